Source: an optimization exercise on an open RTL-to-GDS flow (aim: small area). Production flows keep margins and buffers that such runs may drop.
Only simulation tests tie the RTL to the original design; equivalence was not proved.
The runs stand in the order in which they began. Some may have run side by side, so a run need not build on the results above it, and the first need not be the original design.
The series may have gaps, and a smaller design here may also do less where the tests do not look.
In runs 4 to 9 the design's own scripts or RTL, not TritonCTS, make the clock network.
The flow treats the clock pin as an ideal source. Dropping or thinning the clock tree relies on that and would not hold on a real chip.
Power is estimated from default activity; no workload was simulated.

## design.v

```verilog
`timescale 1ns / 1ps 
module mdio_interface #(
parameter REGISTER_RD_WR_CNT = 7 
)(
    input clk_8_3mhz,
    input reset_n,
    input pckt_rcvd,
    input done,
    output rd_wr_sig,
    output reg busy,
    output reg mdio_packet_valid,
    output reg [95:0] mdio_packet_reg
    );
localparam [1:0]    idle            = 2'b00, 
                    active          = 2'b01,
                    send            = 2'b10,
                    wait_state      = 2'b11;
localparam [1:0]    data_idle           = 2'b00,
                    data_feed           = 2'b01,
                    data_infinite_wait  = 2'b10;
localparam [1:0]    transact_idle   = 2'b00,
                    transact_write  = 2'b01,
                    transact_read   = 2'b10;                  
reg [1:0] transact_state,transact_next_state;
reg [1:0] state, next_state; 
reg [1:0] data_state,data_state_next; 
reg packetise_complt;
reg transact_complt;
reg rd_wr;
reg [2:0] data_counter;
reg [4:0] reg_addr;
reg [15:0] reg_data;
reg data_valid;
reg data_seq_valid;
reg [15:0] reg_data_i;
wire data_valid_posedge;
reg pckt_rcvd_d,pckt_rcvd_d1; 
wire packet_rcvd;        
reg done_d,done_d1; 
wire transmit_complt;        
reg transmit_complt_d;
reg data_seq_valid_d, data_seq_valid_d1,data_seq_valid_d2,data_seq_valid_d3;
localparam [31:0] preamble         = {32{1'b1}};
localparam [1:0] sof                = 2'b01;
localparam [1:0] read_opcode        = 2'b10;
localparam [1:0] write_opcode       = 2'b01;
localparam [4:0] phy_addr_reg       = 5'b00011; 
localparam [1:0] trn_arnd_read      = 2'b00;
localparam [1:0] trn_arnd_write     = 2'b10;
reg [4:0] register_addr[0:6]; 
reg [15:0] register_data[0:6];
assign data_valid_posedge = ((data_counter == 3'b001) && (transact_complt == 1'b1))? 1'b0 : data_valid ;
assign packet_rcvd = (pckt_rcvd_d && (~ pckt_rcvd_d1));
assign transmit_complt = (done_d && (~ done_d1));
assign rd_wr_sig = rd_wr;
always@(posedge clk_8_3mhz)
begin
  if(!reset_n)
  begin
    pckt_rcvd_d <= 1'b0;
    pckt_rcvd_d1 <= 1'b0;
    done_d <= 1'b0;
    done_d1 <= 1'b0;
    transmit_complt_d <= 1'b0;
    data_seq_valid_d <= 1'b0;
    data_seq_valid_d1 <= 1'b0;
    data_seq_valid_d2 <= 1'b0;
    data_seq_valid_d3 <= 1'b0;
	register_addr[0] <= 5'h0;
    register_addr[1] <= 5'h0;
    register_addr[2] <= 5'h0;
    register_addr[3] <= 5'h0;
    register_addr[4] <= 5'h0;
    register_addr[5] <= 5'h0;
    register_addr[6] <= 5'h0; 
    register_data[0] <= 16'h0000;
    register_data[1] <= 16'h0000;
    register_data[2] <= 16'h0000;
    register_data[3] <= 16'h0000;
    register_data[4] <= 16'h0000;
    register_data[5] <= 16'h0000;
    register_data[6] <= 16'h0000;
  end
  else
  begin
    pckt_rcvd_d <= pckt_rcvd;
    pckt_rcvd_d1 <= pckt_rcvd_d;
    transmit_complt_d <= transmit_complt;
    done_d <= done;
    done_d1 <= done_d;
    data_seq_valid_d <= data_seq_valid;
    data_seq_valid_d1 <= data_seq_valid_d;
    data_seq_valid_d2 <= data_seq_valid_d1;
    data_seq_valid_d3 <= data_seq_valid_d2;
	register_addr[0] <= 5'h2;
    register_addr[1] <= 5'h4;
    register_addr[2] <= 5'h0;
    register_addr[3] <= 5'h15;
    register_addr[4] <= 5'h16;
    register_addr[5] <= 5'h10;
    register_addr[6] <= 5'h0; 
    register_data[0] <= 16'h0000;
    register_data[1] <= 16'h0081;
    register_data[2] <= 16'hA000;
    register_data[3] <= 16'h3000;
    register_data[4] <= 16'h0002;
    register_data[5] <= 16'h1023;
    register_data[6] <= 16'hA000;
  end
end
always @(posedge clk_8_3mhz)
begin
  if (!reset_n)
  begin
    reg_addr <= 5'b0;
    reg_data <= 16'b0;
    data_valid <= 1'b0;
  end
  else 
  begin
  case (data_counter)
  4'b001: 
   begin
    reg_addr <= register_addr[0];
    reg_data <= register_data[0];
    data_valid <= 1'b1;
   end
  4'b010: 
   begin
    reg_addr <= register_addr[1];
    reg_data <= register_data[1];
    data_valid <= 1'b1;
   end
  4'b011:               
   begin
    reg_addr <= register_addr[2];
    reg_data <= register_data[2];
    data_valid <= 1'b1;
   end
  4'b100:                
   begin
   reg_addr <= register_addr[3];
   reg_data <= register_data[3];
   data_valid <= 1'b1;
   end
  4'b101: 
    begin
     reg_addr <= register_addr[4];
     reg_data <= register_data[4];
     data_valid <= 1'b1;
    end
  4'b110: 
    begin
     reg_addr <= register_addr[5];
     reg_data <= register_data[5];
     data_valid <= 1'b1;
    end
  4'b111:                 
    begin
     reg_addr <= register_addr[6];
     reg_data <= register_data[6];
     data_valid <= 1'b1;
    end
   4'b000:                 
    begin
     reg_addr <= register_addr[0];
     reg_data <= register_data[0];
     data_valid <= 1'b0;
    end
  default: 
    begin
     reg_addr <= register_addr[0];
     reg_data <= register_data[0];
     data_valid <= 1'b1;
    end
   endcase
  end
 end
always @(posedge clk_8_3mhz)
begin
  if (!reset_n)
  begin
  data_state <= data_idle;
  end
 else
 begin 
  data_state <= data_state_next;
 end
end
always @ *
  begin
    case(data_state)
    data_idle:
      begin
      if((reset_n) && (REGISTER_RD_WR_CNT != 0))
          data_state_next <= data_feed;
      else
         data_state_next <= data_idle;
      end
    data_feed : 
      begin
      if ((data_counter == 3'b000) || ((data_counter == 3'b001) && (transact_complt == 1'b1)))
        data_state_next <= data_infinite_wait; 
      else
        data_state_next <= data_feed;
      end
    data_infinite_wait:
     data_state_next <= data_infinite_wait; 
    default:
     data_state_next <= data_idle;
    endcase
  end
always @(posedge clk_8_3mhz)
begin
 if (!reset_n)
 begin
  data_counter <= 3'b0;
  data_seq_valid <= 1'b0;
 end
else
begin
 if(data_state == data_idle)
 begin
  if(REGISTER_RD_WR_CNT != 0) 
    begin        
    data_counter <= REGISTER_RD_WR_CNT;
    data_seq_valid <= 1'b1;
    end
  else
    begin
    data_counter <= 3'b0;
    data_seq_valid <= 1'b0;
    end
 end
 else if(data_state == data_feed)
  begin
     if (transact_complt == 1'b1)
      begin
        data_counter <= data_counter - 1;
        data_seq_valid <= 1'b1;
      end
     else if(transmit_complt_d == 1'b1)
     begin
      data_seq_valid <= 1'b1;
      data_counter <= data_counter;
     end
     else
     begin
       data_counter <= data_counter;
       data_seq_valid <= 1'b0;
     end
  end
  else
   begin
    data_counter <= 3'b0;
    data_seq_valid <= 1'b0;
   end
 end
 end
always@ (posedge clk_8_3mhz)
begin 
if (!reset_n) 
  transact_state <= transact_idle;
else
  transact_state <= transact_next_state;
end
always@ *
begin 
case (transact_state)
transact_idle: 
  if(data_counter > 3'b000)
    transact_next_state <= transact_write;
  else 
    transact_next_state <= transact_idle;
transact_write: 
  if(transmit_complt_d == 1'b1)
    transact_next_state <= transact_read;
  else 
    transact_next_state <= transact_write;
transact_read : 
  if(transmit_complt_d == 1'b1)
    transact_next_state <= transact_idle;
  else 
    transact_next_state <= transact_read;
default:
    transact_next_state <= transact_idle;
endcase           
end
always@ (posedge clk_8_3mhz)
begin
if(!reset_n)
  begin
  rd_wr <= 1'b0;
  reg_data_i <= reg_data;
  transact_complt <= 1'b0;
  end
else
  begin
  transact_complt <= 1'b0;
  case(transact_state)
  transact_idle:
    begin
      rd_wr <= 1'b0;
      reg_data_i <= reg_data_i;
    end
  transact_write: 
    begin
      rd_wr <= 1'b0;
      if((data_seq_valid_d2 == 1'b1) && (data_valid_posedge == 1'b1))
      reg_data_i <= reg_data;
    end
  transact_read:
    begin
    rd_wr <= 1'b1;
    reg_data_i <= {16{1'b0}};
    if(transmit_complt_d == 1'b1)
      begin
      transact_complt <= 1'b1;
      end
    else
      transact_complt <= 1'b0;
    end
  default :
    begin
      rd_wr <= 1'b0;
      reg_data_i <= reg_data_i;
    end
  endcase
  end
end
always @(posedge clk_8_3mhz)
begin 
if (!reset_n) 
    state <= idle;
else
    state <= next_state;
end
always@*
begin 
case (state)
idle: if((data_valid_posedge == 1'b1) && (data_seq_valid_d3 == 1'b1))
        next_state <= active;
      else 
        next_state <= idle;
active: if(packetise_complt == 1'b1)
        next_state <= send;
      else 
        next_state <= active;
send : if(packet_rcvd == 1'b1)
        next_state <= wait_state;
      else 
        next_state <= send;        
wait_state : if(transmit_complt_d == 1'b1)
            next_state <= idle;
         else 
            next_state <= wait_state;
default:
        next_state <= idle;
endcase           
end
always@(posedge clk_8_3mhz)
begin
if(!reset_n)
begin
    mdio_packet_reg <= {96{1'b0}};
    mdio_packet_valid <= 1'b0;
end
else
  case(state)
  idle: 
    begin
     mdio_packet_reg <= {96{1'b1}};
     busy <= 1'b0;
     packetise_complt <= 1'b0;
     mdio_packet_valid <= 1'b0;
    end
  active: 
    begin
     busy <= 1'b1;
      if(rd_wr == 1'b1)
      begin
         mdio_packet_reg <= {preamble,sof,read_opcode,phy_addr_reg,reg_addr,trn_arnd_read,{16{1'b1}},preamble};
         mdio_packet_valid <= 1'b1;
         packetise_complt <= 1'b1;  
      end
      else
      begin
         mdio_packet_reg <= {preamble,sof,write_opcode,phy_addr_reg,reg_addr,trn_arnd_write,reg_data_i,preamble};
         mdio_packet_valid <= 1'b1;
         packetise_complt <= 1'b1;
      end
    end
  send : 
    begin
     busy <= 1'b1;
     mdio_packet_reg <= mdio_packet_reg;
     packetise_complt <= 1'b0;
     mdio_packet_valid <= 1'b0;
    end
  wait_state : 
    begin
     busy <= 1'b1;
     mdio_packet_reg <= mdio_packet_reg;
     packetise_complt <= 1'b0;
     mdio_packet_valid <= 1'b0;
    end
  default: 
    begin
      mdio_packet_reg <= {96{1'b1}};
      packetise_complt <= 1'b0;
      mdio_packet_valid <= 1'b0;
      busy <= 1'b0;
    end
  endcase
end
endmodule
`timescale 1ns / 1ps 
module mdio_phy(
    input clk_8_3mhz,
    input reset_n,
    input [95:0] mdio_packet_data,
    input mdio_packet_valid,
    input rd_wr_sig,
    output pckt_rcvd,
    output done,
    output reg [15:0] read_reg_data,
    output read_valid,
    input mdio_in,
    output mdio_out,
    output read_en,
    output mdc
    );
reg packet_valid_d,packet_valid_d1;
reg [6:0]counter; 
reg [95:0] mdio_packet_data_reg;
reg [95:0] shift_mdio_packet;
reg mdio_reg,pckt_rcvd_reg,done_reg;
reg rd_wr_sig_d, rd_wr_sig_d1;
reg start_d, start_d1;
reg start,serialise_complt;
wire posedge_packet_valid, start_posedge;
reg [15:0] read_reg;
reg read_valid_reg;
reg read_en_reg;
(*KEEP="TRUE"*) reg mdio_in_reg;
assign mdc = clk_8_3mhz;
assign mdio_out = mdio_reg;
assign done = done_reg;
assign pckt_rcvd = pckt_rcvd_reg;
assign read_en = read_en_reg;
assign posedge_packet_valid = (packet_valid_d && (~ packet_valid_d1));
assign read_valid = read_valid_reg; 
assign start_posedge =  (start_d && (~ start_d1));
always@(posedge clk_8_3mhz)
begin
  if(!reset_n)
    begin
    packet_valid_d <= 1'b0;
    packet_valid_d1 <= 1'b0;
    rd_wr_sig_d1 <= 1'b0;
    rd_wr_sig_d <= 1'b0;
    start_d <= 1'b0;
    start_d1<= 1'b0;
    mdio_in_reg <= 1'b0;
    end
  else
    begin
    packet_valid_d <= mdio_packet_valid;
    packet_valid_d1 <= packet_valid_d;
    rd_wr_sig_d <= rd_wr_sig;
    rd_wr_sig_d1 <= rd_wr_sig_d;
    start_d <= start;
    start_d1 <= start_d;
    mdio_in_reg <= mdio_in;
    end
end
always@(posedge clk_8_3mhz)
begin
  if(!reset_n)
    begin
      mdio_packet_data_reg <= {96{1'b0}};
      pckt_rcvd_reg <= 1'b0;
      start <= 1'b0;
    end
  else
   begin
    if (posedge_packet_valid == 1'b1)
      begin
      mdio_packet_data_reg <= mdio_packet_data;
      pckt_rcvd_reg <= 1'b1;
      start <= 1'b1;
      end
    else if (serialise_complt == 1'b1)
      begin
      start <= 1'b0;
      mdio_packet_data_reg <= mdio_packet_data_reg;
      pckt_rcvd_reg <= 1'b0;
      end
    else
      begin
      mdio_packet_data_reg <= mdio_packet_data_reg;
      pckt_rcvd_reg <= 1'b0;
      start <= start;
      end
   end
end
always@ (posedge clk_8_3mhz)
begin
  if (!reset_n)
  begin
    read_reg_data <= {16{1'b0}};
    read_valid_reg <= 1'b0;
  end
  else
  begin
    if((done_reg == 1'b1) && (rd_wr_sig_d1 == 1'b1))
      begin
          read_reg_data <= read_reg;
          read_valid_reg <= 1'b1;
      end
    else
      begin
          read_reg_data <= read_reg_data;
          read_valid_reg <= 1'b0;
      end
  end
end
always@(negedge clk_8_3mhz)
begin
if(!reset_n)
  begin
  mdio_reg <= 1'b1;
  counter <= 7'b0;
  done_reg <= 1'b0;
  serialise_complt <= 1'b0;
  shift_mdio_packet <= {96{1'b1}};
  end
else
  begin
  if (start == 1'b1) 
  begin
  if (start_posedge == 1'b1)
    begin
    shift_mdio_packet <= mdio_packet_data_reg;
    end
  else if (counter == 7'h60)
    begin 
    counter <= 7'b0;
    done_reg <= 1'b1;
    serialise_complt <= 1'b1;
    end
  else
    begin
    mdio_reg <= shift_mdio_packet[95];    
    shift_mdio_packet <= { shift_mdio_packet[94:0], 1'b0};
    counter <= counter + 1'b1;
    done_reg <= 1'b0;
    end
  end
  else
    begin
    serialise_complt <= 1'b0;
    mdio_reg <= 1'b1;
    counter <= 7'b0;
    done_reg <= 1'b0;
    end
  end
end    
always@ (posedge clk_8_3mhz)
begin
  if (!reset_n) 
  read_reg <= {16{1'b0}};
  else
  begin
    if (rd_wr_sig_d1 ==1'b1)
      begin
      if ((counter > 7'd49)  && (counter < 7'd67))
      read_reg <= {read_reg[14:0], mdio_in_reg};
      else
      read_reg <= read_reg;
      end
    else
      read_reg <= {16{1'b0}};
  end
end
always@ (counter,rd_wr_sig_d1,reset_n)
begin
  if (!reset_n) 
  read_en_reg <= 1'b0;
  else
  begin
    if (rd_wr_sig_d1 ==1'b1)
      begin
      if ((counter > 7'd49)  && (counter < 7'd67))
          read_en_reg <= 1'b1;
      else if (counter == 7'd48) 
          read_en_reg <= 1'b1;
      else
          read_en_reg <= 1'b0;
      end
    else if (start == 1'b0)
        read_en_reg <= 1'b0;
    else 
        read_en_reg <= 1'b0;
  end
end
endmodule
`timescale 1ns / 1ps 
module mdc_if_top(
    input clk_8_3mhz,
    input reset_n,
    input mdio_in,
    output [15:0] read_reg_data,
    output read_valid,
    output busy,
    output mdio_out,
    output read_en
    );
wire pckt_rcvd;
wire done;
wire mdio_packet_valid;
wire [95:0] mdio_packet_data;
wire rd_wr_sig;
wire mdc_unused;
mdio_interface mdio_if_inst(
    .clk_8_3mhz(clk_8_3mhz),
   .reset_n(reset_n),
   .rd_wr_sig(rd_wr_sig),
   .pckt_rcvd(pckt_rcvd),
   .done(done),
   .busy(busy),
   .mdio_packet_valid(mdio_packet_valid),
   .mdio_packet_reg(mdio_packet_data)
    );
mdio_phy mdio_phy_inst(
        .clk_8_3mhz(clk_8_3mhz),
        .reset_n(reset_n),
        .mdio_packet_data(mdio_packet_data),
        .mdio_packet_valid(mdio_packet_valid),
        .pckt_rcvd(pckt_rcvd),
        .done(done),
        .rd_wr_sig(rd_wr_sig),
        .read_reg_data(read_reg_data),
        .read_valid(read_valid),
        .mdio_in(mdio_in),
        .mdio_out(mdio_out),
        .read_en(read_en),
        .mdc(mdc_unused)
        );
endmodule
```

## run.sh

```bash
#!/bin/bash
# synth_recipe.tcl (not shown) runs the flow's synth.tcl, then flattens the netlist and writes it again
# the make line also repeats each setting of config.mk as NAME=value (left out here)
make -C /OpenROAD-flow-scripts/flow DESIGN_CONFIG=/design/flow/config.mk WORK_HOME=/design/flow/orfs CLKGATE_MAP_FILE= SYNTH_SCRIPT=/design/flow/synth_recipe.tcl finish
```

## config.mk

```make
export PLATFORM = sky130hd
export DESIGN_NAME = mdc_if_top
export DESIGN_NICKNAME = mdc_if_top
export VERILOG_FILES = /design/flow/design.v
export SDC_FILE = /design/flow/constraint.sdc
export NUM_CORES = 4
export LEC_CHECK = 0
export CAP_MARGIN = 20
export CORE_MARGIN = 2
export CORE_UTILIZATION = 40
export SLEW_MARGIN = 20
```

## constraint.sdc

```tcl
create_clock -name core_clock -period 20.0 [get_ports {clk_8_3mhz}]
set_input_delay 4.0000 -clock core_clock [delete_from_list [all_inputs] [get_ports {clk_8_3mhz}]]
set_output_delay 4.0000 -clock core_clock [all_outputs]
set_load 0.01 [all_outputs]
```

==> results of run 1 <==
## cell type report
| type | instances | area (sq um) |
|---|---|---|
| inverter | 11 | 41.3 |
| multi-input combinational | 510 | 3160 |
| clock inverter | 123 | 602 |
| tap | 265 | 332 |
| timing repair buffer | 29 | 268 |
| clock buffer | 24 | 601 |
| sequential | 222 | 4530 |
| fill | 1891 | 9990 |
## placed cells by master, fill, tap and decap left out, types with 8 or more instances in the layout
master,n
and3_1,16
mux2i_1,16
dfxtp_1,213
inv_1,117
nor2_1,37
edfxtp_1,9
a21boi_0,32
a2bb2oi_1,47
ha_1,8
and2_1,27
clkdlybuf4s50_1,21
o21ai_0,77
nand2_1,127
a221o_1,35
a21oi_1,16
clkbuf_16,24
## report_power, final
| part | switching (uW) | total (uW) | internal [uW] |
|---|---|---|---|
| Combinational | 12.5 | 22.6 | 10.0 |
| Sequential | 4.21 | 459 | 454 |
| Clock | 230 | 540 | 310 |
| Total | 247 | 1020 | 774 |
## synthesized netlist by cell type, drive strengths merged, types with 5 or more instances
| library cell | count | area [sq um] |
|---|---|---|
| dfxtp | 213 | 4260 |
| nand2 | 128 | 480 |
| o21ai | 77 | 385 |
| clkbuf | 49 | 184 |
| a2bb2oi | 47 | 412 |
| nor2 | 38 | 143 |
| a221o | 35 | 350 |
| a21boi | 32 | 240 |
| and2 | 27 | 169 |
| a21oi | 17 | 85.1 |
| and3 | 17 | 111 |
| mux2i | 16 | 160 |
| buf | 13 | 96.3 |
| inv | 11 | 41.3 |
| edfxtp | 9 | 270 |
| ha | 8 | 100 |
| nor2b | 7 | 43.8 |
| nor3 | 7 | 35.0 |
| nand2b | 6 | 37.5 |
| nand3 | 5 | 25.0 |
| o221a | 5 | 56.3 |
## stage by stage
| stage | util [%] | std cells | power [uW] | hold slack [ns] | worst slack (ns) |
|---|---|---|---|---|---|
| 2_1_floorplan | - | 806 | 517 | 0.367 | 4.61 |
| 3_3_place_gp | 42.7 | 1038 | 522 | 0.371 | 4.05 |
| 3_5_place_dp | 42.7 | 1038 | 522 | 0.374 | 4.04 |
| 4_1_cts | 48.8 | 1184 | 1040 | 0.383 | 3.44 |
| 5_1_grt | 48.8 | 1184 | 1080 | 0.394 | 3.38 |
| 6_report | 48.8 | 1184 | 1020 | 0.384 | 3.47 |
## layer usage
metal  share of wire (%)  wire length, um
met2                  44             6610
met1                  51             7590
met3                 3.5              528
met4                 1.8              266
met5                   0                0
## worst paths after layout
check,endpoint,slack (ns),cells past startpoint
min reg2reg,mdio_if_inst.transmit_complt_d,0.38,1
min,mdio_if_inst.transmit_complt_d,0.38,1
max,read_en,3.47,4
max reg2reg,mdio_phy_inst.shift_mdio_packet[47],7.44,5
## cells by family (layout without fill, tap and decap cells)
kind of cell	Yosys count	count (layout)	share of synthesized area, %
xor+xnor	6	6	0.658
buf+inv	74	187	4.07
fa+ha+maj	8	8	1.25
flops	222	222	56.7
mux	16	16	2.00
simple gates	248	248	14.3
compound gates	232	232	20.9
==> results.txt, run 1 <==
* Status: timing/DRC/antenna clean
* Die X at 145 um
* Die area at 21100 sq um
* DR WL/cell at 12.7 um
* Met3 GRT Util at 4.55%
* Cts hold-fix bufs at 0
* Cts repair resizes at 0
* Ys flop type: dfxtp_1
* Met2 Track Usage GR at 21.5%
* Mapped Cells at 806
* WL final at 15.0 mm
* Clock Skew at 0.0870 ns
* Grt ovf at 0
* CP peak stage delay at 0.61 ns
* Seq/Total Area, Yosys at 56.7%
* Slew Viols, Final at 0
* Cell chosen for the clock root: clkbuf_16
* Nets at 914
* Layout area overhead at 19.3%
* # diodes at 0
* Setup crit end kind: primary output
* Static leakage at 0.00401 uW
* Worst Path Buf+Inv at 1
* Final setup violation count at 0
* Share of layout cells above drive strength 1 at 6.42%
* Type of the tightest min-delay check: reg -> reg
* Syn Area/Cell at 9.91 sq um
* Final count of hold timing violations at 0
* Setup TNS at 0 ns
* Vias in the first global route at 5802
* Worst slew pin tran at 0.989 ns
* Hold path start: mdio_if_inst.done_d1
* Critical path's top delay family: simple AND/OR/NAND/NOR gates
* Routed Antenna Nets at 0
* VDD IR max at 0.0648 mV
* DPL Wire Length at 8.22 mm
* Die Height at 145 um
* Gpl congestion at 0.714
* Crit path arrival time at 12.53 ns
* Largest net degree at the start of global routing at 89
* Synth Register Bits at 222
* First-pass GRT wire length at 25.8 mm
* Synth Cell Area at 7990 sq um
* Drt pass-1 iters at 4
* Worst Path Max Fanout at 8
* Clk sink count at 222
* Final Cell Area at 9530 sq um
* Fraction of registers with async set/reset at 0%
* Core area at 19500 sq um
* Bufs on Longest Clock Path at 3
* Number of flip-flops in the largest register at 96
* Global route hottest layer: met2
* Met1 usage at 18.0%
* # Post-CTS Setup Buffers at 0
* Critical-path cell list: or4b_4 -> a211oi_1 -> o21a_1 -> clkdlybuf4s50_1
* CTS tree: yes
* H-tree depth at 1
* Iter 0 DRT Violations at 322
* CP startpoint kind: flip-flop
* Via density at 4.96
* EDFF count, synth at 9
* RSZ-0062 raised after global routing: false
* Max cap viols at 0
* CP startpoint: mdio_phy_inst.counter[2]
* Power Dens Cells at 107 nW/um^2
* Synthesis Warnings at 4
* Initial Utilization at 40.9%
* Unique masters post-synth at 47
* Synthesized Nets at 817
* Io pins at 23
* CP max stage cell: or4b_4
* IO Port Bufs at 22
* CTS Buf Count at 23
* Number of placement rows at 51
* GRT Resource Usage Total at 13.9%
* R2R Path Start: mdio_phy_inst.start_d
* WP data required at 16.00 ns
* Dpl cell area at 8330 sq um
* Drt drc at 0
* Kind of critical path: reg -> out
* Initial antenna violation count at 0
* Worst-path clk slew at 0.06 ns
* Slew HR at 33.9%
* Via count at 5867
* Worst-skew pair later-pin latency at 0.58 ns
==> run 2, diff against run 1 <==
==> design.v (replaced) <==
`timescale 1ns / 1ps
module mdc_if_top(
    input clk_8_3mhz,
    input reset_n,
    input mdio_in,
    output reg [15:0] read_reg_data,
    output read_valid,
    output busy,
    output mdio_out,
    output read_en
    );
reg [6:0] c;
reg [3:0] f;
reg [15:0] sr;
wire done = f[3] & f[2] & f[1];
wire rd   = f[0];
always @(posedge clk_8_3mhz)
begin
  if (!reset_n) begin
    c <= 7'd97;
    f <= 4'd15;
  end else begin
    c <= (c == 7'd107) ? 7'd0 : c + 7'd1;
    if (c == 7'd103 && f != 4'd14)
      f <= f + 4'd1;
  end
end
reg [4:0] addr;
reg [15:0] data;
always @*
begin
  case (f[3:1])
    3'd0: begin addr = 5'h00; data = 16'hA000; end
    3'd1: begin addr = 5'h10; data = 16'h1023; end
    3'd2: begin addr = 5'h16; data = 16'h0002; end
    3'd3: begin addr = 5'h15; data = 16'h3000; end
    3'd4: begin addr = 5'h00; data = 16'hA000; end
    3'd5: begin addr = 5'h04; data = 16'h0081; end
    3'd6: begin addr = 5'h02; data = 16'h0000; end
    default: begin addr = 5'h1F; data = 16'hFFFF; end
  endcase
end
wire [31:0] frame = rd ? {2'b01, 2'b10, 5'b00011, addr, 2'b00, 16'hFFFF}
                        : {2'b01, 2'b01, 5'b00011, addr, 2'b10, data};
wire bit_out = frame[~c[4:0]];
assign mdio_out = ~reset_n | ~(c[6:5] == 2'b01) | bit_out | done;
assign busy = ~done & ~(c >= 7'd99 && c <= 7'd103);
assign read_en = reset_n & rd & (c == 7'd46 || (c >= 7'd48 && c <= 7'd64));
assign read_valid = rd & (c == 7'd96);
always @(posedge clk_8_3mhz)
  sr <= {sr[14:0], (rd && c[6:4] == 3'b011) ? mdio_in : sr[15]};
always @(posedge clk_8_3mhz)
begin
  if (!reset_n)
    read_reg_data <= 16'h0000;
  else if (rd && c == 7'd95)
    read_reg_data <= {sr[14:0], sr[15]};
end
endmodule
==> results.txt, run 2 <==
* # diodes at 0 (unchanged)
* Gpl congestion at 0.883 (+24%)
* Synth top area cells: dfxtp_1 47%, mux2i_1 8.7%, nor2b_1 5.8%
* Worst-path clk slew at 0.08 ns (+0.02 ns)
* H-tree depth at 2 (+1)
* Fmax at 98.2 MHz
* Fraction of registers with async set/reset at 0% (unchanged)
* Most common cell after layout, fill and taps aside: dfxtp_1
* Crit path arrival time at 6.18 ns (-6.35 ns)
* Commonest cells post-synth: 43 x dfxtp_1, 17 x nor2b_1, 16 x mux2i_1
* CP max stage cell: clkdlybuf4s50_1
* Finished Layout Cells at 250 (-79%)
* Post-synth top area cell: dfxtp_1
* Drt drc at 0 (unchanged)
* Critical-path cell list: clkdlybuf4s50_1 -> nand3_1 -> nand3b_1 -> o32a_1 -> clkdlybuf4s50_1
* Synthesized Nets at 190 (-77%)
* Seq/Total Area, Yosys at 46.7% (-10 points)
* Worst-skew pair later-pin latency at 0.29 ns (-0.29 ns)
* Status: timing/DRC/antenna clean
* Clk pwr share at 38.9% (-14 points)
* Worst Path Max Fanout at 26 (+18)
* Setup crit end kind: primary output
* Clk sink count at 43 (-81%)
* Switch Pwr at 39.0 uW (-84%)
* Via count at 1311 (-78%)
* Setup TNS at 0 ns (unchanged)
* Initial antenna violation count at 0 (unchanged)
* Initial Utilization at 42.0% (+1.1 points)
* Core area at 4380 sq um (-78%)
* DR WL/cell at 13.7 um (+7.8%)
* CP startpoint kind: input pin
* Sequential standard cell area at 861 sq um (-81%)
* Cts hold-fix bufs at 0 (unchanged)
* Routed Antenna Nets at 0 (unchanged)
* Cell chosen for the clock root: clkbuf_8
* Layout Utilization at 49.2% (+0.35 points)
* Worst slew pin tran at 0.750 ns (-0.239 ns)
* Final count of hold timing violations at 0 (unchanged)
* Slew HR at 49.8% (+16 points)
* Kind of critical path: in -> out
* Io pins at 23 (unchanged)
* Unique masters post-synth at 43 (-8.5%)
* CTS tree: yes
* Most frequent cells in the layout: 43 x dfxtp_1, 22 x clkdlybuf4s50_1, 17 x nor2b_1, 16 x mux2i_1, 11 x o21ai_0
* Cts repair resizes at 0 (unchanged)
* Flop pwr share at 54.0% (+9.1 points)
* VDD IR max at 0.0275 mV (-58%)
* Drt pass-1 iters at 4 (unchanged)
* DPL Wire Length at 2.32 mm (-72%)
* WL final at 3.41 mm (-77%)
* EDFF count, synth at 0 (-9)
* Tcrit/Tclk final at 50.9%
* First-pass GRT wire length at 5.87 mm (-77%)
* Die area at 5160 sq um (-76%)
* CP peak stage delay at 0.96 ns (+0.35 ns)
* Slew Viols, Final at 0 (unchanged)
* Switching share of total power at 23.1% (-1.0 points)
* # Post-CTS Setup Buffers at 0 (unchanged)
* Worst r2r path cells at 6 (+1)
* Ys flop type: dfxtp_1
* Share of layout cells above drive strength 1 at 8.08% (+1.7 points)
* Static leakage at 0.000791 uW (-80%)
* Final setup violation count at 0 (unchanged)
* Largest net degree at the start of global routing at 27 (-70%)
* GRT Resource Usage Total at 14.6% (+0.69 points)
* IO Port Bufs at 22 (unchanged)
* Fillers at 407 (-78%)
* Share of Yosys cell area claimed by the top area cell type at 46.7% (-6.6 points)
* Bufs on Longest Clock Path at 2 (-1)
* Type of the tightest min-delay check: reg -> reg
* Final min period at 10.18 ns
* Nets at 206 (-77%)
* Clock Skew at 0.00945 ns (-0.0775 ns)
* Max cap viols at 0 (unchanged)
* RSZ-0062 raised after global routing: false
* Synthesis Warnings at 1 (-3)
* Int Power at 130 uW (-83%)
* Via density at 5.24 (+5.8%)
* Most common cell in the synthesized netlist: dfxtp_1
* CTS Buf Count at 5 (-78%)
* Footprint of the multi-input gates at 875 sq um (-72%)
* Die X at 71.9 um (-51%)
* Logic gate share of total power at 7.1% (+4.9 points)
* Mapped Cells at 181 (-78%)
* Hold Crit Depth at 0 (-1)
* Number of placement rows at 24 (-53%)
* Vias in the first global route at 1242 (-79%)
* Synth Register Bits at 43 (-81%)
* Power Dens Cells at 78.3 nW/um^2 (-27%)
* Iter 0 DRT Violations at 39 (-88%)
* WP data required at 16.00 ns (about the same)
* Syn Area/Cell at 10.2 sq um (+2.6%)
* Grt ovf at 0 (unchanged)
* Worst path most repeated cell: clkdlybuf4s50_1
* Layout area overhead at 17.1%
* Synth Cell Area at 1840 sq um (-77%)
* Dpl cells at 242 (-77%)
* Die Height at 71.9 um (-51%)
[run 2: logic make-up (layout without fill, tap and decap cells)]
kind of cell,after synthesis,after routing,synth area share [%]
flops,43,43,46.7
mux,17,17,9.31
buf+inv,19,36,5.77
compound gates,26,26,9.04
xor+xnor,7,7,3.33
simple gates,63,63,21.7
fa+ha+maj,6,6,4.08
[run 2: power by group through the flow]
stage | combinational (uW) | clock (uW) | sequential (uW)
final | 12.0 | 65.6 | 91.1
after detailed placement | 12.1 | 0 | 92.9
after CTS | 12.1 | 67.3 | 90.9
after global placement | 11.7 | 0 | 92.9
after floorplan | 11.7 | 0 | 89.8
after global routing | 13.6 | 72.2 | 91.5
[run 2: metal layers]
layer	share of wire [%]	track usage (%)	up-vias
met1	47	19.0	626
met3	4.1	3.52	4
li1	-	-	653
met4	1.4	6.92	0
met2	47	22.8	28
met5	0	0	-
[run 2: worst paths after layout]
path,start,to,slack [ns]
worst min-delay path,sr[13],sr[14],0.35
worst max-delay path,reset_n,mdio_out,9.82
worst min register to register,sr[13],sr[14],0.35
worst max register to register,c[0],f[3],17.90
[run 2: per-stage QoR]
| stage | cell area [sq um] | hold slack, ns | worst slack (ns) | power, uW |
|---|---|---|---|---|
| after floorplan | 1840 | 0.331 | 11.43 | 102 |
| after global placement | 2040 | 0.335 | 9.83 | 105 |
| after detailed placement | 2040 | 0.339 | 9.78 | 105 |
| after CTS | 2160 | 0.355 | 9.76 | 170 |
| after global routing | 2160 | 0.362 | 9.57 | 177 |
| final | 2160 | 0.353 | 9.82 | 169 |
[run 2: area by class of cell]
cell class                 count  share of cell area (%)
tap                           52                    3.02
clock inverter                 3                    2.03
clock buffer                   5                    3.19
sequential                    43                    39.9
timing repair buffer          22                    10.2
inverter                       6                    1.04
multi-input combinational    119                    40.6
[run 2: worst max-delay path, delay by kind of cell]
kind	cells	cell delay (ns)
buf+inv	2	1.44
simple gates	2	0.40
compound gates	1	0.34
==> run 3, diff against run 2 <==
--- a/design.v
+++ b/design.v
@@ -19,7 +19,7 @@
   if (!reset_n) begin
-    c <= 7'd97;
+    c <= 7'd21;
     f <= 4'd15;
   end else begin
-    c <= (c == 7'd107) ? 7'd0 : c + 7'd1;
-    if (c == 7'd103 && f != 4'd14)
+    c <= (&c) ? 7'd20 : c + 7'd1;
+    if (c == 7'd27 && f != 4'd14)
       f <= f + 4'd1;
@@ -42,18 +42,15 @@
 end
-wire [31:0] frame = rd ? {2'b01, 2'b10, 5'b00011, addr, 2'b00, 16'hFFFF}
-                        : {2'b01, 2'b01, 5'b00011, addr, 2'b10, data};
+wire [31:0] frame = {2'b01, rd ? 2'b10 : 2'b01, 5'b00011, addr, 2'b10, data};
 wire bit_out = frame[~c[4:0]];
-assign mdio_out = ~reset_n | ~(c[6:5] == 2'b01) | bit_out | done;
-assign busy = ~done & ~(c >= 7'd99 && c <= 7'd103);
-assign read_en = reset_n & rd & (c == 7'd46 || (c >= 7'd48 && c <= 7'd64));
-assign read_valid = rd & (c == 7'd96);
+assign mdio_out = ~reset_n | ~(c[6:5] == 2'b10) | bit_out | done;
+assign busy = ~done & ~(c >= 7'd23 && c <= 7'd27);
+assign read_en = reset_n & rd & (c == 7'd78 || (c >= 7'd80 && c <= 7'd96));
+assign read_valid = rd & (c == 7'd20);
 always @(posedge clk_8_3mhz)
-  sr <= {sr[14:0], (rd && c[6:4] == 3'b011) ? mdio_in : sr[15]};
+  sr <= {sr[14:0], (rd && c[6:4] == 3'b101) ? mdio_in : sr[15]};
+wire ld = rd & (&c);
+wire ld1 = reset_n & ld;
+wire ld0 = reset_n & ~ld;
 always @(posedge clk_8_3mhz)
-begin
-  if (!reset_n)
-    read_reg_data <= 16'h0000;
-  else if (rd && c == 7'd95)
-    read_reg_data <= {sr[14:0], sr[15]};
-end
+  read_reg_data <= ({16{ld1}} & {sr[14:0], sr[15]}) | ({16{ld0}} & read_reg_data);
 endmodule
==> flow/run.sh (new file) <==
#!/bin/bash
# Layout flow: the standard synthesis, then an area-only re-mapping of
# the combinational logic (registers untouched), then the standard ORFS
# steps with minimum-size port buffers and a small clock tree.
set -euo pipefail
W=$PWD
R=$W/orfs/results/sky130hd/mdc_if_top/base

# 1. standard synthesis, unchanged
bash standard.sh synth > 01_synth_standard.log 2>&1

# 2. re-map the combinational cells for area; flip-flops keep names and cells
cp $R/1_2_yosys.v $W/synth_standard.v
SYNTH_IN=$W/synth_standard.v SYNTH_OUT=$W/synth_remap.v ABC_SCRIPT=$W/flow/area.abc \
  yosys -c $W/flow/remap.tcl > 02_remap.log 2>&1
cp $W/synth_remap.v $R/1_2_yosys.v
rm -f $R/1_synth.odb $R/1_synth.sdc

# 3. the rest of the standard flow
export BUFFER_PORTS_ARGS="-buffer_cell sky130_fd_sc_hd__buf_1"
export CTS_ARGS="-sink_clustering_enable -repair_clock_nets -dont_use_dummy_load -root_buf sky130_fd_sc_hd__clkbuf_4 -buf_list sky130_fd_sc_hd__clkbuf_4"
bash standard.sh > 03_layout.log 2>&1
==> flow/area.abc (new file) <==
strash
&get -n
&dch -f
&nf -R 1000
&put
==> flow/remap.tcl (new file) <==
# Re-map the combinational logic of the standard synthesis netlist for
# minimum area. Flip-flop cells are kept as black boxes, so their instance
# names, cell types and connections stay as the standard synthesis made them.
yosys -import
set lib /OpenROAD-flow-scripts/flow/platforms/sky130hd/lib/sky130_fd_sc_hd__tt_025C_1v80.lib
read_liberty -ignore_miss_func $lib
blackbox sky130_fd_sc_hd__df* sky130_fd_sc_hd__edf* sky130_fd_sc_hd__sdf* sky130_fd_sc_hd__dl*
read_verilog $::env(SYNTH_IN)
hierarchy -top mdc_if_top
flatten
opt -purge
abc -liberty $lib -dont_use *probe* -dont_use *lpflow* -script $::env(ABC_SCRIPT)
opt_clean -purge
write_verilog -noattr -selected -nohex -nodec $::env(SYNTH_OUT).tmp.v

design -reset
read_liberty -lib $lib
read_verilog $::env(SYNTH_OUT).tmp.v
hierarchy -top mdc_if_top
opt_clean -purge
yosys rename -hide w:*.*
opt_clean -purge
hilomap -singleton -hicell sky130_fd_sc_hd__conb_1 HI -locell sky130_fd_sc_hd__conb_1 LO
insbuf -buf sky130_fd_sc_hd__buf_1 A X
opt_clean -purge
tee -o $::env(SYNTH_OUT).stat stat -liberty $lib
check -assert -mapped
write_verilog -noattr -nohex -nodec $::env(SYNTH_OUT)
==> standard.sh (new file) <==
#!/bin/bash
# synth_recipe.tcl (not shown) runs the flow's synth.tcl, then flattens the netlist and writes it again
# the make line also repeats each setting of config.mk as NAME=value (left out here)
make -C /OpenROAD-flow-scripts/flow DESIGN_CONFIG=/design/flow/config.mk WORK_HOME=/design/flow/orfs CLKGATE_MAP_FILE= SYNTH_SCRIPT=/design/flow/synth_recipe.tcl "${@:-finish}"
removed: run.sh
==> results.txt, run 3 <==
* Initial antenna violation count at 0 (unchanged)
* CP max stage cell: buf_1
* Slew Viols, Final at 0 (unchanged)
* Fmax at 113 MHz (+15%)
* Core area at 3420 sq um (-22%)
* Synthesis Warnings at 1 (unchanged)
* Critical path depth in cells at 4 (-1)
* Iter 0 DRT Violations at 67 (+72%)
* Worst Path Max Fanout at 10 (-62%)
* Mapped Cells at 140 (-23%)
* Die area at 4130 sq um (-20%)
* Vias in the first global route at 1010 (-19%)
* Worst-path clk slew at 0.11 ns (+0.03 ns)
* Tcrit/Tclk final at 44.1% (-6.8 points)
* Worst r2r path cells at 5 (-1)
* Share of layout cells above drive strength 1 at 4.19% (-3.9 points)
* Initial Utilization at 42.5% (+0.52 points)
* Critical path's top delay family: buffers and inverters
* Bufs on Longest Clock Path at 2 (unchanged)
* Setup TNS at 0 ns (unchanged)
* DR WL/cell at 13.4 um (-2.0%)
* CTS Buf Count at 5 (unchanged)
* CTS tree: yes
* Via density at 5.51 (+5.0%)
* Synthesized Nets at 143 (-25%)
* WP data required at 16.00 ns (about the same)
* Type of the tightest min-delay check: reg -> reg
* VDD IR max at 0.0429 mV (+56%)
* Dpl cell area at 1590 sq um (-22%)
* Critical-path cell list: buf_1 -> nand3_1 -> a21oi_1 -> buf_1
* Drt pass-1 iters at 4 (unchanged)
* CP startpoint kind: input pin
* Final count of hold timing violations at 0 (unchanged)
* Cts repair resizes at 0 (unchanged)
* R2R setup slack at 17.62 ns (-0.28 ns)
* Largest net degree at the start of global routing at 17 (-37%)
* Fillers at 342 (-16%)
* Nets at 172 (-17%)
* WL final at 2.85 mm (-16%)
* Clock Skew at 0.0208 ns (+0.0113 ns)
* CP startpoint: reset_n
* Routed Antenna Nets at 0 (unchanged)
* IO Port Bufs at 22 (unchanged)
* Die X at 64.3 um (-11%)
* Worst path most repeated cell: buf_1
* Max cap viols at 0 (unchanged)
* Tot Pwr at 132 uW (-22%)
* # Post-CTS Setup Buffers at 0 (unchanged)
* Hold_ws at 0.348 ns (-0.00486 ns)
* DPL Wire Length at 1.90 mm (-18%)
* Final min period at 8.83 ns (-1.36 ns)
* Die Height at 64.3 um (-11%)
* GRT Resource Usage Total at 14.6% (+0.041 points)
* Number of placement rows at 21 (-13%)
* Clk sink count at 43 (unchanged)
* Static leakage at 0.000601 uW (-24%)
* Syn Area/Cell at 10.4 sq um (+2.0%)
* Gpl congestion at 0.851 (-3.6%)
* Most frequent cells in the layout: 43 x dfxtp_1, 22 x buf_1, 16 x a22o_1, 10 x nand2_1, 9 x nor2_1
* Power Dens Cells at 80.5 nW/um^2 (+2.9%)
* Io pins at 23 (unchanged)
* Status: timing/DRC/antenna clean
* Worst slew pin tran at 0.686 ns (-0.0645 ns)
* First-pass GRT wire length at 4.75 mm (-19%)
* Cell chosen for the clock root: clkbuf_4
* Critical Path Sink: read_en
* Drt drc at 0 (unchanged)
* Kind of critical path: in -> out
* Crit path arrival time at 4.83 ns (-1.35 ns)
* Most common cell after layout, fill and taps aside: dfxtp_1
* Synth Cell Area at 1450 sq um (-21%)
* Worst Path Buf+Inv at 2 (unchanged)
* Slew HR at 54.1% (+4.3 points)
* H-tree depth at 2 (unchanged)
* Grt ovf at 0 (unchanged)
* Via count at 1173 (-11%)
* Layout area overhead at 12.7%
* Final Worst Setup Slack at 11.17 ns (+1.36 ns)
* # diodes at 0 (unchanged)
* RSZ-0062 raised after global routing: false
* CP peak stage delay at 0.31 ns (-0.65 ns)
* R2R Path Start: c[1]
* Post-place setup slack at 11.19 ns (+1.41 ns)
* Final setup violation count at 0 (unchanged)
* RR Endpoint: read_reg_data[13]
* Worst-skew pair later-pin latency at 0.33 ns (+0.04 ns)
* Cts hold-fix bufs at 0 (unchanged)
* Final Cell Area at 1640 sq um (-24%)
* Setup crit end kind: primary output
-- run 3: changes by cell type in the layout (fill, tap and decap cells not counted), sizes merged, moves of 14 or more --
cell,before,now
mux2i,16,0
nor2b,17,3
a22o,0,16
clkdlybuf4s50,22,0
buf,0,22
-- run 3: worst register-to-register path, delay by kind of cell (launching register included) --
family,cells,cell delay (ns)
AND/OR/NAND/NOR,4,1.53
flip-flops,1,0.55
AO/OA/AOI/OAI,1,0.24
-- run 3: per-layer routing --
metal | wire, um | track usage (%)
met2 | 1260 | 19.9
met3 | 206 | 4.58
met5 | 0 | 0
met4 | 34 | 6.38
met1 | 1350 | 21.1
-- run 3: cell type report --
type	instances	area (sq um)	share of cell area [%]
sequential	43	861	52.6
multi-input combinational	94	587	35.9
clock buffer	5	37.5	2.29
tap	46	57.6	3.52
inverter	3	11.3	0.688
timing repair buffer	22	82.6	5.05
-- run 3: through the flow --
stage,util [%],std cells
after global placement,46.6,208
after floorplan,-,140
after CTS,47.7,213
after global routing,47.9,213
after detailed placement,46.6,208
final,47.9,213
-- run 3: where the power goes --
part | leakage (uW) | switching [uW] | internal (uW)
combinational | 0.000230 | 4.18 | 2.98
sequential | 0.000348 | 3.00 | 86.9
clock | 0.0000230 | 23.0 | 11.8
total | 0.000601 | 30.2 | 102
-- run 3: worst min-delay path by stage --
stage,start,endpoint,cells after the start
6_report,sr[14],sr[15],0
5_1_grt,sr[14],sr[15],0
4_1_cts,sr[14],sr[15],0
3_5_place_dp,sr[5],sr[6],0
3_3_place_gp,sr[3],sr[4],0
2_1_floorplan,sr[9],sr[10],0
==> run 4, diff against run 3 <==
--- a/flow/run.sh
+++ b/flow/run.sh
@@ -3,3 +3,4 @@
 # the combinational logic (registers untouched), then the standard ORFS
-# steps with minimum-size port buffers and a small clock tree.
+# steps with minimum-size port buffers and a one-level clock tree
+# (clock_tree.tcl replaces the tree CTS builds).
 set -euo pipefail
@@ -21,2 +22,3 @@
 export CTS_ARGS="-sink_clustering_enable -repair_clock_nets -dont_use_dummy_load -root_buf sky130_fd_sc_hd__clkbuf_4 -buf_list sky130_fd_sc_hd__clkbuf_4"
+export POST_CTS_TCL=$W/flow/clock_tree.tcl CLKTREE_NBUF=2 CLKTREE_CELL=sky130_fd_sc_hd__clkbuf_8 CLKTREE_PORT=clk_8_3mhz
 bash standard.sh > 03_layout.log 2>&1
==> flow/area.abc (replaced) <==
strash
&get -n
&deepsyn -T 60
&dch -f
&nf -R 1000
&put
==> flow/clock_tree.tcl (new file) <==
# Replace the clock tree CTS built with a one-level tree: the clock port
# drives CLKTREE_NBUF buffers (CLKTREE_CELL), each placed at the centre of
# the flip-flops it drives. The flip-flops are split into groups by position.
set block [ord::get_db_block]
set db [ord::get_db]
set nbuf $::env(CLKTREE_NBUF)
set master [$db findMaster $::env(CLKTREE_CELL)]
set clk_port_net [$block findNet $::env(CLKTREE_PORT)]

# collect the clock sinks and the CTS buffers below the port
set sinks {}
set bufs {}
set todo [list $clk_port_net]
while {[llength $todo]} {
  set net [lindex $todo 0]
  set todo [lrange $todo 1 end]
  foreach it [$net getITerms] {
    set inst [$it getInst]
    set mname [[$inst getMaster] getName]
    if {[string match "sky130_fd_sc_hd__clkbuf_*" $mname] || [string match "sky130_fd_sc_hd__clkinv_*" $mname] || [string match "sky130_fd_sc_hd__buf_*" $mname]} {
      if {[$it isOutputSignal]} { continue }
      if {[lsearch $bufs $inst] < 0} {
        lappend bufs $inst
        lappend todo [[$inst findITerm X] getNet]
      }
    } else {
      if {[$it isInputSignal]} { lappend sinks $it }
    }
  }
}
puts "clock_tree: [llength $sinks] sinks, removing [llength $bufs] CTS cells"
foreach b $bufs {
  set onet [[$b findITerm X] getNet]
  foreach it [$b getITerms] { $it disconnect }
  odb::dbInst_destroy $b
  if {$onet != "NULL" && $onet != $clk_port_net} { odb::dbNet_destroy $onet }
}
foreach it $sinks { $it disconnect }

# split the sinks into nbuf groups of near-equal size by recursive
# bisection along the longer side of each group's bounding box
set items {}
foreach it $sinks {
  set box [[$it getInst] getBBox]
  lappend items [list [expr {([$box xMin] + [$box xMax]) / 2}] [expr {([$box yMin] + [$box yMax]) / 2}] $it]
}
proc split_groups {items k} {
  if {$k <= 1} { return [list $items] }
  set xs {}; set ys {}
  foreach e $items { lappend xs [lindex $e 0]; lappend ys [lindex $e 1] }
  set xs [lsort -integer $xs]; set ys [lsort -integer $ys]
  set axis [expr {([lindex $xs end] - [lindex $xs 0]) >= ([lindex $ys end] - [lindex $ys 0]) ? 0 : 1}]
  set items [lsort -integer -index $axis $items]
  set k1 [expr {$k / 2}]
  set n1 [expr {[llength $items] * $k1 / $k}]
  return [concat [split_groups [lrange $items 0 [expr {$n1 - 1}]] $k1] \
                 [split_groups [lrange $items $n1 end] [expr {$k - $k1}]]]
}
set groups [split_groups $items $nbuf]
for {set g 0} {$g < $nbuf} {incr g} {
  set grp [lindex $groups $g]
  set net [odb::dbNet_create $block "clknet_leaf_$g"]
  $net setSigType CLOCK
  set inst [odb::dbInst_create $block $master "clkbuf_leaf_$g"]
  [$inst findITerm A] connect $clk_port_net
  [$inst findITerm X] connect $net
  set sx 0; set sy 0
  foreach e $grp {
    [lindex $e 2] connect $net
    set sx [expr {$sx + [lindex $e 0]}]
    set sy [expr {$sy + [lindex $e 1]}]
  }
  set cnt [llength $grp]
  $inst setLocation [expr {$sx / $cnt}] [expr {$sy / $cnt}]
  $inst setPlacementStatus PLACED
  puts "clock_tree: clkbuf_leaf_$g drives $cnt sinks"
}
$clk_port_net setSigType CLOCK
detailed_placement
check_placement -verbose
estimate_parasitics -placement
repair_timing -hold
detailed_placement
check_placement -verbose
report_clock_skew
==> results.txt, run 4 <==
* Number of placement rows at 21 (unchanged)
* Final min period at 8.76 ns (-0.0706 ns)
* Worst path most repeated cell: buf_1
* Static leakage at 0.000602 uW (+0.19%)
* Mapped Cells at 136 (-2.9%)
* WL final at 2.75 mm (-3.6%)
* Via count at 1088 (-7.2%)
* Most common cell after layout, fill and taps aside: dfxtp_1
* Syn Area/Cell at 10.5 sq um (+1.3%)
* Most frequent cells in the layout: 43 x dfxtp_1, 22 x buf_1, 16 x a22o_1, 12 x nand2_1, 11 x nor2_1
* Type of the tightest min-delay check: reg -> reg
* Worst r2r path cells at 9 (+4)
* Drt pass-1 iters at 4 (unchanged)
* Worst-skew pair later-pin latency at 0.17 ns (-0.16 ns)
* WHS Endpoint: sr[14]
* Post-place setup slack at 11.26 ns (+0.0647 ns)
* R2R Path Start: c[0]
* R2R setup slack at 17.21 ns (-0.41 ns)
* Clk sink count at 43 (unchanged)
* CP max stage cell: buf_1
* Synthesized Nets at 139 (-2.8%)
* VDD IR max at 0.0414 mV (-3.4%)
* Io pins at 23 (unchanged)
* Worst-path clk slew at 0.12 ns (about the same)
* Worst Path Max Fanout at 10 (unchanged)
* Iter 0 DRT Violations at 105 (+57%)
* IO Port Bufs at 22 (unchanged)
* Kind of critical path: in -> out
* Tot Pwr at 142 uW (+7.8%)
* Fmax at 114 MHz (+0.81%)
* Hold path start: sr[13]
* Setup crit end kind: primary output
* Via density at 5.26 (-4.6%)
* Die area at 4070 sq um (-1.5%)
* GRT Resource Usage Total at 14.4% (-0.28 points)
* CP startpoint kind: input pin
* # diodes at 0 (unchanged)
* Layout area overhead at 12.4%
* Vias in the first global route at 1025 (+1.5%)
* Initial Utilization at 42.2% (-0.37 points)
* Final count of hold timing violations at 0 (unchanged)
* Core area at 3390 sq um (-0.77%)
* Slew HR at 55.6% (+1.6 points)
* Final setup violation count at 0 (unchanged)
* Die Height at 63.8 um (-0.77%)
* RSZ-0062 raised after global routing: false
* Layout Utilization at 47.4% (-0.51 points)
* Final Worst Setup Slack at 11.24 ns (+0.0706 ns)
* Initial antenna violation count at 0 (unchanged)
* Die X at 63.8 um (-0.77%)
* Synth Cell Area at 1430 sq um (-1.6%)
* DR WL/cell at 13.3 um (-0.82%)
* Nets at 166 (-3.5%)
* Crit path arrival time at 4.76 ns (-0.07 ns)
* Largest net degree at the start of global routing at 23 (+6)
* Synthesis Warnings at 1 (unchanged)
* Tcrit/Tclk final at 43.8% (-0.35 points)
* Critical-path cell list: buf_1 -> nand3_1 -> nor2_1 -> buf_1
* Worst slew pin tran at 0.662 ns (-0.0235 ns)
* Max cap viols at 0 (unchanged)
* WP data required at 16.00 ns (about the same)
* Hold Crit Depth at 0 (unchanged)
* Power Dens Cells at 88.4 nW/um^2 (+9.8%)
* Clock Skew at 0.00197 ns (-0.0188 ns)
* Drt drc at 0 (unchanged)
* First-pass GRT wire length at 4.75 mm (-0.15%)
* Status: timing/DRC/antenna clean
* Setup TNS at 0 ns (unchanged)
* Routed Antenna Nets at 0 (unchanged)
* Gpl congestion at 0.831 (-2.3%)
* DPL Wire Length at 1.94 mm (+1.9%)
* Share of layout cells above drive strength 1 at 2.48% (-1.7 points)
* RR Endpoint: f[3]
* CP peak stage delay at 0.29 ns (-0.02 ns)
* Grt ovf at 0 (unchanged)
* Slew Viols, Final at 0 (unchanged)
==> run 4: worst max-delay path: cells and delay by family <==
| family | cells | cell delay (ns) |
|---|---|---|
| buf+inv | 2 | 0.46 |
| simple gates | 2 | 0.29 |
==> run 4: area by class of cell <==
type | instances | area [sq um]
Fill cell | 349 | 1780
Sequential cell | 43 | 861
Multi-Input combinational cell | 90 | 559
Timing Repair Buffer | 23 | 90.1
Tap cell | 46 | 57.6
Buffer | 2 | 27.5
Inverter | 3 | 11.3
==> run 4: power breakdown <==
part           internal (uW)  total (uW)  switching, uW
Combinational           8.18        18.2           10.0
Clock                   9.41        29.8           20.4
Sequential              88.4        94.0           5.61
==> run 4: worst max path at each step <==
stage	from	end	slack (ns)	cells after the start
finish	reset_n	read_en	11.24	4
global route	reset_n	read_en	11.15	4
global placement	reset_n	read_en	11.29	4
floorplan	reset_n	read_en	11.73	2
detailed placement	reset_n	read_en	11.26	4
==> run 4: metal layers <==
| metal | wire, um | part of all wire [%] | track usage (%) | vias up |
|---|---|---|---|---|
| met5 | 0 | 0 | 0 | - |
| met2 | 1290 | 47 | 23.9 | 16 |
| met3 | 100 | 3.6 | 2.11 | 4 |
| met4 | 43 | 1.6 | 4.08 | 0 |
| li1 | - | - | - | 546 |
| met1 | 1310 | 48 | 19.4 | 522 |
==> run 4: metrics by stage <==
stage               hold slack (ns)  cells  area (sq um)
global placement              0.335    205          1580
floorplan                     0.331    136          1430
global route                  0.368    207          1610
detailed placement            0.340    205          1580
finish                        0.359    207          1610
==> run 5, diff against run 4 <==
--- a/design.v
+++ b/design.v
@@ -39,3 +39,3 @@
     3'd6: begin addr = 5'h02; data = 16'h0000; end
-    default: begin addr = 5'h1F; data = 16'hFFFF; end
+    default: begin addr = 5'h05; data = 16'h2080; end  
   endcase
--- a/flow/run.sh
+++ b/flow/run.sh
@@ -14,3 +14,4 @@
 cp $R/1_2_yosys.v $W/synth_standard.v
-SYNTH_IN=$W/synth_standard.v SYNTH_OUT=$W/synth_remap.v ABC_SCRIPT=$W/flow/area.abc \
+SYNTH_IN=$W/synth_standard.v SYNTH_OUT=$W/synth_remap.v \
+  ABC_SCRIPTS="$(ls $W/flow/abc*.script | tr '\n' ' ')" \
   yosys -c $W/flow/remap.tcl > 02_remap.log 2>&1
==> flow/abc1.script (new file) <==
strash
&get -n
&deepsyn -T 20
&dch -f
&nf -R 1000
&put
==> flow/abc2.script (new file) <==
strash
&get -n
&deepsyn -T 20
&dch -f
&nf -R 1000
&put
strash
&get -n
&deepsyn -T 20
&dch -f
&nf -R 1000
&put
==> flow/abc3.script (new file) <==
strash
&get -n
&deepsyn -T 20
&dc2
&dch -f
&nf -R 1000
&put
==> flow/abc4.script (new file) <==
strash
collapse
sop
fx
strash
&get -n
&deepsyn -T 20
&dch -f
&nf -R 1000
&put
==> flow/abc5.script (new file) <==
strash
collapse
strash
&get -n
&deepsyn -T 20
&dch -f
&nf -R 1000
&put
--- a/flow/remap.tcl
+++ b/flow/remap.tcl
@@ -1,3 +1,4 @@
 # Re-map the combinational logic of the standard synthesis netlist for
-# minimum area. Flip-flop cells are kept as black boxes, so their instance
+# minimum area: each ABC script in ABC_SCRIPTS is tried and the smallest
+# result kept. Flip-flop cells are black boxes throughout, so their instance
 # names, cell types and connections stay as the standard synthesis made them.
@@ -11,5 +12,22 @@
 opt -purge
-abc -liberty $lib -dont_use *probe* -dont_use *lpflow* -script $::env(ABC_SCRIPT)
-opt_clean -purge
-write_verilog -noattr -selected -nohex -nodec $::env(SYNTH_OUT).tmp.v
+design -save base
+
+set best_area 1e18
+set best_file ""
+set i 0
+foreach script $::env(ABC_SCRIPTS) {
+  incr i
+  design -load base
+  abc -liberty $lib -dont_use *probe* -dont_use *lpflow* -script $script
+  opt_clean -purge
+  set st [tee -q -s result.string stat -liberty $lib]
+  regexp {Chip area for module '\\mdc_if_top': ([0-9.]+)} $st -> area
+  puts "remap: $script area $area"
+  write_verilog -noattr -selected -nohex -nodec $::env(SYNTH_OUT).try$i.v
+  if {$area < $best_area} {
+    set best_area $area
+    set best_file $::env(SYNTH_OUT).try$i.v
+  }
+}
+puts "remap: best $best_file area $best_area"
 
@@ -17,3 +35,3 @@
 read_liberty -lib $lib
-read_verilog $::env(SYNTH_OUT).tmp.v
+read_verilog $best_file
 hierarchy -top mdc_if_top
removed: flow/area.abc
==> results.txt, run 5 <==
* Status: timing/DRC/antenna clean
* Most common cell after layout, fill and taps aside: dfxtp_1
* Synth Cell Area at 1410 sq um (-1.3%)
* Static leakage at 0.000600 uW (-0.33%)
* Worst r2r path cells at 7 (-2)
* Drt drc at 0 (unchanged)
* CP startpoint: reset_n
* IO Port Bufs at 22 (unchanged)
* Die X at 63.4 um (-0.61%)
* Share of layout cells above drive strength 1 at 2.52% (+0.031 points)
* Tcrit/Tclk final at 43.9% (+0.15 points)
* RSZ-0062 raised after global routing: false
* Clk sink count at 43 (unchanged)
* WL final at 2.81 mm (+2.4%)
* Synthesized Nets at 137 (-1.4%)
* Final Worst Setup Slack at 11.21 ns (-0.0304 ns)
* Via density at 5.30 (+0.79%)
* First-pass GRT wire length at 4.82 mm (+1.5%)
* CP startpoint kind: input pin
* CP peak stage delay at 0.28 ns (about the same)
* Grt ovf at 0 (unchanged)
* Initial Utilization at 41.9% (-0.23 points)
* Fmax at 114 MHz (-0.35%)
* Drt pass-1 iters at 4 (unchanged)
* WP data required at 16.00 ns (about the same)
* Type of the tightest min-delay check: reg -> reg
* Syn Area/Cell at 10.5 sq um (+0.16%)
* Worst-skew pair later-pin latency at 0.17 ns (about the same)
* Dpl cells at 203 (-0.98%)
* Iter 0 DRT Violations at 82 (-22%)
* Initial antenna violation count at 0 (unchanged)
* Footprint of the multi-input gates at 544 sq um (-2.7%)
* Finished Layout Cells at 205 (-0.97%)
* Nets at 164 (-1.2%)
* Number of placement rows at 21 (unchanged)
* Power Dens Cells at 88.2 nW/um^2 (-0.22%)
* Critical Path Sink: read_en
* DR WL/cell at 13.7 um (+3.4%)
* Hold path start: sr[8]
* Via count at 1086 (-0.18%)
* Layout area overhead at 12.6%
* Fillers at 347 (-0.57%)
* Routed Antenna Nets at 0 (unchanged)
* Worst path most repeated cell: buf_1
* DPL Wire Length at 1.97 mm (+1.8%)
* Sequential standard cell area at 861 sq um (unchanged)
* Slew Viols, Final at 0 (unchanged)
* GRT Resource Usage Total at 14.8% (+0.47 points)
* Worst slew pin tran at 0.676 ns (+0.0135 ns)
* CP max stage cell: buf_1
* Most frequent cells in the layout: 43 x dfxtp_1, 22 x buf_1, 16 x a22o_1, 12 x a21oi_1
* Post-place setup slack at 11.22 ns (-0.0407 ns)
* R2R setup slack at 17.89 ns (+0.68 ns)
* Clock Skew at 0.00634 ns (+0.00437 ns)
* R2R Path Start: c[1]
* Critical-path cell list: buf_1 -> nand3_1 -> nor2_1 -> buf_1
* Core area at 3360 sq um (-0.78%)
* Worst-path clk slew at 0.12 ns (about the same)
* Vias in the first global route at 1049 (+2.3%)
* Die area at 4020 sq um (-1.2%)
* Setup TNS at 0 ns (unchanged)
* Synthesis Warnings at 1 (unchanged)
* Gpl congestion at 0.791 (-4.8%)
* Crit path arrival time at 4.79 ns (+0.03 ns)
* Slew HR at 54.7% (-0.90 points)
* Final setup violation count at 0 (unchanged)
* # diodes at 0 (unchanged)
* Mapped Cells at 134 (-1.5%)
* RR Endpoint: f[3]
* Io pins at 23 (unchanged)
* Final count of hold timing violations at 0 (unchanged)
* Setup crit end kind: primary output
* Final min period at 8.79 ns (+0.0304 ns)
* Worst Path Max Fanout at 11 (+1)
* Die Height at 63.4 um (-0.61%)
* Largest net degree at the start of global routing at 23 (unchanged)
* Dpl cell area at 1560 sq um (-1.2%)
* Max cap viols at 0 (unchanged)
* Final Cell Area at 1590 sq um (-1.2%)
* Tot Pwr at 140 uW (-1.4%)
* Kind of critical path: in -> out
* VDD IR max at 0.0365 mV (-12%)
## run 5: where the power goes
group,switching [uW],internal [uW],leakage (uW)
Combinational,8.78,6.69,0.000237
Sequential,5.86,88.4,0.000349
Clock,20.9,9.42,0.0000144
## run 5: routing by layer
layer  up-vias  track usage (%)  part of all wire [%]
li1        542                -                     -
met1       515             20.6                    50
met2        26             24.2                    45
met3         3             1.96                   4.0
met4         0             4.08                   1.0
met5         -                0                     0
## run 5: per-stage QoR
step,utilization (%),hold WS [ns]
floorplan,-,0.331
global placement,46.3,0.333
detailed placement,46.3,0.337
global route,47.2,0.369
finish,47.2,0.359
## run 5: worst min-delay path by stage
| stage | end | cells past startpoint |
|---|---|---|
| floorplan | sr[10] | 0 |
| global placement | sr[10] | 0 |
| detailed placement | sr[9] | 0 |
| global route | sr[12] | 0 |
| finish | sr[9] | 0 |
## run 5: cell type report
class / instances / share of cell area (%)
tap: 46 / 3.62
timing repair buffer: 23 / 5.67
multi-input combinational: 89 / 34.3
inverter: 2 / 0.473
buffer: 2 / 1.73
sequential: 43 / 54.2
## run 5: worst max-delay path: cells and delay by family
family | cells | cell delay [ns]
buffers and inverters | 2 | 0.44
AND/OR/NAND/NOR | 2 | 0.34
==> run 6, diff against run 5 <==
--- a/flow/run.sh
+++ b/flow/run.sh
@@ -1,6 +1,2 @@
 #!/bin/bash
-# Layout flow: the standard synthesis, then an area-only re-mapping of
-# the combinational logic (registers untouched), then the standard ORFS
-# steps with minimum-size port buffers and a one-level clock tree
-# (clock_tree.tcl replaces the tree CTS builds).
 set -euo pipefail
@@ -23,3 +19,3 @@
 export CTS_ARGS="-sink_clustering_enable -repair_clock_nets -dont_use_dummy_load -root_buf sky130_fd_sc_hd__clkbuf_4 -buf_list sky130_fd_sc_hd__clkbuf_4"
-export POST_CTS_TCL=$W/flow/clock_tree.tcl CLKTREE_NBUF=2 CLKTREE_CELL=sky130_fd_sc_hd__clkbuf_8 CLKTREE_PORT=clk_8_3mhz
+export POST_CTS_TCL=$W/flow/clock_tree.tcl CLKTREE_CANDIDATES="2 sky130_fd_sc_hd__clkbuf_8 4 sky130_fd_sc_hd__clkbuf_4 3 sky130_fd_sc_hd__clkbuf_8 4 sky130_fd_sc_hd__clkbuf_8" CLKTREE_MAX_SLEW=0.112 CLKTREE_PORT=clk_8_3mhz
 bash standard.sh > 03_layout.log 2>&1
==> flow/clock_tree.tcl (replaced) <==
# Replace the clock tree CTS built with a one-level tree: the clock port
# drives a few buffers, each placed at the centre of the flip-flops it
# drives, the flip-flops split into groups by position. The candidates in
# CLKTREE_CANDIDATES ("count cell" pairs, smallest area first) are tried in
# turn; the first whose estimated clock-pin slew stays under
# CLKTREE_MAX_SLEW (ns) is kept.
set block [ord::get_db_block]
set db [ord::get_db]
set clk_port_net [$block findNet $::env(CLKTREE_PORT)]

proc tree_cells {root} {
  # buffers and sinks below root
  set sinks {}; set bufs {}
  set todo [list $root]
  while {[llength $todo]} {
    set net [lindex $todo 0]
    set todo [lrange $todo 1 end]
    foreach it [$net getITerms] {
      if {[$it isOutputSignal]} { continue }
      set inst [$it getInst]
      set mname [[$inst getMaster] getName]
      if {[regexp {^sky130_fd_sc_hd__(clkbuf|clkinv|buf|inv|clkdlybuf)} $mname]} {
        if {[lsearch $bufs $inst] < 0} {
          lappend bufs $inst
          foreach o [$inst getITerms] {
            if {[$o isOutputSignal]} { lappend todo [$o getNet] }
          }
        }
      } else {
        lappend sinks $it
      }
    }
  }
  return [list $sinks $bufs]
}

proc rip_tree {root} {
  lassign [tree_cells $root] sinks bufs
  foreach b $bufs {
    set onets {}
    foreach o [$b getITerms] {
      if {[$o isOutputSignal]} { lappend onets [$o getNet] }
    }
    foreach it [$b getITerms] { $it disconnect }
    odb::dbInst_destroy $b
    foreach n $onets {
      if {$n != "NULL" && $n != $root} { odb::dbNet_destroy $n }
    }
  }
  foreach it $sinks { $it disconnect }
  return $sinks
}

proc split_groups {items k} {
  if {$k <= 1} { return [list $items] }
  set xs {}; set ys {}
  foreach e $items { lappend xs [lindex $e 0]; lappend ys [lindex $e 1] }
  set xs [lsort -integer $xs]; set ys [lsort -integer $ys]
  set axis [expr {([lindex $xs end] - [lindex $xs 0]) >= ([lindex $ys end] - [lindex $ys 0]) ? 0 : 1}]
  set items [lsort -integer -index $axis $items]
  set k1 [expr {$k / 2}]
  set n1 [expr {[llength $items] * $k1 / $k}]
  return [concat [split_groups [lrange $items 0 [expr {$n1 - 1}]] $k1] \
                 [split_groups [lrange $items $n1 end] [expr {$k - $k1}]]]
}

proc build_tree {root sinks nbuf cell} {
  set block [ord::get_db_block]
  set master [[ord::get_db] findMaster $cell]
  set items {}
  foreach it $sinks {
    set box [[$it getInst] getBBox]
    lappend items [list [expr {([$box xMin] + [$box xMax]) / 2}] [expr {([$box yMin] + [$box yMax]) / 2}] $it]
  }
  set groups [split_groups $items $nbuf]
  for {set g 0} {$g < $nbuf} {incr g} {
    set grp [lindex $groups $g]
    set net [odb::dbNet_create $block "clknet_leaf_$g"]
    $net setSigType CLOCK
    set inst [odb::dbInst_create $block $master "clkbuf_leaf_$g"]
    [$inst findITerm A] connect $root
    [$inst findITerm X] connect $net
    set sx 0; set sy 0
    foreach e $grp {
      [lindex $e 2] connect $net
      set sx [expr {$sx + [lindex $e 0]}]
      set sy [expr {$sy + [lindex $e 1]}]
    }
    set cnt [llength $grp]
    $inst setLocation [expr {$sx / $cnt}] [expr {$sy / $cnt}]
    $inst setPlacementStatus PLACED
    puts "clock_tree: clkbuf_leaf_$g ($cell) drives $cnt sinks"
  }
}

proc max_clk_slew {sinks} {
  set mx 0
  foreach it $sinks {
    set pin [get_pins [[$it getInst] getName]/[[$it getMTerm] getName]]
    set s [get_property $pin slew_max]
    if {$s > $mx} { set mx $s }
  }
  return $mx
}

$clk_port_net setSigType CLOCK
set sinks [rip_tree $clk_port_net]
puts "clock_tree: [llength $sinks] sinks"
set ncand [llength $::env(CLKTREE_CANDIDATES)]
set ci 0
foreach {nbuf cell} $::env(CLKTREE_CANDIDATES) {
  incr ci 2
  build_tree $clk_port_net $sinks $nbuf $cell
  detailed_placement
  estimate_parasitics -placement
  set s [max_clk_slew $sinks]
  puts "clock_tree: $nbuf x $cell: estimated clock-pin slew $s"
  if {$s <= $::env(CLKTREE_MAX_SLEW) || $ci >= $ncand} { break }
  set sinks [rip_tree $clk_port_net]
}
check_placement -verbose
estimate_parasitics -placement
repair_timing -hold
detailed_placement
check_placement -verbose
report_clock_skew
--- a/config.mk
+++ b/config.mk
@@ -7,5 +7,6 @@
 export LEC_CHECK = 0
-export CAP_MARGIN = 20
+export CAP_MARGIN = 0
 export CORE_MARGIN = 2
 export CORE_UTILIZATION = 40
-export SLEW_MARGIN = 20
+export GPL_TIMING_DRIVEN = 0
+export SLEW_MARGIN = 0
==> results.txt, run 6 <==
* Status: timing/DRC/antenna clean
* Setup crit end kind: primary output
* Final setup violation count at 0 (unchanged)
* Global route hottest layer: met1
* Die Height at 63.5 um (+0.21%)
* Initial Utilization at 42.1% (+0.19 points)
* Drt pass-1 iters at 4 (unchanged)
* Most frequent cells in the layout: 43 x dfxtp_1, 22 x buf_1, 16 x a22o_1, 12 x nand2_1, 11 x nor2_1
* Clk sink count at 43 (unchanged)
* Met2 Track Usage GR at 20.4% (-3.8 points)
* Crit path arrival time at 4.97 ns (+0.18 ns)
* Worst-path clk slew at 0.10 ns (-0.02 ns)
* GRT Resource Usage Total at 14.5% (-0.36 points)
* Slew HR at 25.9% (-29 points)
* Grt ovf at 0 (unchanged)
* Via density at 5.38 (+1.6%)
* Final min period at 8.97 ns (+0.179 ns)
* Layout area overhead at 12.0%
* Number of placement rows at 21 (unchanged)
* # diodes at 0 (unchanged)
* Worst slew pin tran at 1.11 ns (+0.432 ns)
* Tcrit/Tclk final at 44.8% (+0.90 points)
* Gpl congestion at 0.843 (+6.5%)
* Synthesis Warnings at 1 (unchanged)
* Final count of hold timing violations at 0 (unchanged)
* Critical Path Sink: mdio_out
* WL final at 2.57 mm (-8.8%)
* Core area at 3360 sq um (unchanged)
* DPL Wire Length at 1.77 mm (-10%)
* Met3 GRT Util at 3.57% (+1.6 points)
* Syn Area/Cell at 10.6 sq um (+0.44%)
* Type of the tightest min-delay check: reg -> reg
* VDD IR max at 0.0455 mV (+25%)
* R2R setup slack at 17.02 ns (-0.87 ns)
* Fmax at 112 MHz (-2.0%)
* Nets at 165 (+0.61%)
* Die X at 63.5 um (+0.21%)
* Mapped Cells at 134 (unchanged)
* Kind of critical path: in -> out
* DR WL/cell at 12.5 um (-9.3%)
* RR Endpoint: read_reg_data[7]
* IO Port Bufs at 22 (unchanged)
* RSZ-0062 raised after global routing: false
* Iter 0 DRT Violations at 53 (-35%)
* Share of layout cells above drive strength 1 at 2.50% (-0.016 points)
* Drt drc at 0 (unchanged)
* Routed Antenna Nets at 0 (unchanged)
* Via count at 1109 (+2.1%)
* CP startpoint: reset_n
* Largest net degree at the start of global routing at 18 (-22%)
* Synthesized Nets at 137 (unchanged)
* Io pins at 23 (unchanged)
* Max cap viols at 0 (unchanged)
* Setup TNS at 0 ns (unchanged)
* Initial antenna violation count at 0 (unchanged)
* Worst r2r path cells at 6 (-1)
* First-pass GRT wire length at 4.70 mm (-2.5%)
* Worst-skew pair later-pin latency at 0.16 ns (about the same)
* Synth Cell Area at 1420 sq um (+0.44%)
* Worst Path Max Fanout at 11 (unchanged)
* WP data required at 16.00 ns (about the same)
* Clock Skew at 0.00604 ns (-0.000302 ns)
* R2R Path Start: c[1]
* Vias in the first global route at 1012 (-3.5%)
* Most common cell after layout, fill and taps aside: dfxtp_1
* CP startpoint kind: input pin
* Static leakage at 0.000601 uW (+0.18%)
* Met1 usage at 21.1% (+0.44 points)
* Slew Viols, Final at 0 (unchanged)
* Layout Utilization at 47.2% (about the same)
* Power Dens Cells at 86.8 nW/um^2 (-1.6%)
* Die area at 4030 sq um (+0.41%)
## run 6: cell count changes in the layout (fill, tap and decap cells not counted), sizes merged, moves of 2 or more
| cell | delta |
|---|---|
| nand2 | +3 |
| nand3 | -2 |
| clkbuf | +2 |
| a21oi | -3 |
| nor3 | -2 |
| nor2 | +2 |
## run 6: through the flow
step                      hold slack [ns]  setup slack (ns)  instance area [sq um]  total power (uW)  std cells
after global placement              0.331             11.04                   1560               110        202
after global routing                0.364             10.88                   1590               147        206
after floorplan                     0.331             11.56                   1420               106        134
after detailed placement            0.337             11.00                   1560               111        202
final                               0.353             11.03                   1590               138        206
## run 6: layout make-up
class	count	area, sq um
fillers	358	1780
flip-flops and latches	43	861
multi-input cells	89	548
repair buffers	22	82.6
well taps	46	57.6
plain buffers	4	30.0
inverters	2	7.51
## run 6: routing by layer
metal	vias to the layer above	wire length [um]
met5	-	0
met4	0	43
met3	4	151
met2	39	1100
met1	516	1270
li1	550	-
## run 6: where the power goes
part	leakage [uW]	total, uW	switching [uW]	internal [uW]
registers	0.000349	93.8	5.47	88.3
logic	0.000234	15.4	8.57	6.83
clock network	0.0000184	28.5	18.9	9.59
## run 6: worst min path at each step
stage | startpoint | end | slack (ns) | cells past startpoint
after floorplan | sr[9] | sr[10] | 0.33 | 0
final | sr[9] | sr[10] | 0.35 | 0
after global placement | sr[9] | sr[10] | 0.33 | 0
after detailed placement | sr[7] | sr[8] | 0.34 | 0
after global routing | sr[7] | sr[8] | 0.36 | 0
## run 6: worst max-delay path: stages
cell     delay, ns
buf_1         0.32
nand2_1       0.09
nor2_1        0.11
nand3_1       0.08
a211o_1       0.23
buf_1         0.13
==> run 7, diff against run 6 <==
==> flow/run.sh (replaced) <==
#!/bin/bash
set -euo pipefail
W=$PWD
R=$W/orfs/results/sky130hd/mdc_if_top/base

# 1. standard synthesis, unchanged
bash standard.sh synth > 01_synth_standard.log 2>&1

# 2. re-map the combinational cells for area; flip-flops keep names and cells.
#    Two starting points: the standard synthesis netlist, and the RTL
#    synthesized directly with its flip-flops renamed to the standard names.
cp $R/1_2_yosys.v $W/synth_standard.v
starts="$W/synth_standard.v"
if RTL_IN=$W/design.v RTL_OUT=$W/synth_rtl_raw.v yosys -c $W/flow/rtl_synth.tcl > 02a_rtl_synth.log 2>&1 &&
   python3 $W/flow/rename_flops.py $W/synth_standard.v $W/synth_rtl_raw.v $W/synth_rtl.v > 02b_rename_flops.log 2>&1; then
  starts="$starts $W/synth_rtl.v"
fi
best=""
best_area=""
k=0
for start in $starts; do
  k=$((k + 1))
  SYNTH_IN=$start SYNTH_OUT=$W/synth_remap$k.v \
    ABC_SCRIPTS="$(ls $W/flow/abc*.script | tr '\n' ' ')" REMAP_PASSES=1 \
    yosys -c $W/flow/remap.tcl > 02c_remap$k.log 2>&1 || continue
  area=$(sed -n "s/.*Chip area for module '.mdc_if_top': \([0-9.]*\).*/\1/p" $W/synth_remap$k.v.stat)
  echo "start $start: area $area" >> 02d_remap_choice.log
  if [ -z "$best" ] || awk "BEGIN {exit !($area < $best_area)}"; then
    best=$W/synth_remap$k.v
    best_area=$area
  fi
done
echo "kept $best ($best_area)" >> 02d_remap_choice.log
cp $best $W/synth_remap.v
cp $W/synth_remap.v $R/1_2_yosys.v
rm -f $R/1_synth.odb $R/1_synth.sdc

# 3. the rest of the standard flow
export BUFFER_PORTS_ARGS="-buffer_cell sky130_fd_sc_hd__buf_1"
export CTS_ARGS="-sink_clustering_enable -repair_clock_nets -dont_use_dummy_load -root_buf sky130_fd_sc_hd__clkbuf_4 -buf_list sky130_fd_sc_hd__clkbuf_4"
export POST_CTS_TCL=$W/flow/clock_tree.tcl CLKTREE_CANDIDATES="2 sky130_fd_sc_hd__clkbuf_8 3 sky130_fd_sc_hd__clkbuf_4 4 sky130_fd_sc_hd__clkbuf_4 5 sky130_fd_sc_hd__clkbuf_4" CLKTREE_MAX_SLEW=0.118 CLKTREE_PORT=clk_8_3mhz
bash standard.sh > 03_layout.log 2>&1
--- a/flow/clock_tree.tcl
+++ b/flow/clock_tree.tcl
@@ -2,6 +2,6 @@
 # drives a few buffers, each placed at the centre of the flip-flops it
-# drives, the flip-flops split into groups by position. The candidates in
-# CLKTREE_CANDIDATES ("count cell" pairs, smallest area first) are tried in
-# turn; the first whose estimated clock-pin slew stays under
-# CLKTREE_MAX_SLEW (ns) is kept.
+# drives, the flip-flops split into groups by position. For each candidate
+# in CLKTREE_CANDIDATES ("count cell" pairs), the buffer of any group whose
+# estimated clock-pin slew is over CLKTREE_MAX_SLEW (ns) is upsized until
+# none is; the candidate with the smallest buffer area is kept.
 set block [ord::get_db_block]
@@ -66,5 +66,4 @@
 
-proc build_tree {root sinks nbuf cell} {
+proc build_tree {root sinks cells} {
   set block [ord::get_db_block]
-  set master [[ord::get_db] findMaster $cell]
   set items {}
@@ -74,5 +73,8 @@
   }
+  set nbuf [llength $cells]
   set groups [split_groups $items $nbuf]
+  set result {}
   for {set g 0} {$g < $nbuf} {incr g} {
     set grp [lindex $groups $g]
+    set master [[ord::get_db] findMaster [lindex $cells $g]]
     set net [odb::dbNet_create $block "clknet_leaf_$g"]
@@ -83,4 +85,6 @@
     set sx 0; set sy 0
+    set gs {}
     foreach e $grp {
       [lindex $e 2] connect $net
+      lappend gs [lindex $e 2]
       set sx [expr {$sx + [lindex $e 0]}]
@@ -91,4 +95,5 @@
     $inst setPlacementStatus PLACED
-    puts "clock_tree: clkbuf_leaf_$g ($cell) drives $cnt sinks"
+    lappend result [list $inst $gs]
   }
+  return $result
 }
@@ -105,2 +110,10 @@
 
+set upsize(sky130_fd_sc_hd__clkbuf_2) sky130_fd_sc_hd__clkbuf_4
+set upsize(sky130_fd_sc_hd__clkbuf_4) sky130_fd_sc_hd__clkbuf_8
+set upsize(sky130_fd_sc_hd__clkbuf_8) sky130_fd_sc_hd__clkbuf_16
+proc cell_area {name} {
+  set m [[ord::get_db] findMaster $name]
+  return [expr {[$m getWidth] * [$m getHeight]}]
+}
+
 $clk_port_net setSigType CLOCK
@@ -108,13 +121,36 @@
 puts "clock_tree: [llength $sinks] sinks"
-set ncand [llength $::env(CLKTREE_CANDIDATES)]
-set ci 0
+set best_cells {}
+set best_area 0
 foreach {nbuf cell} $::env(CLKTREE_CANDIDATES) {
-  incr ci 2
-  build_tree $clk_port_net $sinks $nbuf $cell
-  detailed_placement
-  estimate_parasitics -placement
-  set s [max_clk_slew $sinks]
-  puts "clock_tree: $nbuf x $cell: estimated clock-pin slew $s"
-  if {$s <= $::env(CLKTREE_MAX_SLEW) || $ci >= $ncand} { break }
-  set sinks [rip_tree $clk_port_net]
+  set cells [lrepeat $nbuf $cell]
+  while 1 {
+    set groups [build_tree $clk_port_net $sinks $cells]
+    detailed_placement
+    estimate_parasitics -placement
+    set worst -1; set worst_slew 0
+    for {set g 0} {$g < $nbuf} {incr g} {
+      set s [max_clk_slew [lindex $groups $g 1]]
+      if {$s > $::env(CLKTREE_MAX_SLEW) && $s > $worst_slew} { set worst $g; set worst_slew $s }
+    }
+    set sinks [rip_tree $clk_port_net]
+    if {$worst < 0} { break }
+    set c [lindex $cells $worst]
+    if {![info exists upsize($c)]} { set cells {}; break }
+    lset cells $worst $upsize($c)
+  }
+  if {[llength $cells] == 0} { continue }
+  set area 0
+  foreach c $cells { set area [expr {$area + [cell_area $c]}] }
+  puts "clock_tree: candidate $nbuf x $cell gives $cells, area $area"
+  if {[llength $best_cells] == 0 || $area < $best_area} {
+    set best_cells $cells
+    set best_area $area
+  }
+}
+puts "clock_tree: using $best_cells"
+set groups [build_tree $clk_port_net $sinks $best_cells]
+detailed_placement
+estimate_parasitics -placement
+for {set g 0} {$g < [llength $best_cells]} {incr g} {
+  puts "clock_tree: [[lindex $groups $g 0] getName] ([lindex $best_cells $g]) drives [llength [lindex $groups $g 1]] sinks, estimated slew [max_clk_slew [lindex $groups $g 1]]"
 }
==> flow/remap.tcl (replaced) <==
# Re-map the combinational logic of the standard synthesis netlist for
# minimum area: each ABC script in ABC_SCRIPTS is tried and the smallest
# result kept. Each pass re-maps the smallest netlist of the pass before,
# for REMAP_PASSES passes, and the smallest netlist of all passes is kept. Flip-flop cells are
# black boxes throughout, so their instance names, cell types and
# connections stay as the standard synthesis made them.
yosys -import
set lib /OpenROAD-flow-scripts/flow/platforms/sky130hd/lib/sky130_fd_sc_hd__tt_025C_1v80.lib

proc load_gates {lib file} {
  design -reset
  read_liberty -ignore_miss_func $lib
  blackbox sky130_fd_sc_hd__df* sky130_fd_sc_hd__edf* sky130_fd_sc_hd__sdf* sky130_fd_sc_hd__dl*
  read_verilog $file
  hierarchy -top mdc_if_top
  flatten
  opt -purge
}

set best_area 1e18
set best_file ""
set cur $::env(SYNTH_IN)
for {set pass 1} {$pass <= $::env(REMAP_PASSES)} {incr pass} {
  load_gates $lib $cur
  design -save base
  set pass_area 1e18
  set pass_file ""
  set i 0
  foreach script $::env(ABC_SCRIPTS) {
    incr i
    design -load base
    abc -liberty $lib -dont_use *probe* -dont_use *lpflow* -script $script
    opt_clean -purge
    set st [tee -q -s result.string stat -liberty $lib]
    regexp {Chip area for module '\\mdc_if_top': ([0-9.]+)} $st -> area
    puts "remap: pass $pass $script area $area"
    if {$area < $pass_area} {
      set pass_area $area
      set pass_file $::env(SYNTH_OUT).pass${pass}_try$i.v
      write_verilog -noattr -selected -nohex -nodec $pass_file
    }
  }
  if {$pass_area < $best_area} {
    set best_area $pass_area
    set best_file $pass_file
  }
  puts "remap: after pass $pass best $best_file area $best_area"
  set cur $pass_file
}

design -reset
read_liberty -lib $lib
read_verilog $best_file
hierarchy -top mdc_if_top
opt_clean -purge
yosys rename -hide w:*.*
opt_clean -purge
hilomap -singleton -hicell sky130_fd_sc_hd__conb_1 HI -locell sky130_fd_sc_hd__conb_1 LO
insbuf -buf sky130_fd_sc_hd__buf_1 A X
opt_clean -purge
tee -o $::env(SYNTH_OUT).stat stat -liberty $lib
check -assert -mapped
write_verilog -noattr -nohex -nodec $::env(SYNTH_OUT)
==> flow/rename_flops.py (new file) <==
#!/usr/bin/env python3
"""Give each flip-flop of a netlist the instance name the standard synthesis
gave the flip-flop that drives the same register net (its Q net).

usage: rename_flops.py STANDARD.v IN.v OUT.v
Exits with status 1, writing nothing, unless both netlists have the same
flip-flops: the same count, Q nets and cell types."""
import re
import sys

INST = re.compile(r'^(\s*)(sky130_fd_sc_hd__\w+)\s+(\S+)\s*\((.*?)\);', re.M | re.S)
QPIN = re.compile(r'\.Q\(\s*(.*?)\s*\)', re.S)


def norm(net):
    return net.strip().lstrip('\\').strip()


def aliases(text):
    """single-bit nets joined by assign statements: net -> set of names"""
    cls = {}
    for a, b in re.findall(r'^\s*assign\s+(\\?\S+(?:\s*\[\d+\])?)\s*=\s*(\\?\S+(?:\s*\[\d+\])?)\s*;', text, re.M):
        a, b = norm(a).replace(' ', ''), norm(b).replace(' ', '')
        if ':' in a or ':' in b or "'" in a or "'" in b:
            continue
        s = cls.get(a, {a}) | cls.get(b, {b})
        for n in s:
            cls[n] = s
    return cls


def flops(text):
    cls = aliases(text)
    out = {}
    for m in INST.finditer(text):
        cell, name, body = m.group(2), m.group(3), m.group(4)
        if not re.match(r'sky130_fd_sc_hd__(df|edf|sdf)', cell):
            continue
        q = QPIN.search(body)
        if not q:
            sys.exit('flip-flop %s without Q' % name)
        for n in cls.get(norm(q.group(1)).replace(' ', ''), {norm(q.group(1)).replace(' ', '')}):
            out[n] = (cell, name)
    return out


std_text = open(sys.argv[1]).read()
new_text = open(sys.argv[2]).read()
std = flops(std_text)
new = flops(new_text)
rename = {}
for q, (cell, name) in std.items():
    if q not in new or new[q][0] != cell:
        print('no flip-flop of type %s on net %s' % (cell, q))
        sys.exit(1)
    if rename.get(new[q][1], name) != name:
        print('flip-flop %s matches two standard names' % new[q][1])
        sys.exit(1)
    rename[new[q][1]] = name
if len(rename) != len(set(v[1] for v in std.values())) or \
        len(rename) != len(set(v[1] for v in new.values())):
    print('flip-flop counts differ')
    sys.exit(1)


def sub(m):
    indent, cell, name, body = m.groups()
    if name in rename:
        name = rename[name]
    return '%s%s %s (%s);' % (indent, cell, name, body)


out = INST.sub(sub, new_text)
open(sys.argv[3], 'w').write(out)
print('renamed %d flip-flops' % len(rename))
==> flow/rtl_synth.tcl (new file) <==
# A second starting point for the area re-mapping: the RTL synthesized
# directly (flattened, without the fsm and share passes, as the standard
# synthesis does), its flip-flops mapped to the same cells. rename_flops.py
# then gives each flip-flop the name the standard synthesis gave it.
yosys -import
set lib /OpenROAD-flow-scripts/flow/platforms/sky130hd/lib/sky130_fd_sc_hd__tt_025C_1v80.lib
read_liberty -lib $lib
read_verilog $::env(RTL_IN)
synth -top mdc_if_top -flatten -nofsm -noshare
dfflibmap -liberty $lib -dont_use *probe* -dont_use *lpflow*
opt
abc -liberty $lib -dont_use *probe* -dont_use *lpflow*
opt_clean -purge
check -assert
write_verilog -noattr -nohex -nodec $::env(RTL_OUT)
==> results.txt, run 7 <==
* Status: timing/DRC/antenna clean
* Final min period at 9.32 ns (+0.353 ns)
* Tcrit/Tclk final at 46.6% (+1.8 points)
* Core area at 3360 sq um (unchanged)
* Slew HR at 22.3% (-3.6 points)
* CP startpoint kind: input pin
* Layout area overhead at 12.5%
* Worst-skew pair later-pin latency at 0.16 ns (about the same)
* CP startpoint: reset_n
* Worst Path Buf+Inv at 3 (+1)
* GRT Resource Usage Total at 14.9% (+0.47 points)
* Grt ovf at 0 (unchanged)
* Fmax at 107 MHz (-3.8%)
* WP data required at 16.00 ns (about the same)
* # diodes at 0 (unchanged)
* Routed Antenna Nets at 0 (unchanged)
* Via count at 1105 (-0.36%)
* Sequential standard cell area at 861 sq um (unchanged)
* Synthesis Warnings at 1 (unchanged)
* Critical-path cell list: buf_1 -> clkinv_1 -> a21oi_1 -> nand4_1 -> a311o_1 -> buf_1
* Max cap viols at 0 (unchanged)
* Footprint of the multi-input gates at 531 sq um (-3.2%)
* Final Worst Setup Slack at 10.68 ns (-0.353 ns)
* Mapped Cells at 133 (-0.75%)
* Gpl congestion at 0.821 (-2.6%)
* Final count of hold timing violations at 0 (unchanged)
* Synthesized Nets at 136 (-0.73%)
* Hold path start: sr[1]
* Layout Utilization at 47.2% (unchanged)
* Initial Utilization at 41.9% (-0.19 points)
* Most common cell after layout, fill and taps aside: dfxtp_1
* Share of layout cells above drive strength 1 at 2.52% (+0.016 points)
* Via density at 5.39 (+0.13%)
* Type of the tightest min-delay check: reg -> reg
* Most frequent cells in the layout: 43 x dfxtp_1, 22 x buf_1, 16 x a22o_1, 14 x nor2_1, 12 x nand2_1
* RSZ-0062 raised after global routing: false
* Power Dens Cells at 80.9 nW/um^2 (-6.8%)
* Critical path's top delay family: buffers and inverters
* Worst Path Max Fanout at 9 (-2)
* Largest net degree at the start of global routing at 18 (unchanged)
* Clock Skew at 0.0262 ns (+0.0202 ns)
* Kind of critical path: in -> out
* Setup TNS at 0 ns (unchanged)
* Die Height at 63.4 um (-0.20%)
* Static leakage at 0.000587 uW (-2.4%)
* VDD IR max at 0.0409 mV (-10%)
* CP peak stage delay at 0.30 ns (-0.02 ns)
* Fillers at 359 (+0.28%)
* IO Port Bufs at 22 (unchanged)
* Nets at 164 (-0.61%)
* Post-place setup slack at 10.71 ns (-0.288 ns)
* DPL Wire Length at 1.89 mm (+6.4%)
* Die X at 63.4 um (-0.20%)
* Worst-path clk slew at 0.10 ns (about the same)
* Drt drc at 0 (unchanged)
* Syn Area/Cell at 10.6 sq um (+0.31%)
* Worst path most repeated cell: buf_1
* Slew Viols, Final at 0 (unchanged)
* Final setup violation count at 0 (unchanged)
* Worst slew pin tran at 1.16 ns (+0.0534 ns)
* WL final at 2.79 mm (+8.7%)
* Crit path arrival time at 5.32 ns (+0.35 ns)
* Vias in the first global route at 997 (-1.5%)
* Initial antenna violation count at 0 (unchanged)
* R2R Path Start: c[1]
* CP max stage cell: a311o_1
* Setup crit end kind: primary output
* First-pass GRT wire length at 4.71 mm (+0.15%)
* Drt pass-1 iters at 4 (unchanged)
* Io pins at 23 (unchanged)
* Synth Cell Area at 1410 sq um (-0.44%)
* Clk sink count at 43 (unchanged)
* DR WL/cell at 13.6 um (+9.2%)
* Iter 0 DRT Violations at 59 (+11%)
* Number of placement rows at 21 (unchanged)
* Die area at 4020 sq um (-0.41%)
* Hold_ws at 0.354 ns (+0.000641 ns)
[run 7: path summary, 6_finish.rpt]
kind                       endpoint  slack, ns  cells after the start
setup / recovery           mdio_out      10.68                      6
hold / removal                sr[2]       0.35                      0
setup reg to reg  read_reg_data[13]      16.84                      6
hold reg to reg               sr[2]       0.35                      0
[run 7: metrics by stage]
step                total power (uW)  std cells  cell area (sq um)
floorplan                       95.9        133               1410
global placement                98.1        201               1550
detailed placement              98.2        201               1550
global route                     135        205               1590
finish                           128        205               1590
[run 7: area by class of cell]
class                      instances  share of cell area [%]
buffer                             4                    2.29
inverter                           5                    1.18
multi-input combinational         85                    33.4
sequential                        43                    54.3
tap                               46                    3.63
timing repair buffer              22                    5.21
[run 7: power by group]
part,internal (uW),switching [uW]
clock,11.8,20.1
combinational,2.71,4.23
sequential,87.0,2.54
[run 7: routing by layer]
layer / vias up / wire (um) / GRT usage [%]
met5: - / 0 / 0
met4: 0 / 51 / 6.52
met3: 7 / 152 / 3.57
met2: 30 / 1250 / 22.4
met1: 517 / 1340 / 20.5
li1: 551 / - / -
==> run 8, diff against run 7 <==
--- a/flow/run.sh
+++ b/flow/run.sh
@@ -40,3 +40,3 @@
 export CTS_ARGS="-sink_clustering_enable -repair_clock_nets -dont_use_dummy_load -root_buf sky130_fd_sc_hd__clkbuf_4 -buf_list sky130_fd_sc_hd__clkbuf_4"
-export POST_CTS_TCL=$W/flow/clock_tree.tcl CLKTREE_CANDIDATES="2 sky130_fd_sc_hd__clkbuf_8 3 sky130_fd_sc_hd__clkbuf_4 4 sky130_fd_sc_hd__clkbuf_4 5 sky130_fd_sc_hd__clkbuf_4" CLKTREE_MAX_SLEW=0.118 CLKTREE_PORT=clk_8_3mhz
+export POST_CTS_TCL=$W/flow/clock_tree.tcl CLKTREE_CANDIDATES="2 sky130_fd_sc_hd__clkbuf_8 3 sky130_fd_sc_hd__clkbuf_4 4 sky130_fd_sc_hd__clkbuf_4 5 sky130_fd_sc_hd__clkbuf_4" CLKTREE_MAX_SLEW=0.12 CLKTREE_PORT=clk_8_3mhz
 bash standard.sh > 03_layout.log 2>&1
--- a/flow/clock_tree.tcl
+++ b/flow/clock_tree.tcl
@@ -2,3 +2,3 @@
 # drives a few buffers, each placed at the centre of the flip-flops it
-# drives, the flip-flops split into groups by position. For each candidate
+# drives, the flip-flops split into compact groups by position. For each candidate
 # in CLKTREE_CANDIDATES ("count cell" pairs), the buffer of any group whose
@@ -66,2 +66,40 @@
 
+# refine the groups: balanced k-means (each group at most ceil(n/k) sinks),
+# assigning the closest sink-centre pairs first, starting from the bisection
+proc kmeans_groups {items k} {
+  set groups [split_groups $items $k]
+  set n [llength $items]
+  set cap [expr {($n + $k - 1) / $k}]
+  for {set round 0} {$round < 20} {incr round} {
+    set centres {}
+    foreach grp $groups {
+      set sx 0; set sy 0
+      foreach e $grp { set sx [expr {$sx + [lindex $e 0]}]; set sy [expr {$sy + [lindex $e 1]}] }
+      lappend centres [list [expr {$sx / [llength $grp]}] [expr {$sy / [llength $grp]}]]
+    }
+    set pairs {}
+    for {set i 0} {$i < $n} {incr i} {
+      set e [lindex $items $i]
+      for {set g 0} {$g < $k} {incr g} {
+        set c [lindex $centres $g]
+        lappend pairs [list [expr {abs([lindex $e 0] - [lindex $c 0]) + abs([lindex $e 1] - [lindex $c 1])}] $i $g]
+      }
+    }
+    set pairs [lsort -integer -index 0 $pairs]
+    set done {}
+    set count [lrepeat $k 0]
+    set new [lrepeat $k {}]
+    foreach pr $pairs {
+      lassign $pr d i g
+      if {[dict exists $done $i] || [lindex $count $g] >= $cap} { continue }
+      dict set done $i 1
+      lset count $g [expr {[lindex $count $g] + 1}]
+      lset new $g [concat [lindex $new $g] [list [lindex $items $i]]]
+    }
+    if {$new eq $groups} { break }
+    set groups $new
+  }
+  return $groups
+}
+
 proc build_tree {root sinks cells} {
@@ -74,3 +112,3 @@
   set nbuf [llength $cells]
-  set groups [split_groups $items $nbuf]
+  set groups [kmeans_groups $items $nbuf]
   set result {}
@@ -132,2 +170,3 @@
       set s [max_clk_slew [lindex $groups $g 1]]
+      puts "clock_tree: trying $cells: group $g ([llength [lindex $groups $g 1]] sinks) estimated slew $s"
       if {$s > $::env(CLKTREE_MAX_SLEW) && $s > $worst_slew} { set worst $g; set worst_slew $s }
==> results.txt, run 8 <==
* Core area at 3360 sq um (unchanged)
* Die X at 63.4 um (unchanged)
* Critical-path cell list: buf_1 -> clkinv_1 -> a21oi_1 -> nand4_1 -> a311o_1 -> buf_1
* Layout area overhead at 12.5% (unchanged)
* R2R Path Start: c[1]
* Tcrit/Tclk final at 46.5% (-0.081 points)
* Mapped Cells at 133 (unchanged)
* Worst-path clk slew at 0.10 ns (about the same)
* Grt ovf at 0 (unchanged)
* Finished Layout Cells at 205 (unchanged)
* # diodes at 0 (unchanged)
* Most frequent cells in the layout: 43 x dfxtp_1, 22 x buf_1, 16 x a22o_1, 14 x nor2_1, 12 x nand2_1
* Number of placement rows at 21 (unchanged)
* Worst path most repeated cell: buf_1
* Largest net degree at the start of global routing at 18 (unchanged)
* Final setup violation count at 0 (unchanged)
* Final Worst Setup Slack at 10.70 ns (+0.0161 ns)
* Worst-skew pair later-pin latency at 0.16 ns (about the same)
* GRT Resource Usage Total at 14.4% (-0.57 points)
* First-pass GRT wire length at 4.62 mm (-1.9%)
* Fmax at 108 MHz (+0.17%)
* Slew HR at 23.9% (+1.5 points)
* Synth Cell Area at 1410 sq um (unchanged)
* Setup TNS at 0 ns (unchanged)
* Synthesized Nets at 136 (unchanged)
* Most common cell after layout, fill and taps aside: dfxtp_1
* Routed Antenna Nets at 0 (unchanged)
* CP max stage cell: a311o_1
* Drt pass-1 iters at 4 (unchanged)
* Drt drc at 0 (unchanged)
* Nets at 164 (unchanged)
* Kind of critical path: in -> out
* Post-place setup slack at 10.71 ns (unchanged)
* R2R setup slack at 16.88 ns (+0.04 ns)
* Setup crit end kind: primary output
* WP data required at 16.00 ns (about the same)
* Max cap viols at 0 (unchanged)
* DPL Wire Length at 1.89 mm (unchanged)
* Power Dens Cells at 80.9 nW/um^2 (about the same)
* Vias in the first global route at 976 (-2.1%)
* Worst Path Buf+Inv at 3 (unchanged)
* VDD IR max at 0.0415 mV (+1.4%)
* Worst r2r path cells at 6 (unchanged)
* IO Port Bufs at 22 (unchanged)
* Die Height at 63.4 um (unchanged)
* Clk sink count at 43 (unchanged)
* Iter 0 DRT Violations at 42 (-29%)
* Worst Path Max Fanout at 9 (unchanged)
* Dpl cells at 201 (unchanged)
* Status: timing/DRC/antenna clean
* Crit path arrival time at 5.30 ns (-0.02 ns)
* Final count of hold timing violations at 0 (unchanged)
* DR WL/cell at 13.4 um (-1.7%)
* Type of the tightest min-delay check: reg -> reg
* Initial Utilization at 41.9% (unchanged)
* Slew Viols, Final at 0 (unchanged)
* Via count at 1103 (-0.18%)
* Io pins at 23 (unchanged)
* Via density at 5.38 (-0.18%)
* Hold Crit Depth at 0 (unchanged)
* WL final at 2.74 mm (-1.7%)
* WHS Endpoint: sr[14]
* Share of layout cells above drive strength 1 at 2.52% (unchanged)
* Initial antenna violation count at 0 (unchanged)
* Worst slew pin tran at 1.14 ns (-0.0231 ns)
* Clock Skew at 0.0303 ns (+0.00405 ns)
* CP peak stage delay at 0.30 ns (about the same)
* Critical path's top delay family: buffers and inverters
* CP startpoint kind: input pin
* RSZ-0062 raised after global routing: false
* Gpl congestion at 0.821 (unchanged)
* RR Endpoint: read_reg_data[13]
* Static leakage at 0.000587 uW (unchanged)
* Die area at 4020 sq um (unchanged)
* Syn Area/Cell at 10.6 sq um (unchanged)
* Synthesis Warnings at 1 (unchanged)
* Final min period at 9.30 ns (-0.0161 ns)
* Hold path start: sr[13]
[run 8: cell counts in the layout (fill, tap and decap cells not counted)]
No cell type changed its count.
[run 8: worst max path at each step]
stage / from / endpoint / slack, ns / cells after the start
floorplan: reset_n / mdio_out / 11.36 / 4
global placement: reset_n / mdio_out / 10.69 / 6
detailed placement: reset_n / mdio_out / 10.71 / 6
global route: reset_n / mdio_out / 10.57 / 6
finish: reset_n / mdio_out / 10.70 / 6
[run 8: final cells by class]
class	count	area, sq um
Timing Repair Buffer	22	82.6
Inverter	5	18.8
Tap cell	46	57.6
Buffer	4	36.3
Fill cell	358	1780
Multi-Input combinational cell	85	531
Sequential cell	43	861
[run 8: where the power goes]
part,total [uW],leakage [uW],switching [uW],internal [uW]
combinational,6.96,0.000218,4.25,2.71
sequential,89.5,0.000348,2.52,87.0
clock,31.9,0.0000210,20.1,11.8
total,128,0.000587,26.9,101
[run 8: metrics by stage]
| step | power [uW] | hold slack [ns] | instance area [sq um] | utilization (%) |
|---|---|---|---|---|
| after floorplan | 95.9 | 0.331 | 1410 | - |
| after global placement | 98.1 | 0.332 | 1550 | 46.1 |
| after detailed placement | 98.2 | 0.338 | 1550 | 46.1 |
| after global routing | 134 | 0.324 | 1590 | 47.2 |
| final | 128 | 0.333 | 1590 | 47.2 |
[run 8: routing by layer]
metal / vias to the layer above / share of wire [%] / track usage (%)
met4: 0 / 0.77 / 4.08
met3: 4 / 5.7 / 3.57
met5: - / 0 / 0
met2: 36 / 45 / 22.1
met1: 515 / 48 / 20.0
li1: 548 / - / -
==> run 9, diff against run 8 <==
--- a/flow/run.sh
+++ b/flow/run.sh
@@ -40,3 +40,3 @@
 export CTS_ARGS="-sink_clustering_enable -repair_clock_nets -dont_use_dummy_load -root_buf sky130_fd_sc_hd__clkbuf_4 -buf_list sky130_fd_sc_hd__clkbuf_4"
-export POST_CTS_TCL=$W/flow/clock_tree.tcl CLKTREE_CANDIDATES="2 sky130_fd_sc_hd__clkbuf_8 3 sky130_fd_sc_hd__clkbuf_4 4 sky130_fd_sc_hd__clkbuf_4 5 sky130_fd_sc_hd__clkbuf_4" CLKTREE_MAX_SLEW=0.12 CLKTREE_PORT=clk_8_3mhz
+export POST_CTS_TCL=$W/flow/clock_tree.tcl CLKTREE_CANDIDATES="2 sky130_fd_sc_hd__clkbuf_8 0 2 sky130_fd_sc_hd__clkbuf_8 2 3 sky130_fd_sc_hd__clkbuf_4 0 4 sky130_fd_sc_hd__clkbuf_4 0 4 sky130_fd_sc_hd__clkbuf_4 1 4 sky130_fd_sc_hd__clkbuf_4 2 4 sky130_fd_sc_hd__clkbuf_4 3 5 sky130_fd_sc_hd__clkbuf_4 0" CLKTREE_MAX_SLEW=0.12 CLKTREE_PORT=clk_8_3mhz
 bash standard.sh > 03_layout.log 2>&1
--- a/flow/clock_tree.tcl
+++ b/flow/clock_tree.tcl
@@ -3,3 +3,4 @@
 # drives, the flip-flops split into compact groups by position. For each candidate
-# in CLKTREE_CANDIDATES ("count cell" pairs), the buffer of any group whose
+# in CLKTREE_CANDIDATES ("count cell extra" triples, extra loosening the
+# balance of the groups), the buffer of any group whose
 # estimated clock-pin slew is over CLKTREE_MAX_SLEW (ns) is upsized until
@@ -66,8 +67,9 @@
 
-# refine the groups: balanced k-means (each group at most ceil(n/k) sinks),
+# refine the groups: balanced k-means (each group at most ceil(n/k) + extra
+# sinks),
 # assigning the closest sink-centre pairs first, starting from the bisection
-proc kmeans_groups {items k} {
+proc kmeans_groups {items k extra} {
   set groups [split_groups $items $k]
   set n [llength $items]
-  set cap [expr {($n + $k - 1) / $k}]
+  set cap [expr {($n + $k - 1) / $k + $extra}]
   for {set round 0} {$round < 20} {incr round} {
@@ -104,3 +106,3 @@
 
-proc build_tree {root sinks cells} {
+proc build_tree {root sinks cells extra} {
   set block [ord::get_db_block]
@@ -112,3 +114,3 @@
   set nbuf [llength $cells]
-  set groups [kmeans_groups $items $nbuf]
+  set groups [kmeans_groups $items $nbuf $extra]
   set result {}
@@ -161,6 +163,6 @@
 set best_area 0
-foreach {nbuf cell} $::env(CLKTREE_CANDIDATES) {
+foreach {nbuf cell extra} $::env(CLKTREE_CANDIDATES) {
   set cells [lrepeat $nbuf $cell]
   while 1 {
-    set groups [build_tree $clk_port_net $sinks $cells]
+    set groups [build_tree $clk_port_net $sinks $cells $extra]
     detailed_placement
@@ -182,5 +184,6 @@
   foreach c $cells { set area [expr {$area + [cell_area $c]}] }
-  puts "clock_tree: candidate $nbuf x $cell gives $cells, area $area"
+  puts "clock_tree: candidate $nbuf x $cell (extra $extra) gives $cells, area $area"
   if {[llength $best_cells] == 0 || $area < $best_area} {
     set best_cells $cells
+    set best_extra $extra
     set best_area $area
@@ -189,3 +192,3 @@
 puts "clock_tree: using $best_cells"
-set groups [build_tree $clk_port_net $sinks $best_cells]
+set groups [build_tree $clk_port_net $sinks $best_cells $best_extra]
 detailed_placement
==> results.txt, run 9 <==
* Setup TNS at 0 ns (unchanged)
* # diodes at 0 (unchanged)
* Type of the tightest min-delay check: reg -> reg
* Worst-path clk slew at 0.11 ns (about the same)
* Number of placement rows at 21 (unchanged)
* Most frequent cells in the layout: 43 x dfxtp_1, 22 x buf_1, 16 x a22o_1, 14 x nor2_1, 12 x nand2_1
* Initial Utilization at 41.9% (unchanged)
* Die X at 63.4 um (unchanged)
* CP startpoint kind: input pin
* Clock Skew at 0.0125 ns (-0.0178 ns)
* Core area at 3360 sq um (unchanged)
* Via density at 5.43 (+0.91%)
* Fmax at 107 MHz (-0.10%)
* Worst Path Max Fanout at 9 (unchanged)
* Syn Area/Cell at 10.6 sq um (unchanged)
* Post-place setup slack at 10.71 ns (unchanged)
* Final setup violation count at 0 (unchanged)
* Gpl congestion at 0.821 (unchanged)
* Mapped Cells at 133 (unchanged)
* Footprint of the multi-input gates at 531 sq um (unchanged)
* Status: timing/DRC/antenna clean
* Layout Utilization at 47.0% (-0.19 points)
* Worst-skew pair later-pin latency at 0.17 ns (about the same)
* VDD IR max at 0.0395 mV (-4.8%)
* Grt ovf at 0 (unchanged)
* Die Height at 63.4 um (unchanged)
* Final count of hold timing violations at 0 (unchanged)
* Die area at 4020 sq um (unchanged)
* Worst path most repeated cell: buf_1
* Vias in the first global route at 978 (+0.20%)
* DR WL/cell at 13.4 um (+0.47%)
* GRT Resource Usage Total at 14.4% (+0.038 points)
* RSZ-0062 raised after global routing: false
* Critical path's top delay family: buffers and inverters
* Slew HR at 23.0% (-0.86 points)
* WP data required at 16.00 ns (about the same)
* Crit path arrival time at 5.31 ns (about the same)
* Slew Viols, Final at 0 (unchanged)
* Initial antenna violation count at 0 (unchanged)
* Static leakage at 0.000584 uW (-0.44%)
* Tot Pwr at 126 uW (-1.4%)
* Routed Antenna Nets at 0 (unchanged)
* Max cap viols at 0 (unchanged)
* Setup crit end kind: primary output
* CP max stage cell: a311o_1
* Fillers at 354 (-1.1%)
* Worst slew pin tran at 1.15 ns (+0.0128 ns)
* IO Port Bufs at 22 (unchanged)
* Drt pass-1 iters at 5 (+1)
* Final min period at 9.31 ns (+0.00940 ns)
* Dpl cell area at 1550 sq um (unchanged)
* Iter 0 DRT Violations at 54 (+29%)
* DPL Wire Length at 1.89 mm (unchanged)
* Final Cell Area at 1580 sq um (-0.39%)
* Synth Cell Area at 1410 sq um (unchanged)
* CP peak stage delay at 0.30 ns (about the same)
* Worst Path Buf+Inv at 3 (unchanged)
* Synthesis Warnings at 1 (unchanged)
* Drt drc at 0 (unchanged)
* Power Dens Cells at 80.0 nW/um^2 (-1.1%)
* Critical-path cell list: buf_1 -> clkinv_1 -> a21oi_1 -> nand4_1 -> a311o_1 -> buf_1
* Synthesized Nets at 136 (unchanged)
* Share of layout cells above drive strength 1 at 2.52% (unchanged)
* Most common cell after layout, fill and taps aside: dfxtp_1
* Via count at 1113 (+0.91%)
* WL final at 2.75 mm (+0.47%)
* Nets at 164 (unchanged)
* Io pins at 23 (unchanged)
* Clk sink count at 43 (unchanged)
* Sequential standard cell area at 861 sq um (unchanged)
* Largest net degree at the start of global routing at 18 (unchanged)
* Kind of critical path: in -> out
* Tcrit/Tclk final at 46.6% (+0.047 points)
* First-pass GRT wire length at 4.59 mm (-0.61%)
* Layout area overhead at 12.1%
* Final Worst Setup Slack at 10.69 ns (-0.00940 ns)
[run 9: final cells by class]
type / instances / share of cell area, %
sequential: 43 / 54.5
inverter: 5 / 1.19
buffer: 4 / 1.90
multi-input combinational: 85 / 33.6
timing repair buffer: 22 / 5.23
tap: 46 / 3.64
[run 9: layer usage]
| metal | vias up | wire [um] | part of all wire, % | global-route usage, % |
|---|---|---|---|---|
| li1 | 549 | - | - | - |
| met1 | 520 | 1300 | 47 | 19.8 |
| met2 | 41 | 1260 | 46 | 22.1 |
| met3 | 3 | 174 | 6.3 | 3.57 |
| met4 | 0 | 18 | 0.65 | 4.89 |
| met5 | - | 0 | 0 | 0 |
[run 9: report_power, final]
group	switching (uW)	leakage (uW)	total (uW)	internal [uW]
logic	4.23	0.000218	6.94	2.71
clock network	20.4	0.0000184	30.0	9.61
registers	2.53	0.000348	89.5	87.0
total	27.2	0.000584	126	99.3
[run 9: worst paths after layout]
check / from / slack, ns / endpoint / cells past startpoint
max: reset_n / 10.69 / mdio_out / 6
min reg2reg: sr[11] / 0.35 / sr[12] / 0
max reg2reg: c[1] / 16.84 / read_reg_data[12] / 6
min: sr[11] / 0.35 / sr[12] / 0
[run 9: worst register-to-register path, delay by kind of cell (launching register included)]
family	cells	cell delay [ns]
AOI/OAI and AO/OA	1	0.32
DFF	1	0.51
and+or+nand+nor	5	2.21
[run 9: through the flow]
step | hold WS [ns] | std cells
2_1_floorplan | 0.331 | 133
3_3_place_gp | 0.332 | 201
3_5_place_dp | 0.338 | 201
5_1_grt | 0.368 | 205
6_report | 0.349 | 205

[separate check: timing with driven ports]
No port has a modelled driver above. Below, the same layouts with a new extraction and two added sets of constraints. Step 1 (the two cells are an assumption about what drives the block):
set clk [get_ports {clk_8_3mhz}]
set_driving_cell -lib_cell sky130_fd_sc_hd__clkbuf_16 $clk
set_driving_cell -lib_cell sky130_fd_sc_hd__buf_2 [delete_from_list [all_inputs] $clk]
Step 2 also shifts input and output timing later by t, the mid clock arrival at the registers, as if the neighbouring blocks saw the same clock. a / b / c = ideal ports / drivers / drivers and shift; a / b = the first two.
| run | shift t [ns] | setup slack, ns | worst data-port slew with drivers (ns) | pins driven straight from the clock port |
|---|---|---|---|---|
| run 2 | 0.313 | 9.818 / 9.793 / 9.793 | 0.03 | 1 |
| run 3 | 0.347 | 11.174 / 11.148 / 11.148 | 0.03 | 1 |
| run 4 | 0.202 | 11.245 / 11.223 / 11.223 | 0.03 | 2 |
| run 5 | 0.204 | 11.214 / 11.190 / 11.190 | 0.03 | 2 |
| run 6 | 0.200 | 11.035 / 11.014 / 11.014 | 0.03 | 4 |
| run 7 | 0.195 | 10.682 / 10.657 / 10.657 | 0.03 | 4 |
| run 8 | 0.189 | 10.698 / 10.674 / 10.674 | 0.04 | 4 |
| run 9 | 0.202 | 10.689 / 10.664 / 10.664 | 0.04 | 4 |
After both steps setup and hold are still met in every run listed. For run 3, which loses most, drivers alone change the setup slack by -0.026 ns; drivers and shift together by -0.026 ns.
